This design comes from an exercise in tuning for small area on the open sky130 flow, not from production work. RTL that was checked went through simulation tests only; none was proved equivalent to the original. The runs stand in the order in which they began. Some may have run side by side, so a run need not build on the results above it, and the first need not be the original design. Some runs may be left out. An edit can pass the tests and still lose a function that they never use. The RTL of run 1 was laid out without a check of its function. No activity file was given, so power comes from the tool's default toggle rates.

<file path="design.v">
`timescale 1ns / 1ps
module qadd #(
	parameter FP_WORD_LENGTH = 32,
    parameter FP_FRAC_LENGTH = 15
)
(
    input [FP_WORD_LENGTH-1:0] a,
    input [FP_WORD_LENGTH-1:0] b,
    output [FP_WORD_LENGTH-1:0] c
);
reg [FP_WORD_LENGTH-1:0] res;
assign c = res;
always @(a,b) begin
    if(a[FP_WORD_LENGTH-1] == b[FP_WORD_LENGTH-1]) begin						 
        res[FP_WORD_LENGTH-2:0] = a[FP_WORD_LENGTH-2:0] + b[FP_WORD_LENGTH-2:0];		 
        res[FP_WORD_LENGTH-1] = a[FP_WORD_LENGTH-1];							 
        end												 
    else if(a[FP_WORD_LENGTH-1] == 0 && b[FP_WORD_LENGTH-1] == 1) begin		 
        if( a[FP_WORD_LENGTH-2:0] > b[FP_WORD_LENGTH-2:0] ) begin					 
            res[FP_WORD_LENGTH-2:0] = a[FP_WORD_LENGTH-2:0] - b[FP_WORD_LENGTH-2:0];			 
            res[FP_WORD_LENGTH-1] = 0;										 
            end
        else begin												 
            res[FP_WORD_LENGTH-2:0] = b[FP_WORD_LENGTH-2:0] - a[FP_WORD_LENGTH-2:0];			 
            if (res[FP_WORD_LENGTH-2:0] == 0)
                res[FP_WORD_LENGTH-1] = 0;										 
            else
                res[FP_WORD_LENGTH-1] = 1;										 
            end
        end
    else begin												 
        if( a[FP_WORD_LENGTH-2:0] > b[FP_WORD_LENGTH-2:0] ) begin					 
            res[FP_WORD_LENGTH-2:0] = a[FP_WORD_LENGTH-2:0] - b[FP_WORD_LENGTH-2:0];			 
            if (res[FP_WORD_LENGTH-2:0] == 0)
                res[FP_WORD_LENGTH-1] = 0;										 
            else
                res[FP_WORD_LENGTH-1] = 1;										 
            end
        else begin												 
            res[FP_WORD_LENGTH-2:0] = b[FP_WORD_LENGTH-2:0] - a[FP_WORD_LENGTH-2:0];			 
            res[FP_WORD_LENGTH-1] = 0;										 
            end
    end
end
endmodule
`timescale 1ns / 1ps
module qmults 
    #(
	parameter FP_WORD_LENGTH = 32,
	parameter FP_FRAC_LENGTH = 15
	)
	(
	input wire clk,
	input wire valid,
	input wire [7:0] a,
	input wire [FP_WORD_LENGTH-1:0] b,
	output wire [FP_WORD_LENGTH-1:0] y
	);
    reg [7:0] a_pipeline [0:6];
    reg [2*FP_WORD_LENGTH-2:0] b_pipeline [0:6];
    reg [2*FP_WORD_LENGTH-2:0] partials [0:7];
    reg [0:7] signs;
    integer i;
	always @( posedge clk )
	begin
        if( valid ) begin
            a_pipeline[0] <= a;
            b_pipeline[0] <= b;
            signs[0] <= b[FP_WORD_LENGTH-1];
            for (i = 1; i < 7; i = i+1) begin
                a_pipeline[i] <= a_pipeline[i-1];
                b_pipeline[i] <= b_pipeline[i-1];
            end
            partials[0] <= a[0] ? b : 0;
            for (i = 1; i < 8; i = i+1) begin
                partials[i] <= (a_pipeline[i-1][i] ? b_pipeline[i-1] << i : 0) +
                        partials[i-1];
                signs[i] <= signs[i-1];
            end
        end
	end
	assign y[FP_WORD_LENGTH-1] = signs[7];
	assign y[FP_WORD_LENGTH-2:0] = partials[7][FP_WORD_LENGTH-2:0];
endmodule
`timescale 1ns / 1ps
module mac
#(
    parameter integer FP_WORD_LENGTH = 32,
    parameter integer FP_FRAC_LENGTH = 15
)
(
    input clk,
    input valid,
    input [7:0] in,
    input [FP_WORD_LENGTH-1:0] w,
    input [FP_WORD_LENGTH-1:0] b,
    output [FP_WORD_LENGTH-1:0] out
    );
	wire [FP_WORD_LENGTH-1:0] d;
    qmults 
    #(
        .FP_WORD_LENGTH(FP_WORD_LENGTH),
        .FP_FRAC_LENGTH(FP_FRAC_LENGTH)
    )qmults_unit(
        .clk(clk),
        .valid(valid),
        .a(in),
        .b(w),
        .y(d)
    );
    qadd #(
        .FP_WORD_LENGTH(FP_WORD_LENGTH),
        .FP_FRAC_LENGTH(FP_FRAC_LENGTH)
    )qadd_unit(
        .a(d),
        .b(b),
        .c(out)
    );
endmodule
`timescale 1 ns / 1 ps
module register
#(
    parameter FP_WORD_LENGTH = 32
) 
(
	input clk,
	input reset, 
	input valid,
	input [FP_WORD_LENGTH-1:0] w, 
	output reg [FP_WORD_LENGTH-1:0] r
);
always @(posedge clk)
begin
	if( reset ) 
		r <= 0;
	else if( valid )
		r <= w;
end	 
endmodule 
module shift
#(
    parameter FP_WORD_LENGTH = 32,
    parameter IMAGE_WIDTH = 640,
    parameter KERNEL_SIZE = 3
)
(
	input clk,
	input valid,
	input [FP_WORD_LENGTH-1:0] data_in,
	output [FP_WORD_LENGTH-1:0] data_out
);
	localparam D = IMAGE_WIDTH-KERNEL_SIZE;
	reg [FP_WORD_LENGTH-1:0] hr[D-1:0];
	integer i;
	always @(posedge clk) 
	begin
	   if( valid ) begin
            hr[0] <= data_in;
            for(i=1; i<D; i=i+1)
                hr[i] <= hr[i-1];
       end
	end
	assign data_out = hr[D-1];
endmodule
`timescale 1ns / 1ps
module conv
#(
    parameter integer IMAGE_HEIGHT = 480,
    parameter integer IMAGE_WIDTH  = 640,
    parameter integer KERNEL_SIZE  = 3,
    parameter integer FP_WORD_LENGTH = 32,
    parameter integer FP_FRAC_LENGTH = 15
)
(	
    input wire clk,
    input wire reset,
	input wire [6:0] display_mode,
    input wire [7:0] pxl_in,
    output reg [23:0] pxl_out,
    output wire ready_in,
	input wire valid_in,
	output wire valid_out,
	output wire sop_out,
	output wire eop_out
);
    reg [FP_WORD_LENGTH-1 : 0] kernel_00;
    reg [FP_WORD_LENGTH-1 : 0] kernel_01;
    reg [FP_WORD_LENGTH-1 : 0] kernel_02;
    reg [FP_WORD_LENGTH-1 : 0] kernel_10;
    reg [FP_WORD_LENGTH-1 : 0] kernel_11;
    reg [FP_WORD_LENGTH-1 : 0] kernel_12;
    reg [FP_WORD_LENGTH-1 : 0] kernel_20;
    reg [FP_WORD_LENGTH-1 : 0] kernel_21;
    reg [FP_WORD_LENGTH-1 : 0] kernel_22;
	always @*
	begin 
		case(display_mode)
			7'b0000000:			 
				begin
					kernel_00 = 32'b00000000000000000000000000000000;
					kernel_01 = 32'b00000000000000000000000000000000;
					kernel_02 = 32'b00000000000000000000000000000000;
					kernel_10 = 32'b00000000000000000000000000000000;
					kernel_11 = 32'b00000000000000001000000000000000;
					kernel_12 = 32'b00000000000000000000000000000000;
					kernel_20 = 32'b00000000000000000000000000000000;
					kernel_21 = 32'b00000000000000000000000000000000;
					kernel_22 = 32'b00000000000000000000000000000000;
				end
			7'b0000001:			 
				begin
					kernel_00 = 32'b00000000000000000000100110011101;
					kernel_01 = 32'b00000000000000000000111111011010;
					kernel_02 = 32'b00000000000000000000100110011101;
					kernel_10 = 32'b00000000000000000000111111011010;
					kernel_11 = 32'b00000000000000000001101000100011;
					kernel_12 = 32'b00000000000000000000111111011010;
					kernel_20 = 32'b00000000000000000000100110011101;
					kernel_21 = 32'b00000000000000000000111111011010;
					kernel_22 = 32'b00000000000000000000100110011101;
				end
			7'b0000010:			 
				begin
					kernel_00 = 32'b00000000000000000000110100001010;
					kernel_01 = 32'b00000000000000000000111011000110;
					kernel_02 = 32'b00000000000000000000110100001010;
					kernel_10 = 32'b00000000000000000000111011000110;
					kernel_11 = 32'b00000000000000000001000010111110;
					kernel_12 = 32'b00000000000000000000111011000110;
					kernel_20 = 32'b00000000000000000000110100001010;
					kernel_21 = 32'b00000000000000000000111011000110;
					kernel_22 = 32'b00000000000000000000110100001010;
				end
			7'b0000100:			 
				begin
					kernel_00 = 32'b00000000000000001000000000000000;
					kernel_01 = 32'b00000000000000000000000000000000;
					kernel_02 = 32'b10000000000000001000000000000000;
					kernel_10 = 32'b00000000000000010000000000000000;
					kernel_11 = 32'b00000000000000000000000000000000;
					kernel_12 = 32'b10000000000000010000000000000000;
					kernel_20 = 32'b00000000000000001000000000000000;
					kernel_21 = 32'b00000000000000000000000000000000;
					kernel_22 = 32'b10000000000000001000000000000000;
				end
			7'b0001000:			 
				begin
					kernel_00 = 32'b10000000000000001000000000000000;
					kernel_01 = 32'b10000000000000010000000000000000;
					kernel_02 = 32'b10000000000000001000000000000000;
					kernel_10 = 32'b00000000000000000000000000000000;
					kernel_11 = 32'b00000000000000000000000000000000;
					kernel_12 = 32'b00000000000000000000000000000000;
					kernel_20 = 32'b00000000000000001000000000000000;
					kernel_21 = 32'b00000000000000010000000000000000;
					kernel_22 = 32'b00000000000000001000000000000000;
				end
			7'b00010000:			 
				begin
					kernel_00 = 32'b00000000000000001000000000000000;
					kernel_01 = 32'b00000000000000000000000000000000;
					kernel_02 = 32'b10000000000000001000000000000000;
					kernel_10 = 32'b00000000000000001000000000000000;
					kernel_11 = 32'b00000000000000000000000000000000;
					kernel_12 = 32'b10000000000000001000000000000000;
					kernel_20 = 32'b00000000000000001000000000000000;
					kernel_21 = 32'b00000000000000000000000000000000;
					kernel_22 = 32'b10000000000000001000000000000000;
				end
			7'b0100000:			 
				begin
					kernel_00 = 32'b00000000000000001000000000000000;
					kernel_01 = 32'b00000000000000001000000000000000;
					kernel_02 = 32'b00000000000000001000000000000000;
					kernel_10 = 32'b00000000000000000000000000000000;
					kernel_11 = 32'b00000000000000000000000000000000;
					kernel_12 = 32'b00000000000000000000000000000000;
					kernel_20 = 32'b10000000000000001000000000000000;
					kernel_21 = 32'b10000000000000001000000000000000;
					kernel_22 = 32'b10000000000000001000000000000000;
				end
			default:		 
				begin
					kernel_00 = 32'b00000000000000000000111000111001;
					kernel_01 = 32'b00000000000000000000111000111001;
					kernel_02 = 32'b00000000000000000000111000111001;
					kernel_10 = 32'b00000000000000000000111000111001;
					kernel_11 = 32'b00000000000000000000111000111001;
					kernel_12 = 32'b00000000000000000000111000111001;
					kernel_20 = 32'b00000000000000000000111000111001;
					kernel_21 = 32'b00000000000000000000111000111001;
					kernel_22 = 32'b00000000000000000000111000111001;
				end
		endcase
	end 
	wire [FP_WORD_LENGTH-1:0] wire_00; wire [FP_WORD_LENGTH-1:0] wire_01; wire [FP_WORD_LENGTH-1:0] wire_02;
    wire [FP_WORD_LENGTH-1:0] wire_10; wire [FP_WORD_LENGTH-1:0] wire_11; wire [FP_WORD_LENGTH-1:0] wire_12;
    wire [FP_WORD_LENGTH-1:0] wire_20; wire [FP_WORD_LENGTH-1:0] wire_21; wire [FP_WORD_LENGTH-1:0] wire_22;
    wire [FP_WORD_LENGTH-1:0] reg_00; wire [FP_WORD_LENGTH-1:0] reg_01; wire [FP_WORD_LENGTH-1:0] reg_02; wire[FP_WORD_LENGTH-1:0] sr_0; 	
    wire [FP_WORD_LENGTH-1:0] reg_10; wire [FP_WORD_LENGTH-1:0] reg_11; wire [FP_WORD_LENGTH-1:0] reg_12; wire[FP_WORD_LENGTH-1:0] sr_1; 
    wire [FP_WORD_LENGTH-1:0] reg_20; wire [FP_WORD_LENGTH-1:0] reg_21; wire [FP_WORD_LENGTH-1:0] reg_22; 
	mac mac_00(clk, valid_in, pxl_in, kernel_00, 0, wire_00);
	register r_00(clk, reset, valid_in, wire_00, reg_00); 
	mac mac_01(clk, valid_in, pxl_in, kernel_01, reg_00, wire_01);
	register r_01(clk, reset, valid_in, wire_01, reg_01); 
	mac mac_02r(clk, valid_in, pxl_in, kernel_02, reg_01, wire_02);
	register r_02r(clk, reset, valid_in, wire_02, reg_02); 
    shift #(.FP_WORD_LENGTH(FP_WORD_LENGTH), .IMAGE_WIDTH(IMAGE_WIDTH), .KERNEL_SIZE(KERNEL_SIZE)) row_1r(clk, valid_in, reg_02, sr_0);
	mac mac_10(clk, valid_in, pxl_in, kernel_10, sr_0, wire_10); 
	register r_10(clk, reset, valid_in, wire_10, reg_10); 
	mac mac_11(clk, valid_in, pxl_in, kernel_11, reg_10, wire_11);
	register r_11(clk, reset, valid_in, wire_11, reg_11);
    mac mac_12r(clk, valid_in, pxl_in, kernel_12, reg_11, wire_12); 
	register r_12(clk, reset, valid_in, wire_12, reg_12); 
	shift #(.FP_WORD_LENGTH(FP_WORD_LENGTH), .IMAGE_WIDTH(IMAGE_WIDTH), .KERNEL_SIZE(KERNEL_SIZE)) row_2(clk, valid_in, reg_12, sr_1);
	mac mac_20(clk, valid_in, pxl_in, kernel_20, sr_1, wire_20);
	register r_20r(clk, reset, valid_in, wire_20, reg_20); 
	mac mac_21(clk, valid_in, pxl_in, kernel_21, reg_20, wire_21); 
	register r_21r(clk, reset, valid_in, wire_21, reg_21); 
	mac mac_22(clk, valid_in, pxl_in, kernel_22, reg_21, wire_22); 
	register r_22r(clk, reset, valid_in, wire_22, reg_22); 
    wire [7:0] temp;
	assign temp = reg_22[FP_WORD_LENGTH-1] ? 8'd0 : (reg_22[FP_WORD_LENGTH-2:FP_FRAC_LENGTH+8] ? 8'd255 : reg_22[FP_FRAC_LENGTH+7:FP_FRAC_LENGTH]);        
	wire zeros_padding;
	assign zeros_padding = (irow < KERNEL_SIZE-1) | (irow > IMAGE_HEIGHT) | 
						   (irow == KERNEL_SIZE-1 && icol0 < 8+1+1) | (irow == IMAGE_HEIGHT && icol0 > 8+1) |
						   (icol0 == 8+1) | (icol0 == KERNEL_SIZE-1+8);
	always @( posedge clk ) 
	begin
		if( zeros_padding ) 
			pxl_out <= 24'd0; 
		else 
			pxl_out <= {3{temp}};
	end 
	reg [9:0] irow;
    reg [9:0] icol0;
    reg [9:0] icol1;
    always @( posedge clk )
    begin
        if( reset ) begin 
			irow <= 10'd0;
			icol0 <= 10'd0;
		end
		else if( irow==IMAGE_HEIGHT+1 && icol0==8+1 ) begin 
			irow <= 10'd1;
			if ( valid_in ) 
				icol0 <= 10'd10;
			else 
				icol0 <= 10'd9;
		end
		else if( valid_in ) begin 
            icol0 <= icol0 + 1;
			if( icol0==IMAGE_WIDTH-1 ) begin
                irow <= irow + 1;
				icol0 <= 10'd0;
			end
		end 
    end
	always @( posedge clk )
	begin 
		if( reset ) 
			icol1 <= 10'd0;
		else 
			icol1 <= icol0;
	end 
	assign ready_in = 1'b1;
	reg valid_out_reg;
	always @( posedge clk )
	begin 
		if( reset )
			valid_out_reg <= 1'b0;
		else if( icol0 != icol1 ) begin 
			if( irow>KERNEL_SIZE/2-1 && irow<IMAGE_HEIGHT+1 ) begin
				if ( icol0>KERNEL_SIZE-1+8-1 )
					valid_out_reg <= 1'b1;
				else if ( irow>KERNEL_SIZE/2 && icol0<8+1+1 )
					valid_out_reg <= 1'b1;
				else
					valid_out_reg <= 1'b0;
			end 
			else if( irow==IMAGE_HEIGHT+1 ) begin 
			    if ( icol0<8+1+1 )
					valid_out_reg <= 1'b1;
				else
					valid_out_reg <= 1'b0; 
			end
			else 
				valid_out_reg <= 1'b0;
		end
		else 
			valid_out_reg <= 1'b0;
	end
    assign valid_out = valid_out_reg;
    reg eop_out_reg;
    always @( posedge clk )
    begin
		if( reset )
			eop_out_reg <= 1'b0;
		else if( icol0 != icol1 ) begin 
			if( irow==IMAGE_HEIGHT+1 && icol0==8+1 ) 
				eop_out_reg <= 1'b1;
			else 
				eop_out_reg <= 1'b0; 
		end
		else
		  eop_out_reg <= 1'b0;
    end
    assign eop_out = eop_out_reg;
	reg sop_out_reg;
    always @( posedge clk )
    begin
		if( reset )
			sop_out_reg <= 1'b0;
		else if( icol0 != icol1 ) begin 
			if( irow==KERNEL_SIZE/2 && icol0==KERNEL_SIZE-1+8 )
				sop_out_reg <= 1'b1;
			else 
				sop_out_reg <= 1'b0;
		end
		else
		  sop_out_reg <= 1'b0;
    end
    assign sop_out = sop_out_reg;
endmodule
`timescale 1 ns / 1 ps
	module avalon_filter_3x3 #
	(
        parameter integer IMAGE_HEIGHT = 48,
        parameter integer IMAGE_WIDTH  = 64,
        parameter integer KERNEL_SIZE  = 3,
        parameter integer FP_WORD_LENGTH = 32,
        parameter integer FP_FRAC_LENGTH = 15,
		parameter integer SINK_DATA_WIDTH	= 24,
		parameter integer SOURCE_DATA_WIDTH	= 24
	)
	(
		input wire Clk,
		input wire Reset,
		input wire [6:0] Display_mode,
		output wire Sink_ready,
		input wire Sink_valid,
		input wire Sink_sop,
		input wire Sink_eop,
		input wire [SINK_DATA_WIDTH-1 : 0] Sink_data,
		input wire Source_ready,
		output wire Source_valid,
		output wire Source_sop,
		output wire Source_eop,
		output wire [SOURCE_DATA_WIDTH-1 : 0] Source_data
	);
    conv #(
        .IMAGE_HEIGHT(IMAGE_HEIGHT),
        .IMAGE_WIDTH(IMAGE_WIDTH),
        .KERNEL_SIZE(KERNEL_SIZE),
        .FP_WORD_LENGTH(FP_WORD_LENGTH),
        .FP_FRAC_LENGTH(FP_FRAC_LENGTH)
    )conv_unit(
        .clk(Clk),
        .reset(Reset),
		.display_mode(Display_mode),
        .pxl_in(Sink_data[7:0]),
        .pxl_out(Source_data),
        .ready_in(Sink_ready),
		.valid_in(Sink_valid),
        .valid_out(Source_valid),
		.sop_out(Source_sop),
        .eop_out(Source_eop)
    );    
	endmodule
</file>
<file path="run.sh">
#!/bin/bash
# synth_recipe.tcl (not shown) runs the flow's synth.tcl, then flattens the netlist and writes it again
# the make line also repeats each setting of config.mk as NAME=value (left out here)
make -C /OpenROAD-flow-scripts/flow DESIGN_CONFIG=/design/flow/config.mk WORK_HOME=/design/flow/orfs CLKGATE_MAP_FILE= SYNTH_SCRIPT=/design/flow/synth_recipe.tcl finish
</file>
<file path="config.mk">
export PLATFORM = sky130hd
export DESIGN_NAME = avalon_filter_3x3
export DESIGN_NICKNAME = avalon_filter_3x3
export VERILOG_FILES = /design/flow/design.v
export SDC_FILE = /design/flow/constraint.sdc
export NUM_CORES = 8
export LEC_CHECK = 0
export CAP_MARGIN = 20
export CORE_MARGIN = 2
export CORE_UTILIZATION = 40
export SLEW_MARGIN = 20
</file>
<file path="constraint.sdc">
create_clock -name core_clock -period 6.0 [get_ports {Clk}]
set_input_delay 1.2000 -clock core_clock [delete_from_list [all_inputs] [get_ports {Clk}]]
set_output_delay 1.2000 -clock core_clock [all_outputs]
set_load 0.01 [all_outputs]
</file>
==> results of run 1 <==
## per-layer routing
layer,global-route usage (%),vias up,share of wire (%)
li1,-,55100,-
met1,25.2,56100,49
met2,25.0,2495,44
met3,2.60,670,5.1
met4,4.38,2,2.5
met5,0,-,0.0032
## worst max-delay path, delay by kind of cell (launching register included)
kind	cells	cell delay, ns
adder cells (fa/ha/maj)	1	0.31
AO/OA/AOI/OAI	10	3.18
buffers and inverters	1	0.49
flip-flops	1	0.62
AND/OR/NAND/NOR	2	0.22
XOR/XNOR	1	0.13
## cells by family after synthesis
family / share of synthesized area, %
other: 0.00172
AOI/OAI and AO/OA: 8.54
muxes: 0.778
adders and majority gates: 6.45
and+or+nand+nor: 6.49
xor gates and xnor gates: 3.57
buffers and inverters: 2.37
DFF: 71.8
## cell type report
cell class	instances	area, um^2
Fill cell	47800	299000
Sequential cell	5332	157000
Clock inverter	304	3130
Clock buffer	709	14900
Multi-Input combinational cell	7989	56500
Inverter	856	3210
Antenna cell	4	10.0
Timing Repair Buffer	238	2250
Tap cell	7234	9050
## path summary, 6_finish.rpt
kind,slack [ns],start,to,cells past startpoint
max,0.93,conv_unit.mac_20.qmults_unit.partials[7][1],conv_unit.r_20r.r[28],15
min,0.35,conv_unit.row_2.hr[9][5],conv_unit.row_2.hr[10][5],0
max reg2reg,0.93,conv_unit.mac_20.qmults_unit.partials[7][1],conv_unit.r_20r.r[28],15
min reg2reg,0.35,conv_unit.row_2.hr[9][5],conv_unit.row_2.hr[10][5],0
## power by group through the flow
stage	registers, mW	clock network [mW]	logic [mW]
after floorplan	46.0	0	12.8
after global placement	47.0	0	19.0
after detailed placement	47.0	0	18.9
after CTS	46.3	34.5	19.0
after global routing	46.5	36.0	21.0
final	46.2	33.4	19.1
## synthesized netlist by cell type (all sizes together), types with 113 or more instances
master | count | area, um^2
nand3 | 146 | 736
nor2 | 886 | 3330
edfxtp | 5018 | 151000
ha | 1032 | 12900
a211oi | 137 | 1050
nor3 | 231 | 1160
a31oi | 113 | 719
nand2 | 644 | 2420
nand4 | 116 | 732
nand2b | 145 | 907
o21bai | 188 | 1420
o21ai | 663 | 3350
clkbuf | 315 | 1180
xor2 | 259 | 2270
mux2i | 143 | 1430
nor2b | 131 | 820
buf | 151 | 781
xnor2 | 631 | 5530
a21oi | 905 | 4580
and2 | 285 | 1780
a21o | 268 | 2010
dfxtp | 314 | 6290
inv | 845 | 3170
## stage by stage
stage	setup WS (ns)	utilization [%]	cell area (um^2)	std cells
after detailed placement	1.06	41.9	228000	21600
after global routing	0.659	45.2	246000	22700
after floorplan	2.28	-	219000	14600
after global placement	1.02	41.9	228000	21600
after CTS	1.00	45.2	246000	22700
final	0.926	45.2	246000	22700
==> run_results.csv, run 1 <==
group,metric,value,unit
worst_setup_path,slowest_delay,0.78,ns
worst_setup_path,endpoint_kind,"register",
floorplanning,ioPinCount,65,
floorplanning,die_h,743,um
layout,final_common_cell,"edfxtp_1",
place,hpwl,330000,um
floorplanning,floorplan.initialDensity,40.1,%
logic_synthesis,avgSynthCellArea,14.9,um^2
floorplanning,fp.dieW,743,um
place,gp_congestion,0.920,
worst_setup_path,cp_slowest_cell,"a2111oi_0",
power,internal_power,70.2,mW
clocking,post_cts_buffers,0,
layout,reg.largest.list,"conv_unit.row_1r.hr: 1952 flops, conv_unit.row_2.hr: 1952 flops, conv_unit.mac_21.qmults_unit.partials: 161 flops",
layout,area_growth,12.5,%
clocking,cts_root_buf,"clkbuf_16",
logic_synthesis,synth_edf_count,5018,
timing,fmax,0.197,GHz
clocking,htree_levels,6,
global_route,grt_remaining_overflow,0,
power,p_switching,28.6,mW
clocking,cts_buffers,558,
drt,drc,0,
clocking,ctsHoldBuffers,0,
power,power_density,401,mW/mm^2
drt,viasPerCell,5.05,
global_route,antenna_found_initial,37,
clocking,clock_latency,1.11,ns
layout,layout_common_cells,"5,018 x edfxtp_1, 1,030 x ha_1, 896 x a21oi_1",
place,port-buffer-count,44,
floorplanning,die_area,0.552,mm^2
timing,worstMarginPinSlew,1.18,ns
drt,drt-total-wl,473000,um
worst_setup_path,path_class,"register to register",
timing,hold_slack,0.347,ns
power,seqPwrFrac,46.8,%
worst_setup_path,worstPathCellList,"inv_1, fa_1, o21bai_1, a21oi_1, o221ai_1, a21oi_1, o21bai_1, a2111oi_0, o41a_1, o22ai_1, o41a_1, nand3_1, xnor2_1, nand2_1, a221oi_1",
power,vdd_drop_max,0.277,mV
worst_setup_path,required,6.91,ns
timing,skew,0.131,ns
min_path,hp-class,"register to register",
timing,setup_violations,0,
worst_setup_path,worstPathMaxFanout,7,
logic_synthesis,syn_inst,14600,
timing,tns,0,ns
logic_synthesis,ys.warnings.count,9,
timing,period_needed,5.07,ns
global_route,grt_max_degree,206,
drt,ant_nets,0,
logic_synthesis,synth_ff_type,"edfxtp_1",
run_status,status,"timing/DRC/antenna clean",
drt,via_count,114000,
power,swShare,28.9,%
layout,nNetsFinal,16100,
worst_setup_path,critPathLaunchType,"register",
floorplanning,rows,271,
timing,max_slew_margin,21.2,%
power,leakage,90.2,nW
global_route,grt_usage,16.7,%
power,clkPwrFrac,33.8,%
clocking,ctsResizeCount,0,
timing,hold_violations,0,
global_route,grt_pass1_wl,703000,um
logic_synthesis,syn_nets,15800,
timing,slew_violations,0,
logic_synthesis,syn_area,0.219,mm^2
logic_synthesis,synth_cell_types,115,
drt,first_iter_violations,10100,
drt,firstDrtPassIters,6,
clocking,clk_pin_slew_worst_paths,0.06,ns
power,p_total,98.8,mW
clocking,cts_buffer_depth,4,
logic_synthesis,ys_ff_latch,5332,
run,drv_cap,0,
drt,wire_per_inst,20.9,um
timing,rsz0062_at_grt,"false",
power,power_frac_comb,19.4,%
clocking,cts_tree,"built",
global_route,grt_pass1_vias,111000,
logic_synthesis,yosysSeqAreaShare,71.8,%
worst_setup_path,crit_arrival,5.98,ns
floorplanning,core,0.545,mm^2
layout,drive_above_1_share,7.54,%
logic_synthesis,async_reset_ff_share,0,%
timing,timing.final.crit_share,84.6,%
clocking,clkSinkCount,5332,
==> run 2: changes to the inputs <==
==> design.v (replaced) <==
module wtree(input [9:0] Co, input [7:0] Ce, input [11:0] U, input g1, input g2, input mn, output [7:0] y);
    wire w0 = ((g1) & ~Co[0]);
    wire w1 = ((g1) & ~Co[1]);
    wire w2 = ((g1) & ~Co[2]);
    wire w3 = ((g1) & ~Co[3]);
    wire w4 = ((g1) & ~Co[4]);
    wire w5 = ((g1) & ~Co[5]);
    wire w6 = ((g1) & ~Co[6]);
    wire w7 = ((g1) & ~Co[7]);
    wire w8 = ((g1) & ~Co[8]);
    wire w9 = ((g1) & ~Co[9]);
    wire w10 = ((g1) & Ce[0]);
    wire w11 = ((g1) & Ce[1]);
    wire w12 = ((g1) & Ce[2]);
    wire w13 = ((g1) & Ce[3]);
    wire w14 = ((g1) & Ce[4]);
    wire w15 = ((g1) & Ce[5]);
    wire w16 = ((g1) & Ce[6]);
    wire w17 = ((g1) & Ce[7]);
    wire w18 = ~U[0];
    wire w19 = ~U[1];
    wire w20 = ~U[2];
    wire w21 = ~U[3];
    wire w22 = ~U[4];
    wire w23 = ~U[5];
    wire w24 = ~U[6];
    wire w25 = ~U[7];
    wire w26 = ~U[8];
    wire w27 = ~U[9];
    wire w28 = ~U[10];
    wire w29 = ~U[11];
    wire w30 = ((g1|mn) & ~U[0]);
    wire w31 = ((g1|mn) & ~U[1]);
    wire w32 = ((g1|mn) & ~U[2]);
    wire w33 = ((g1|mn) & ~U[3]);
    wire w34 = ((g1|mn) & ~U[4]);
    wire w35 = ((g1|mn) & ~U[5]);
    wire w36 = ((g1|mn) & ~U[6]);
    wire w37 = ((g1|mn) & ~U[7]);
    wire w38 = ((g1|mn) & ~U[8]);
    wire w39 = ((g1|mn) & ~U[9]);
    wire w40 = ((g1|mn) & ~U[10]);
    wire w41 = ((g1|mn) & ~U[11]);
    wire w42 = ((g1|g2) & Co[0]);
    wire w43 = ((g1|g2) & Co[1]);
    wire w44 = ((g1|g2) & Co[2]);
    wire w45 = ((g1|g2) & Co[3]);
    wire w46 = ((g1|g2) & Co[4]);
    wire w47 = ((g1|g2) & Co[5]);
    wire w48 = ((g1|g2) & Co[6]);
    wire w49 = ((g1|g2) & Co[7]);
    wire w50 = ((g1|g2) & Co[8]);
    wire w51 = ((g1|g2) & Co[9]);
    wire w52 = ((g2) & ~Ce[0]);
    wire w53 = ((g2) & ~Ce[1]);
    wire w54 = ((g2) & ~Ce[2]);
    wire w55 = ((g2) & ~Ce[3]);
    wire w56 = ((g2) & ~Ce[4]);
    wire w57 = ((g2) & ~Ce[5]);
    wire w58 = ((g2) & ~Ce[6]);
    wire w59 = ((g2) & ~Ce[7]);
    wire w60 = ((g1) & Ce[0]) | ((g2) & U[0]);
    wire w61 = ((g1) & Ce[1]) | ((g2) & U[1]);
    wire w62 = ((g1) & Ce[2]) | ((g2) & U[2]);
    wire w63 = ((g1) & Ce[3]) | ((g2) & U[3]);
    wire w64 = ((g1) & Ce[4]) | ((g2) & U[4]);
    wire w65 = ((g1) & Ce[5]) | ((g2) & U[5]);
    wire w66 = ((g1) & Ce[6]) | ((g2) & U[6]);
    wire w67 = ((g1) & Ce[7]) | ((g2) & U[7]);
    wire w68 = ((g2) & U[8]);
    wire w69 = ((g2) & U[9]);
    wire w70 = ((g2) & U[10]);
    wire w71 = ((g2) & U[11]);
    wire w72 = ((g1) & ~U[0]);
    wire w73 = ((g1) & ~U[1]);
    wire w74 = ((g1) & ~U[2]);
    wire w75 = ((g1) & ~U[3]);
    wire w76 = ((g1) & ~U[4]);
    wire w77 = ((g1) & ~U[5]);
    wire w78 = ((g1) & ~U[6]);
    wire w79 = ((g1) & ~U[7]);
    wire w80 = ((g1) & ~U[8]);
    wire w81 = ((g1) & ~U[9]);
    wire w82 = ((g1) & ~U[10]);
    wire w83 = ((g1) & ~U[11]);
    wire w84 = ((g1) & ~Co[0]) | ((g2) & ~U[0]);
    wire w85 = ((g1) & ~Co[1]) | ((g2) & ~U[1]);
    wire w86 = ((g1) & ~Co[2]) | ((g2) & ~U[2]);
    wire w87 = ((g1) & ~Co[3]) | ((g2) & ~U[3]);
    wire w88 = ((g1) & ~Co[4]) | ((g2) & ~U[4]);
    wire w89 = ((g1) & ~Co[5]) | ((g2) & ~U[5]);
    wire w90 = ((g1) & ~Co[6]) | ((g2) & ~U[6]);
    wire w91 = ((g1) & ~Co[7]) | ((g2) & ~U[7]);
    wire w92 = ((g1) & ~Co[8]) | ((g2) & ~U[8]);
    wire w93 = ((g1) & ~Co[9]) | ((g2) & ~U[9]);
    wire w94 = ((g2) & ~U[10]);
    wire w95 = ((g2) & ~U[11]);
    wire w96 = ((g1) & Ce[0]) | ((g2) & Co[0]) | ((mn) & U[0]);
    wire w97 = ((g1) & Ce[1]) | ((g2) & Co[1]) | ((mn) & U[1]);
    wire w98 = ((g1) & Ce[2]) | ((g2) & Co[2]) | ((mn) & U[2]);
    wire w99 = ((g1) & Ce[3]) | ((g2) & Co[3]) | ((mn) & U[3]);
    wire w100 = ((g1) & Ce[4]) | ((g2) & Co[4]) | ((mn) & U[4]);
    wire w101 = ((g1) & Ce[5]) | ((g2) & Co[5]) | ((mn) & U[5]);
    wire w102 = ((g1) & Ce[6]) | ((g2) & Co[6]) | ((mn) & U[6]);
    wire w103 = ((g1) & Ce[7]) | ((g2) & Co[7]) | ((mn) & U[7]);
    wire w104 = ((g2) & Co[8]) | ((mn) & U[8]);
    wire w105 = ((g2) & Co[9]) | ((mn) & U[9]);
    wire w106 = ((mn) & U[10]);
    wire w107 = ((mn) & U[11]);
    wire w108 = ((g2) & ~U[0]);
    wire w109 = ((g2) & ~U[1]);
    wire w110 = ((g2) & ~U[2]);
    wire w111 = ((g2) & ~U[3]);
    wire w112 = ((g2) & ~U[4]);
    wire w113 = ((g2) & ~U[5]);
    wire w114 = ((g2) & ~U[6]);
    wire w115 = ((g2) & ~U[7]);
    wire w116 = ((g2) & ~U[8]);
    wire w117 = ((g2) & ~U[9]);
    wire w118 = ((g2) & ~U[10]);
    wire w119 = ((g2) & ~U[11]);
    wire w120 = ((g1|g2) & ~Co[0]) | ((mn) & ~U[0]);
    wire w121 = ((g1|g2) & ~Co[1]) | ((mn) & ~U[1]);
    wire w122 = ((g1|g2) & ~Co[2]) | ((mn) & ~U[2]);
    wire w123 = ((g1|g2) & ~Co[3]) | ((mn) & ~U[3]);
    wire w124 = ((g1|g2) & ~Co[4]) | ((mn) & ~U[4]);
    wire w125 = ((g1|g2) & ~Co[5]) | ((mn) & ~U[5]);
    wire w126 = ((g1|g2) & ~Co[6]) | ((mn) & ~U[6]);
    wire w127 = ((g1|g2) & ~Co[7]) | ((mn) & ~U[7]);
    wire w128 = ((g1|g2) & ~Co[8]) | ((mn) & ~U[8]);
    wire w129 = ((g1|g2) & ~Co[9]) | ((mn) & ~U[9]);
    wire w130 = ((mn) & ~U[10]);
    wire w131 = ((mn) & ~U[11]);
    wire w132 = ((g1|g2) & Ce[0]);
    wire w133 = ((g1|g2) & Ce[1]);
    wire w134 = ((g1|g2) & Ce[2]);
    wire w135 = ((g1|g2) & Ce[3]);
    wire w136 = ((g1|g2) & Ce[4]);
    wire w137 = ((g1|g2) & Ce[5]);
    wire w138 = ((g1|g2) & Ce[6]);
    wire w139 = ((g1|g2) & Ce[7]);
    wire w140 = ((g1) & ~Co[0]);
    wire w141 = ((g1) & ~Co[1]);
    wire w142 = ((g1) & ~Co[2]);
    wire w143 = ((g1) & ~Co[3]);
    wire w144 = ((g1) & ~Co[4]);
    wire w145 = ((g1) & ~Co[5]);
    wire w146 = ((g1) & ~Co[6]);
    wire w147 = ((g1) & ~Co[7]);
    wire w148 = ((g1) & ~Co[8]);
    wire w149 = ((g1) & ~Co[9]);
    wire w150 = ((g1) & Ce[0]);
    wire w151 = ((g1) & Ce[1]);
    wire w152 = ((g1) & Ce[2]);
    wire w153 = ((g1) & Ce[3]);
    wire w154 = ((g1) & Ce[4]);
    wire w155 = ((g1) & Ce[5]);
    wire w156 = ((g1) & Ce[6]);
    wire w157 = ((g1) & Ce[7]);
    wire w158 = U[0];
    wire w159 = U[1];
    wire w160 = U[2];
    wire w161 = U[3];
    wire w162 = U[4];
    wire w163 = U[5];
    wire w164 = U[6];
    wire w165 = U[7];
    wire w166 = U[8];
    wire w167 = U[9];
    wire w168 = U[10];
    wire w169 = (g1);
    wire w170 = (g1 | mn);
    wire w171 = (g2);
    wire w172 = (g1);
    wire w173 = (g1 | g2);
    wire w174 = (g2);
    wire w175 = (g2);
    wire w176 = (g2);
    wire w177 = (g1 | mn);
    wire w178 = (g2);
    wire w179 = (g2 | mn);
    wire w180 = (g2 | mn);
    wire w181 = (g1 | mn);
    wire w182 = (mn);
    wire w183 = (mn);
    wire w184 = (g1 | g2);
    wire w185 = w6 ^ w16 ^ w23;
    wire w186 = (w6 & w16) | (w23 & (w6 ^ w16));
    wire w187 = w7 ^ w17 ^ w24;
    wire w188 = (w7 & w17) | (w24 & (w7 ^ w17));
    wire w189 = w8 ^ w25 ^ w36;
    wire w190 = (w8 & w25) | (w36 & (w8 ^ w25));
    wire w191 = w48 ^ w57;
    wire w192 = w48 & w57;
    wire w193 = w9 ^ w26 ^ w37;
    wire w194 = (w9 & w26) | (w37 & (w9 ^ w26));
    wire w195 = w49 ^ w58 ^ w66;
    wire w196 = (w49 & w58) | (w66 & (w49 ^ w58));
    wire w197 = w76 ^ w87 ^ w99;
    wire w198 = (w76 & w87) | (w99 & (w76 ^ w87));
    wire w199 = w27 ^ w38 ^ w50;
    wire w200 = (w27 & w38) | (w50 & (w27 ^ w38));
    wire w201 = w59 ^ w67 ^ w77;
    wire w202 = (w59 & w67) | (w77 & (w59 ^ w67));
    wire w203 = w88 ^ w100 ^ w110;
    wire w204 = (w88 & w100) | (w110 & (w88 ^ w100));
    wire w205 = w28 ^ w39 ^ w51;
    wire w206 = (w28 & w39) | (w51 & (w28 ^ w39));
    wire w207 = w68 ^ w78 ^ w89;
    wire w208 = (w68 & w78) | (w89 & (w68 ^ w78));
    wire w209 = w101 ^ w111 ^ w122;
    wire w210 = (w101 & w111) | (w122 & (w101 ^ w111));
    wire w211 = w134 ^ w141;
    wire w212 = w134 & w141;
    wire w213 = w29 ^ w40 ^ w69;
    wire w214 = (w29 & w40) | (w69 & (w29 ^ w40));
    wire w215 = w79 ^ w90 ^ w102;
    wire w216 = (w79 & w90) | (w102 & (w79 ^ w90));
    wire w217 = w112 ^ w123 ^ w135;
    wire w218 = (w112 & w123) | (w135 & (w112 ^ w123));
    wire w219 = w142 ^ w151 ^ w158;
    wire w220 = (w142 & w151) | (w158 & (w142 ^ w151));
    wire w221 = w41 ^ w70 ^ w80;
    wire w222 = (w41 & w70) | (w80 & (w41 ^ w70));
    wire w223 = w91 ^ w103 ^ w113;
    wire w224 = (w91 & w103) | (w113 & (w91 ^ w103));
    wire w225 = w124 ^ w136 ^ w143;
    wire w226 = (w124 & w136) | (w143 & (w124 ^ w136));
    wire w227 = w152 ^ w159;
    wire w228 = w152 & w159;
    wire w229 = w71 ^ w81 ^ w92;
    wire w230 = (w71 & w81) | (w92 & (w71 ^ w81));
    wire w231 = w104 ^ w114 ^ w125;
    wire w232 = (w104 & w114) | (w125 & (w104 ^ w114));
    wire w233 = w137 ^ w144 ^ w153;
    wire w234 = (w137 & w144) | (w153 & (w137 ^ w144));
    wire w235 = w82 ^ w93 ^ w105;
    wire w236 = (w82 & w93) | (w105 & (w82 ^ w93));
    wire w237 = w115 ^ w126 ^ w138;
    wire w238 = (w115 & w126) | (w138 & (w115 ^ w126));
    wire w239 = w83 ^ w94 ^ w106;
    wire w240 = (w83 & w94) | (w106 & (w83 ^ w94));
    wire w241 = w116 ^ w127;
    wire w242 = w116 & w127;
    wire w243 = w95 ^ w107;
    wire w244 = w95 & w107;
    wire w245 = w3 ^ w13 ^ w20;
    wire w246 = (w3 & w13) | (w20 & (w3 ^ w13));
    wire w247 = w4 ^ w14 ^ w21;
    wire w248 = (w4 & w14) | (w21 & (w4 ^ w14));
    wire w249 = w5 ^ w15 ^ w22;
    wire w250 = (w5 & w15) | (w22 & (w5 ^ w15));
    wire w251 = w33 ^ w45 ^ w54;
    wire w252 = (w33 & w45) | (w54 & (w33 ^ w45));
    wire w253 = w185 ^ w34 ^ w46;
    wire w254 = (w185 & w34) | (w46 & (w185 ^ w34));
    wire w255 = w55 ^ w63 ^ w73;
    wire w256 = (w55 & w63) | (w73 & (w55 ^ w63));
    wire w257 = w84 ^ w96;
    wire w258 = w84 & w96;
    wire w259 = w186 ^ w187 ^ w35;
    wire w260 = (w186 & w187) | (w35 & (w186 ^ w187));
    wire w261 = w47 ^ w56 ^ w64;
    wire w262 = (w47 & w56) | (w64 & (w47 ^ w56));
    wire w263 = w74 ^ w85 ^ w97;
    wire w264 = (w74 & w85) | (w97 & (w74 ^ w85));
    wire w265 = w188 ^ w189 ^ w191;
    wire w266 = (w188 & w189) | (w191 & (w188 ^ w189));
    wire w267 = w65 ^ w75 ^ w86;
    wire w268 = (w65 & w75) | (w86 & (w65 ^ w75));
    wire w269 = w98 ^ w108 ^ w174;
    wire w270 = (w98 & w108) | (w174 & (w98 ^ w108));
    wire w271 = w190 ^ w192 ^ w193;
    wire w272 = (w190 & w192) | (w193 & (w190 ^ w192));
    wire w273 = w195 ^ w197 ^ w109;
    wire w274 = (w195 & w197) | (w109 & (w195 ^ w197));
    wire w275 = w120 ^ w132 ^ 1'b1;
    wire w276 = (w120 & w132) | (1'b1 & (w120 ^ w132));
    wire w277 = w194 ^ w196 ^ w198;
    wire w278 = (w194 & w196) | (w198 & (w194 ^ w196));
    wire w279 = w199 ^ w201 ^ w203;
    wire w280 = (w199 & w201) | (w203 & (w199 ^ w201));
    wire w281 = w121 ^ w133 ^ w140;
    wire w282 = (w121 & w133) | (w140 & (w121 ^ w133));
    wire w283 = w200 ^ w202 ^ w204;
    wire w284 = (w200 & w202) | (w204 & (w200 ^ w202));
    wire w285 = w205 ^ w207 ^ w209;
    wire w286 = (w205 & w207) | (w209 & (w205 ^ w207));
    wire w287 = w211 ^ w150 ^ w175;
    wire w288 = (w211 & w150) | (w175 & (w211 ^ w150));
    wire w289 = w206 ^ w208 ^ w210;
    wire w290 = (w206 & w208) | (w210 & (w206 ^ w208));
    wire w291 = w212 ^ w213 ^ w215;
    wire w292 = (w212 & w213) | (w215 & (w212 ^ w213));
    wire w293 = w217 ^ w219 ^ w176;
    wire w294 = (w217 & w219) | (w176 & (w217 ^ w219));
    wire w295 = w214 ^ w216 ^ w218;
    wire w296 = (w214 & w216) | (w218 & (w214 ^ w216));
    wire w297 = w220 ^ w221 ^ w223;
    wire w298 = (w220 & w221) | (w223 & (w220 ^ w221));
    wire w299 = w225 ^ w227 ^ w177;
    wire w300 = (w225 & w227) | (w177 & (w225 ^ w227));
    wire w301 = w222 ^ w224 ^ w226;
    wire w302 = (w222 & w224) | (w226 & (w222 ^ w224));
    wire w303 = w228 ^ w229 ^ w231;
    wire w304 = (w228 & w229) | (w231 & (w228 ^ w229));
    wire w305 = w233 ^ w160 ^ w178;
    wire w306 = (w233 & w160) | (w178 & (w233 ^ w160));
    wire w307 = w230 ^ w232 ^ w234;
    wire w308 = (w230 & w232) | (w234 & (w230 ^ w232));
    wire w309 = w235 ^ w237 ^ w145;
    wire w310 = (w235 & w237) | (w145 & (w235 ^ w237));
    wire w311 = w154 ^ w161 ^ 1'b1;
    wire w312 = (w154 & w161) | (1'b1 & (w154 ^ w161));
    wire w313 = w236 ^ w238 ^ w239;
    wire w314 = (w236 & w238) | (w239 & (w236 ^ w238));
    wire w315 = w241 ^ w139 ^ w146;
    wire w316 = (w241 & w139) | (w146 & (w241 ^ w139));
    wire w317 = w155 ^ w162 ^ w179;
    wire w318 = (w155 & w162) | (w179 & (w155 ^ w162));
    wire w319 = w240 ^ w242 ^ w243;
    wire w320 = (w240 & w242) | (w243 & (w240 ^ w242));
    wire w321 = w117 ^ w128 ^ w147;
    wire w322 = (w117 & w128) | (w147 & (w117 ^ w128));
    wire w323 = w156 ^ w163 ^ w180;
    wire w324 = (w156 & w163) | (w180 & (w156 ^ w163));
    wire w325 = w244 ^ w118 ^ w129;
    wire w326 = (w244 & w118) | (w129 & (w244 ^ w118));
    wire w327 = w148 ^ w157 ^ w164;
    wire w328 = (w148 & w157) | (w164 & (w148 ^ w157));
    wire w329 = w119 ^ w130;
    wire w330 = w119 & w130;
    wire w331 = w2 ^ w12 ^ w19;
    wire w332 = (w2 & w12) | (w19 & (w2 ^ w12));
    wire w333 = w245 ^ w31 ^ w43;
    wire w334 = (w245 & w31) | (w43 & (w245 ^ w31));
    wire w335 = w52 ^ w60;
    wire w336 = w52 & w60;
    wire w337 = w246 ^ w247 ^ w32;
    wire w338 = (w246 & w247) | (w32 & (w246 ^ w247));
    wire w339 = w44 ^ w53 ^ w61;
    wire w340 = (w44 & w53) | (w61 & (w44 ^ w53));
    wire w341 = w248 ^ w249 ^ w251;
    wire w342 = (w248 & w249) | (w251 & (w248 ^ w249));
    wire w343 = w62 ^ w72 ^ w172;
    wire w344 = (w62 & w72) | (w172 & (w62 ^ w72));
    wire w345 = w250 ^ w252 ^ w253;
    wire w346 = (w250 & w252) | (w253 & (w250 ^ w252));
    wire w347 = w255 ^ w257 ^ w173;
    wire w348 = (w255 & w257) | (w173 & (w255 ^ w257));
    wire w349 = w254 ^ w256 ^ w258;
    wire w350 = (w254 & w256) | (w258 & (w254 ^ w256));
    wire w351 = w259 ^ w261 ^ w263;
    wire w352 = (w259 & w261) | (w263 & (w259 ^ w261));
    wire w353 = w260 ^ w262 ^ w264;
    wire w354 = (w260 & w262) | (w264 & (w260 ^ w262));
    wire w355 = w265 ^ w267 ^ w269;
    wire w356 = (w265 & w267) | (w269 & (w265 ^ w267));
    wire w357 = w266 ^ w268 ^ w270;
    wire w358 = (w266 & w268) | (w270 & (w266 ^ w268));
    wire w359 = w271 ^ w273 ^ w275;
    wire w360 = (w271 & w273) | (w275 & (w271 ^ w273));
    wire w361 = w272 ^ w274 ^ w276;
    wire w362 = (w272 & w274) | (w276 & (w272 ^ w274));
    wire w363 = w277 ^ w279 ^ w281;
    wire w364 = (w277 & w279) | (w281 & (w277 ^ w279));
    wire w365 = w278 ^ w280 ^ w282;
    wire w366 = (w278 & w280) | (w282 & (w278 ^ w280));
    wire w367 = w283 ^ w285 ^ w287;
    wire w368 = (w283 & w285) | (w287 & (w283 ^ w285));
    wire w369 = w284 ^ w286 ^ w288;
    wire w370 = (w284 & w286) | (w288 & (w284 ^ w286));
    wire w371 = w289 ^ w291 ^ w293;
    wire w372 = (w289 & w291) | (w293 & (w289 ^ w291));
    wire w373 = w290 ^ w292 ^ w294;
    wire w374 = (w290 & w292) | (w294 & (w290 ^ w292));
    wire w375 = w295 ^ w297 ^ w299;
    wire w376 = (w295 & w297) | (w299 & (w295 ^ w297));
    wire w377 = w296 ^ w298 ^ w300;
    wire w378 = (w296 & w298) | (w300 & (w296 ^ w298));
    wire w379 = w301 ^ w303 ^ w305;
    wire w380 = (w301 & w303) | (w305 & (w301 ^ w303));
    wire w381 = w302 ^ w304 ^ w306;
    wire w382 = (w302 & w304) | (w306 & (w302 ^ w304));
    wire w383 = w307 ^ w309 ^ w311;
    wire w384 = (w307 & w309) | (w311 & (w307 ^ w309));
    wire w385 = w308 ^ w310 ^ w312;
    wire w386 = (w308 & w310) | (w312 & (w308 ^ w310));
    wire w387 = w313 ^ w315 ^ w317;
    wire w388 = (w313 & w315) | (w317 & (w313 ^ w315));
    wire w389 = w314 ^ w316 ^ w318;
    wire w390 = (w314 & w316) | (w318 & (w314 ^ w316));
    wire w391 = w319 ^ w321 ^ w323;
    wire w392 = (w319 & w321) | (w323 & (w319 ^ w321));
    wire w393 = w320 ^ w322 ^ w324;
    wire w394 = (w320 & w322) | (w324 & (w320 ^ w322));
    wire w395 = w325 ^ w327 ^ w181;
    wire w396 = (w325 & w327) | (w181 & (w325 ^ w327));
    wire w397 = w326 ^ w328 ^ w329;
    wire w398 = (w326 & w328) | (w329 & (w326 ^ w328));
    wire w399 = w149 ^ w165 ^ w182;
    wire w400 = (w149 & w165) | (w182 & (w149 ^ w165));
    wire w401 = w330 ^ w131 ^ w166;
    wire w402 = (w330 & w131) | (w166 & (w330 ^ w131));
    wire w403 = w1 ^ w11;
    wire w404 = w1 & w11;
    wire w405 = w331 ^ w30 ^ w42;
    wire w406 = (w331 & w30) | (w42 & (w331 ^ w30));
    wire w407 = w332 ^ w333 ^ w335;
    wire w408 = (w332 & w333) | (w335 & (w332 ^ w333));
    wire w409 = w334 ^ w336 ^ w337;
    wire w410 = (w334 & w336) | (w337 & (w334 ^ w336));
    wire w411 = w338 ^ w340 ^ w341;
    wire w412 = (w338 & w340) | (w341 & (w338 ^ w340));
    wire w413 = w342 ^ w344 ^ w345;
    wire w414 = (w342 & w344) | (w345 & (w342 ^ w344));
    wire w415 = w346 ^ w348 ^ w349;
    wire w416 = (w346 & w348) | (w349 & (w346 ^ w348));
    wire w417 = w350 ^ w352 ^ w353;
    wire w418 = (w350 & w352) | (w353 & (w350 ^ w352));
    wire w419 = w354 ^ w356 ^ w357;
    wire w420 = (w354 & w356) | (w357 & (w354 ^ w356));
    wire w421 = w358 ^ w360 ^ w361;
    wire w422 = (w358 & w360) | (w361 & (w358 ^ w360));
    wire w423 = w362 ^ w364 ^ w365;
    wire w424 = (w362 & w364) | (w365 & (w362 ^ w364));
    wire w425 = w366 ^ w368 ^ w369;
    wire w426 = (w366 & w368) | (w369 & (w366 ^ w368));
    wire w427 = w370 ^ w372 ^ w373;
    wire w428 = (w370 & w372) | (w373 & (w370 ^ w372));
    wire w429 = w374 ^ w376 ^ w377;
    wire w430 = (w374 & w376) | (w377 & (w374 ^ w376));
    wire w431 = w378 ^ w380 ^ w381;
    wire w432 = (w378 & w380) | (w381 & (w378 ^ w380));
    wire w433 = w382 ^ w384 ^ w385;
    wire w434 = (w382 & w384) | (w385 & (w382 ^ w384));
    wire w435 = w386 ^ w388 ^ w389;
    wire w436 = (w386 & w388) | (w389 & (w386 ^ w388));
    wire w437 = w390 ^ w392 ^ w393;
    wire w438 = (w390 & w392) | (w393 & (w390 ^ w392));
    wire w439 = w394 ^ w396 ^ w397;
    wire w440 = (w394 & w396) | (w397 & (w394 ^ w396));
    wire w441 = w398 ^ w400 ^ w401;
    wire w442 = (w398 & w400) | (w401 & (w398 ^ w400));
    wire w443 = w402 ^ w167;
    wire w444 = w402 & w167;
    wire w445 = w0 ^ w10;
    wire w446 = w0 & w10;
    wire w447 = w403 ^ w18 ^ 1'b1;
    wire w448 = (w403 & w18) | (1'b1 & (w403 ^ w18));
    wire w449 = w404 ^ w405 ^ w170;
    wire w450 = (w404 & w405) | (w170 & (w404 ^ w405));
    wire w451 = w406 ^ w407 ^ w171;
    wire w452 = (w406 & w407) | (w171 & (w406 ^ w407));
    wire w453 = w408 ^ w409 ^ w339;
    wire w454 = (w408 & w409) | (w339 & (w408 ^ w409));
    wire w455 = w410 ^ w411 ^ w343;
    wire w456 = (w410 & w411) | (w343 & (w410 ^ w411));
    wire w457 = w412 ^ w413 ^ w347;
    wire w458 = (w412 & w413) | (w347 & (w412 ^ w413));
    wire w459 = w414 ^ w415 ^ w351;
    wire w460 = (w414 & w415) | (w351 & (w414 ^ w415));
    wire w461 = w416 ^ w417 ^ w355;
    wire w462 = (w416 & w417) | (w355 & (w416 ^ w417));
    wire w463 = w418 ^ w419 ^ w359;
    wire w464 = (w418 & w419) | (w359 & (w418 ^ w419));
    wire w465 = w420 ^ w421 ^ w363;
    wire w466 = (w420 & w421) | (w363 & (w420 ^ w421));
    wire w467 = w422 ^ w423 ^ w367;
    wire w468 = (w422 & w423) | (w367 & (w422 ^ w423));
    wire w469 = w424 ^ w425 ^ w371;
    wire w470 = (w424 & w425) | (w371 & (w424 ^ w425));
    wire w471 = w426 ^ w427 ^ w375;
    wire w472 = (w426 & w427) | (w375 & (w426 ^ w427));
    wire w473 = w428 ^ w429 ^ w379;
    wire w474 = (w428 & w429) | (w379 & (w428 ^ w429));
    wire w475 = w430 ^ w431 ^ w383;
    wire w476 = (w430 & w431) | (w383 & (w430 ^ w431));
    wire w477 = w432 ^ w433 ^ w387;
    wire w478 = (w432 & w433) | (w387 & (w432 ^ w433));
    wire w479 = w434 ^ w435 ^ w391;
    wire w480 = (w434 & w435) | (w391 & (w434 ^ w435));
    wire w481 = w436 ^ w437 ^ w395;
    wire w482 = (w436 & w437) | (w395 & (w436 ^ w437));
    wire w483 = w438 ^ w439 ^ w399;
    wire w484 = (w438 & w439) | (w399 & (w438 ^ w439));
    wire w485 = w440 ^ w441 ^ w183;
    wire w486 = (w440 & w441) | (w183 & (w440 ^ w441));
    wire w487 = w442 ^ w443 ^ w184;
    wire w488 = (w442 & w443) | (w184 & (w442 ^ w443));
    wire w489 = w444 ^ w168 ^ 1'b1;
    wire w490 = (w444 & w168) | (1'b1 & (w444 ^ w168));
    wire [22:0] wa = {w488, w486, w484, w482, w480, w478, w476, w474, w472, w470, w468, w466, w464, w462, w460, w458, w456, w454, w452, w450, w448, w446, w445};
    wire [22:0] wb = {w489, w487, w485, w483, w481, w479, w477, w475, w473, w471, w469, w467, w465, w463, w461, w459, w457, w455, w453, w451, w449, w447, w169};
    wire [22:0] ws = wa + wb;
    assign y = ws[22:15];
endmodule
`timescale 1 ns / 1 ps
module avalon_filter_3x3 #(
    parameter integer IMAGE_HEIGHT = 48,
    parameter integer IMAGE_WIDTH  = 64,
    parameter integer KERNEL_SIZE  = 3,
    parameter integer FP_WORD_LENGTH = 32,
    parameter integer FP_FRAC_LENGTH = 15,
    parameter integer SINK_DATA_WIDTH   = 24,
    parameter integer SOURCE_DATA_WIDTH = 24
) (
    input  wire Clk,
    input  wire Reset,
    input  wire [6:0] Display_mode,
    output wire Sink_ready,
    input  wire Sink_valid,
    input  wire Sink_sop,
    input  wire Sink_eop,
    input  wire [SINK_DATA_WIDTH-1:0] Sink_data,
    input  wire Source_ready,
    output wire Source_valid,
    output wire Source_sop,
    output wire Source_eop,
    output wire [SOURCE_DATA_WIDTH-1:0] Source_data
);
    localparam integer W = IMAGE_WIDTH;
    assign Sink_ready = 1'b1;
    wire acc = Sink_valid & ~Reset;
    reg m_id, g1, g2, sx, sy, px, py, mn;
    always @(posedge Clk) begin
        if (Reset) begin
            m_id <= Display_mode == 7'd0;
            g1   <= Display_mode == 7'd1;
            g2   <= Display_mode == 7'd2;
            sx   <= Display_mode == 7'd4;
            sy   <= Display_mode == 7'd8;
            px   <= Display_mode == 7'd16;
            py   <= Display_mode == 7'd32;
            mn   <= Display_mode != 7'd0 && Display_mode != 7'd1 && Display_mode != 7'd2 &&
                    Display_mode != 7'd4 && Display_mode != 7'd8 && Display_mode != 7'd16 &&
                    Display_mode != 7'd32;
        end
    end
    wire xm = sx | px;
    wire ym = sy | py;
    wire wm = g1 | g2 | mn;
    reg [7:0] lb [0:2*W-1];
    integer i;
    always @(posedge Clk) begin
        if (acc) begin
            lb[0] <= Sink_data[7:0];
            for (i = 1; i < 2*W; i = i + 1) lb[i] <= lb[i-1];
        end
    end
    wire [7:0] cb = Sink_data[7:0] ^ {8{py}};
    wire [7:0] ct = lb[2*W-1] ^ {8{sy}};
    reg [8:0] x0, x1, x2;
    always @(posedge Clk) begin
        if (acc) begin
            x2 <= cb + ct;
            x1 <= x2;
            x0 <= x1;
        end
    end
    reg [5:0] col, row;
    reg primed;
    always @(posedge Clk) begin
        if (Reset) begin
            col <= 6'd0; row <= 6'd0; primed <= 1'b0;
        end else if (Sink_valid) begin
            col <= col + 6'd1;
            if (col == W - 1) row <= (row == IMAGE_HEIGHT - 1) ? 6'd0 : row + 6'd1;
            if (row == 6'd1 && col == 6'd0) primed <= 1'b1;
        end
    end
    reg v1, v2, v3, s1, s2, s3, e1, e2, e3, b1, b2;
    always @(posedge Clk) begin
        v1 <= acc & primed;
        v2 <= v1 & ~Reset;
        v3 <= v2 & ~Reset;
        s1 <= (row == 6'd1) & (col == 6'd1);
        e1 <= (row == 6'd1) & (col == 6'd0);
        b1 <= (row[5:1] == 5'd0) | (col[5:1] == 5'd0);
        s2 <= s1; s3 <= s2;
        e2 <= e1; e3 <= e2;
        b2 <= b1;
    end
    assign Source_valid = v3;
    assign Source_sop = s3;
    assign Source_eop = e3;
    wire [7:0] m0 = lb[W+2], m1 = lb[W+1], m2 = lb[W];
    wire [10:0] f1n = {2'b00, x0} + (xm ? {2'b11, ~x2} : {2'b00, x2}) + {10'd0, xm};
    wire [11:0] f2n = (wm ? {3'd0, x0} + {3'd0, x2} + {4'd0, m1} : 12'd0)
                    + (xm ? 12'd0 : {3'd0, x1})
                    + (ym ? 12'd0 : {4'd0, m0})
                    + (ym ? 12'd0 : (xm ? {4'hf, ~m2} + 12'd1 : {4'd0, m2}));
    reg [10:0] f1;
    reg [11:0] f2;
    reg [7:0] f3;
    always @(posedge Clk) begin
        f1 <= f1n;
        f2 <= f2n;
        f3 <= m1;
    end
    wire [7:0] yw;
    wtree wt (.Co(f1[9:0]), .Ce(f3), .U(f2), .g1(g1), .g2(g2), .mn(mn), .y(yw));
    wire [11:0] t = {f1[10], f1} + ((sx | sy) ? {f2[10:0], 1'b0} : f2)
                  + (sy ? 12'hc04 : py ? 12'hd03 : 12'h000);
    wire [7:0] yi = t[11] ? 8'd0 : (t[10:8] != 3'd0 ? 8'd255 : t[7:0]);
    wire [7:0] y = wm ? yw : (m_id ? f3 : yi);
    reg [7:0] yo;
    always @(posedge Clk) yo <= b2 ? 8'd0 : y;
    assign Source_data = {yo, yo, yo};
endmodule
--- a/config.mk
+++ b/config.mk
@@ -8,4 +8,6 @@
 export CAP_MARGIN = 20
 export CORE_MARGIN = 2
-export CORE_UTILIZATION = 40
+export CORE_UTILIZATION = 60
+export CTS_BUF_LIST = sky130_fd_sc_hd__clkbuf_8
+export PLACE_DENSITY = 0.75
 export SLEW_MARGIN = 20
==> run 2 against run 1 <==
Effect of this change: still clean on timing, DRC and antenna; wire length shrank 85%; cell count fell by 84%; clock-buffer cell count shrank 540; non-clock buffer count shrank 104; clock skew is 0.094 ns lower; maximum frequency is 13% lower; via count shrank 84%; final area fell by 81%; die area decreased by 87%; largest cell class unchanged; highest routed layer is now met4.
==> run_results.csv, run 2 <==
group,metric,value,unit
clocking,cts_root_buf,"clkbuf_8",
floorplanning,core,0.0699,mm^2
timing,setup_violations,0,
logic_synthesis,syn_inst,2261,
run_status,status,"timing/DRC/antenna clean",
logic_synthesis,synth.area.top_cells,"edfxtp_1 75%, fa_1 8.1%, dfxtp_1 3.0%, ha_1 2.9%, inv_1 2.3%",
worst_setup_path,worstPathMaxFanout,7,
logic_synthesis,synth_cell_types,61,
clocking,clk_pin_slew_worst_paths,0.06,ns
run,drv_cap,0,
drt,drt-total-wl,71300,um
clocking,clock_latency,0.79,ns
logic_synthesis,avgSynthCellArea,18.7,um^2
clocking,htree_levels,4,
drt,viasPerCell,5.23,
logic_synthesis,yosysSeqAreaShare,78.2,%
logic_synthesis,synth_edf_count,1059,
layout,area_growth,13.0,%
floorplanning,die_area,0.0726,mm^2
timing,skew,0.0366,ns
worst_setup_path,slowest_delay,0.54,ns
global_route,grt_usage,20.1,%
worst_setup_path,crit_arrival,6.45,ns
place,place_area,0.0444,mm^2
logic_synthesis,synth_top_cells_by_count,"1,059 x edfxtp_1, 263 x inv_1, 171 x fa_1",
logic_synthesis,yosysMostFrequentCell,"edfxtp_1",
clocking,cts_buffer_depth,3,
worst_setup_path,cp_slowest_cell,"fa_1",
logic_synthesis,ys_ff_latch,1122,
worst_setup_path,endpoint_kind,"register",
timing,max_slew_margin,35.3,%
logic_synthesis,syn_nets,2568,
global_route,grt_max_degree,170,
floorplanning,die_h,269,um
clocking,clkSinkCount,1122,
layout,layout_common_cells,"1,059 x edfxtp_1, 312 x inv_1, 169 x clkbuf_8",
logic_synthesis,ys.warnings.count,2,
timing,hold_violations,0,
timing,worstMarginPinSlew,0.967,ns
timing,fin_ws,0.176,ns
global_route,grt_pass1_wl,110000,um
timing,slew_violations,0,
worst_setup_path,path_class,"register to register",
layout,reg.largest.list,"lb: 1024 flops, f2: 12 flops, f1: 11 flops",
layout,fin_util,68.4,%
worst_setup_path,critPathLaunchType,"register",
logic_synthesis,synth_top_area_cell,"edfxtp_1",
worst_setup_path,required,6.63,ns
layout,final_common_cell,"edfxtp_1",
layout,largest_reg_flops,1024,
floorplanning,rows,97,
timing,fmax,0.172,GHz
floorplanning,fp.dieW,269,um
worst_setup_path,worstPathCellList,"buf_6, and2_2, fa_1, inv_1, fa_1, fa_1, inv_1, fa_1, inv_1, fa_1, inv_1, ha_1, a21o_1, nand3_1, a31oi_2, o311a_4, a31o_1, or4_1, a31oi_1, a211oi_1",
logic_synthesis,synth_ff_type,"edfxtp_1",
floorplanning,ioPinCount,65,
timing,period_needed,5.82,ns
global_route,grt_pass1_vias,19600,
place,pre_cts_slack,-0.243,ns
place,gp_congestion,0.882,
drt,wire_per_inst,19.9,um
drt,drc,0,
layout,top_register,"lb",
timing,timing.final.crit_share,97.1,%
logic_synthesis,async_reset_ff_share,0,%
drt,via_count,18800,
drt,ant_nets,0,
layout,drive_above_1_share,13.1,%
floorplanning,floorplan.initialDensity,60.5,%
clocking,cts_tree,"built",
drt,first_iter_violations,1573,
layout,final_area,0.0478,mm^2
worst_setup_path,crit_path_frequent_cell,"fa_1",
global_route,grt_remaining_overflow,0,
clocking,cts_buffers,164,
place,hpwl,45200,um
layout,nNetsFinal,2823,
logic_synthesis,syn_area,0.0423,mm^2
min_path,hp-class,"register to register",
global_route,antenna_found_initial,1,
place,port-buffer-count,44,
drt,firstDrtPassIters,5,
logic_synthesis,yosysTopAreaCellShare,75.2,%
## run 2: logic make-up after synthesis
family | synth area share (%)
compound gates | 2.95
mux | 0.189
flops | 78.2
other cells | 0.00887
xor+xnor | 1.64
fa+ha+maj | 11.0
simple gates | 3.09
buf+inv | 2.92
## run 2: metrics by stage
stage                     TNS, ns  hold WS (ns)  cells
after floorplan                 -         0.310   2261
after global placement    -0.0711         0.311   3274
after detailed placement   -0.700         0.312   3274
after CTS                       0         0.325   3575
after global routing      -0.0409         0.331   3589
final                           0         0.324   3589
## run 2: routing by layer
layer	track usage (%)	wire length, um	vias up
li1	-	-	8693
met1	28.4	32600	9515
met2	30.8	33500	434
met3	4.79	3190	119
met4	7.73	1990	0
met5	0	0	-
## run 2: repair_timing
action,4_1_cts,5_1_grt
setup buffers,4,12
pin swaps,1,19
gates resized for setup,3,40
setup endpoints to repair,6,8
hold buffers,0,0
## run 2: path summary, 6_finish.rpt
check,start,endpoint,slack (ns),depth (start not counted)
max reg2reg,g1,yo[7],0.18,20
min reg2reg,s2,s3,0.32,0
min,s2,s3,0.32,0
max,g1,yo[7],0.18,20
## run 2: cell type report
class	instances	area, um^2
Antenna cell	2	5.00
Clock buffer	169	2330
Clock inverter	128	777
Fill cell	4337	22100
Inverter	267	1010
Multi-Input combinational cell	827	8150
Sequential cell	1122	33100
Tap cell	940	1180
Timing Repair Buffer	134	1280
## run 2: critical path: cells and delay by family, from the launching register on
family	cells	cell delay, ns
buffers and inverters	5	0.43
DFF	1	0.45
adders and majority gates	6	2.84
AOI/OAI and AO/OA	6	1.17
and+or+nand+nor	3	0.79
Power of run 2 is left out: the tool's default activity adds up to more than one toggle a clock period on the data nets, which glitch-free logic cannot reach.
==> run 3: changes to the inputs <==
--- a/config.mk
+++ b/config.mk
@@ -10,4 +10,6 @@
 export CORE_UTILIZATION = 60
 export CTS_BUF_LIST = sky130_fd_sc_hd__clkbuf_8
+export CTS_CLUSTER_DIAMETER = 60
+export CTS_CLUSTER_SIZE = 20
 export PLACE_DENSITY = 0.75
 export SLEW_MARGIN = 20
==> run 3 against run 2 <==
Effect of this change: global-route usage is 0.90 points lower; die area stayed put; cell count is 5.5% lower; sequential cell count unchanged; clock-buffer cell count fell by 96; sequential share of layout area grew 2.7 points; final area fell by 3.7%; via count shrank 3.8%; synthesized cell count is the same; clock skew shrank 0.0072 ns; area after synthesis unchanged; still clean; wire length down 4.0%.
==> run_results.csv, run 3 <==
group,metric,value,unit
global_route,grt_max_degree,170,
clocking,cts_buffer_depth,3,
place,gp_congestion,0.882,
layout,reg.largest.list,"lb: 1024 flops, f2: 12 flops, f1: 11 flops",
logic_synthesis,synth.area.top_cells,"edfxtp_1 75%, fa_1 8.1%, dfxtp_1 3.0%, ha_1 2.9%, inv_1 2.3%",
worst_setup_path,worstPathMaxFanout,3,
layout,n_fill_cell,4577,
logic_synthesis,syn_area,0.0423,mm^2
drt,via_count,18000,
clocking,cts_tree,"built",
clocking,clk_pin_slew_worst_paths,0.11,ns
place,pre_cts_slack,-0.243,ns
floorplanning,die_h,269,um
global_route,busiest_layer,"met2",
logic_synthesis,syn_inst,2261,
logic_synthesis,yosysTopAreaCellShare,75.2,%
logic_synthesis,ys_ff_latch,1122,
timing,hold_violations,0,
global_route,met2_usage,30.7,%
place,port-buffer-count,44,
worst_setup_path,crit_arrival,6.44,ns
place,place_area,0.0444,mm^2
logic_synthesis,yosysMostFrequentCell,"edfxtp_1",
floorplanning,floorplan.initialDensity,60.5,%
logic_synthesis,synth_cell_types,61,
logic_synthesis,avgSynthCellArea,18.7,um^2
logic_synthesis,yosysSeqAreaShare,78.2,%
timing,setup_violations,0,
run_status,status,"timing/DRC/antenna clean",
timing,rsz0062_at_grt,"true",
global_route,grt_remaining_overflow,0,
global_route,antenna_found_initial,1,
timing,worstMarginPinSlew,0.940,ns
floorplanning,die_area,0.0726,mm^2
min_path,hp-class,"register to register",
worst_setup_path,endpoint_kind,"register",
layout,top_register,"lb",
worst_setup_path,critPathLaunchType,"register",
run,drv_cap,0,
timing,slew_violations,0,
clocking,cts_buffers,71,
global_route,gr-usage-met3,2.71,%
clocking,htree_levels,3,
timing,fin_ws,0.0963,ns
global_route,use_met1,28.0,%
logic_synthesis,syn_nets,2568,
global_route,grt_usage,19.2,%
logic_synthesis,synth_edf_count,1059,
drt,drt-total-wl,68500,um
drt,ant_nets,0,
worst_setup_path,path_class,"register to register",
drt,viasPerCell,5.32,
global_route,grt_pass1_vias,18500,
logic_synthesis,synth_ff_type,"edfxtp_1",
timing,skew,0.0294,ns
drt,wire_per_inst,20.2,um
floorplanning,core,0.0699,mm^2
timing,max_slew_margin,37.1,%
global_route,grt_pass1_wl,106000,um
layout,area_growth,8.83,%
drt,firstDrtPassIters,5,
clocking,cts_root_buf,"clkbuf_8",
layout,layout_common_cells,"1,059 x edfxtp_1, 263 x inv_1, 159 x fa_1",
place,hpwl,45200,um
floorplanning,ioPinCount,65,
worst_setup_path,required,6.54,ns
layout,nNetsFinal,2730,
timing,fmax,0.169,GHz
layout,drive_above_1_share,9.87,%
floorplanning,fp.dieW,269,um
layout,final_area,0.0460,mm^2
layout,largest_reg_flops,1024,
drt,first_iter_violations,1481,
logic_synthesis,synth_top_area_cell,"edfxtp_1",
logic_synthesis,synth_top_cells_by_count,"1,059 x edfxtp_1, 263 x inv_1, 171 x fa_1",
clocking,clkSinkCount,1122,
timing,period_needed,5.90,ns
timing,timing.final.crit_share,98.4,%
logic_synthesis,ys.warnings.count,2,
drt,drc,0,
clocking,clock_latency,0.69,ns
timing,hold_slack,0.339,ns
logic_synthesis,async_reset_ff_share,0,%
layout,final_common_cell,"edfxtp_1",
floorplanning,rows,97,
[run 3: timing repair]
item,4_1_cts,5_1_grt
endpoints found under the hold margin,0,0
gates cloned,0,0
hold buffers,0,0
resized for setup,3,63
pin swaps,1,31
buffers inserted,4,12
setup endpoints to repair,6,8
[run 3: path summary, 6_finish.rpt]
kind / to / cells past startpoint / slack, ns / startpoint
setup reg to reg: yo[7] / 21 / 0.1 / g2
setup / recovery: yo[7] / 21 / 0.1 / g2
hold reg to reg: e3 / 0 / 0.34 / e2
hold / removal: e3 / 0 / 0.34 / e2
[run 3: final cells by class]
class / instances / area (um^2) / share of cell area, %
Multi-Input combinational cell: 827 / 8190 / 17.8
Sequential cell: 1122 / 33100 / 71.8
Timing Repair Buffer: 134 / 1310 / 2.84
Clock buffer: 73 / 1000 / 2.18
Clock inverter: 28 / 260 / 0.566
Antenna cell: 2 / 5.00 / 0.0109
Inverter: 267 / 1010 / 2.19
Tap cell: 940 / 1180 / 2.56
[run 3: routing by layer]
| layer | routed length [um] | share of wire (%) |
|---|---|---|
| met2 | 32900 | 48 |
| met4 | 1510 | 2.2 |
| met5 | 0 | 0 |
| met1 | 31500 | 46 |
| met3 | 2640 | 3.9 |
[run 3: logic make-up (layout without fill, tap and decap cells)]
family | count (synthesis) | count (layout) | synth area share (%)
xor gates and xnor gates | 79 | 79 | 1.64
buffers and inverters | 312 | 502 | 2.92
DFF | 1122 | 1122 | 78.2
other | 1 | 3 | 0.00887
muxes | 8 | 8 | 0.189
and+or+nand+nor | 274 | 274 | 3.09
adders and majority gates | 270 | 270 | 11.0
AOI/OAI and AO/OA | 195 | 195 | 2.95
[run 3: critical path, cell delays in order (launching register included)]
cell      delay (ns)
edfxtp_1        0.46
buf_12          0.16
a221o_1         0.38
fa_2            0.63
inv_2           0.05
fa_2            0.35
inv_2           0.06
fa_1            0.43
fa_1            0.54
inv_2           0.04
fa_1            0.55
inv_2           0.05
ha_4            0.23
buf_4           0.14
and3_2          0.22
nor3_2          0.22
a21oi_2         0.12
o311a_4         0.16
a31o_1          0.20
or4_1           0.52
a31oi_1         0.18
a211oi_1        0.07
[run 3: metrics by stage]
step	TNS, ns	util [%]	instances
final	0	65.8	3393
after global routing	-0.0968	65.8	3392
after CTS	0	65.4	3379
after detailed placement	-0.700	63.5	3274
after global placement	-0.0711	63.5	3274
after floorplan	-	-	2261
Power of run 3 is left out for the same reason.
==> run 4: changes to the inputs <==
--- a/config.mk
+++ b/config.mk
@@ -9,7 +9,7 @@
 export CORE_MARGIN = 2
 export CORE_UTILIZATION = 60
-export CTS_BUF_LIST = sky130_fd_sc_hd__clkbuf_8
+export CTS_BUF_LIST = sky130_fd_sc_hd__clkbuf_16
 export CTS_CLUSTER_DIAMETER = 60
-export CTS_CLUSTER_SIZE = 20
+export CTS_CLUSTER_SIZE = 36
 export PLACE_DENSITY = 0.75
 export SLEW_MARGIN = 20
==> run 4 against run 3 <==
Effect of this change: via count up 0.47%; synthesized cell count unchanged; cell count down 0.24%; worst hold slack worse by 0.00057 ns; non-clock buffer count down 1; register-to-register slack about the same; worst setup slack better by 0.0085 ns; still clean; sequential cell count unchanged; largest cell class unchanged.
==> run_results.csv, run 4 <==
group,metric,value,unit
run_status,status,"timing/DRC/antenna clean",
layout,drive_above_1_share,9.98,%
clocking,clkSinkCount,1122,
floorplanning,die_h,269,um
drt,drt-total-wl,71500,um
logic_synthesis,syn_area,0.0423,mm^2
global_route,grt_pass1_vias,18700,
timing,skew,0.0391,ns
floorplanning,fp.dieW,269,um
logic_synthesis,syn_nets,2568,
layout,n_fill_cell,4536,
logic_synthesis,synth.area.top_cells,"edfxtp_1 75%, fa_1 8.1%, dfxtp_1 3.0%, ha_1 2.9%, inv_1 2.3%",
logic_synthesis,yosysMostFrequentCell,"edfxtp_1",
clocking,htree_levels,2,
clocking,ctsHoldBuffers,0,
timing,fmax,0.170,GHz
global_route,grt_max_degree,170,
place,hpwl,45200,um
timing,timing.final.crit_share,98.3,%
drt,drc,0,
global_route,grt_usage,19.9,%
place,port-buffer-count,44,
timing,setup_violations,0,
worst_setup_path,path_class,"register to register",
clocking,cts_tree,"built",
worst_setup_path,crit_arrival,6.37,ns
floorplanning,rows,97,
timing,fin_ws,0.105,ns
logic_synthesis,yosysSeqAreaShare,78.2,%
drt,ant_nets,0,
timing,rsz0062_at_grt,"true",
min_path,hp-class,"register to register",
run,drv_cap,0,
logic_synthesis,avgSynthCellArea,18.7,um^2
layout,n_antenna_cell,0,
logic_synthesis,async_reset_ff_share,0,%
drt,wl_met2,35200,um
drt,wl_met1,32100,um
timing,worstMarginPinSlew,0.940,ns
layout,layout_common_cells,"1,059 x edfxtp_1, 249 x inv_1, 161 x fa_1",
drt,wl_met3,2670,um
timing,max_slew_margin,37.2,%
layout,fin_util,67.0,%
layout,nNetsFinal,2711,
logic_synthesis,synth_edf_count,1059,
logic_synthesis,ys_ff_latch,1122,
worst_setup_path,endpoint_kind,"register",
logic_synthesis,synth_cell_types,61,
clocking,cts_buffers,53,
clocking,clk_pin_slew_worst_paths,0.11,ns
floorplanning,die_area,0.0726,mm^2
worst_setup_path,critPathLaunchType,"register",
place,pre_cts_slack,-0.243,ns
global_route,grt_remaining_overflow,0,
logic_synthesis,ys.warnings.count,2,
logic_synthesis,synth_top_area_cell,"edfxtp_1",
drt,first_iter_violations,1538,
global_route,grt_pass1_wl,109000,um
timing,hold_violations,0,
layout,final_common_cell,"edfxtp_1",
drt,via_count,18100,
logic_synthesis,synth_top_cells_by_count,"1,059 x edfxtp_1, 263 x inv_1, 171 x fa_1",
layout,largest_reg_flops,1024,
logic_synthesis,syn_inst,2261,
timing,period_needed,5.90,ns
layout,top_register,"lb",
layout,reg.largest.list,"lb: 1024 flops, f2: 12 flops, f1: 11 flops",
clocking,cts_root_buf,"clkbuf_16",
drt,firstDrtPassIters,5,
drt,wire_per_inst,21.1,um
clocking,cts_buffer_depth,3,
floorplanning,core,0.0699,mm^2
timing,slew_violations,0,
global_route,antenna_found_initial,1,
logic_synthesis,synth_ff_type,"edfxtp_1",
drt,viasPerCell,5.35,
layout,area_growth,10.7,%
place,gp_congestion,0.882,
clocking,clock_latency,0.65,ns
worst_setup_path,worstPathMaxFanout,7,
floorplanning,floorplan.initialDensity,60.5,%
logic_synthesis,yosysTopAreaCellShare,75.2,%
worst_setup_path,required,6.47,ns
drt,top_layer,"met4",
floorplanning,ioPinCount,65,
==> run 4: cell types whose count changed in the layout (fill, tap and decap cells not counted), sizes merged <==
cell / previous run / this run
clkbuf: 73 / 54
buf: 90 / 89
clkinv: 7 / 26
inv: 284 / 277
clkinvlp: 3 / 5
diode: 2 / 0
==> run 4: kinds of logic (layout without fill, tap and decap cells) <==
logic type,Yosys count,after routing,share of synthesized area [%]
AOI/OAI and AO/OA,195,195,2.95
adders and majority gates,270,270,11.0
buffers and inverters,312,496,2.92
and+or+nand+nor,274,274,3.09
DFF,1122,1122,78.2
xor gates and xnor gates,79,79,1.64
other,1,1,0.00887
muxes,8,8,0.189
==> run 4: final cells by class <==
cell class                      count  area [um^2]  area share (%)
Timing Repair Buffer              133         1290            2.75
Sequential cell                  1122        33100            70.6
Multi-Input combinational cell    827         8180            17.5
Clock inverter                     42          743            1.59
Inverter                          267         1010            2.16
Tap cell                          940         1180            2.51
Clock buffer                       54         1350            2.89
==> run 4: path summary, 6_finish.rpt <==
path	startpoint	endpoint	slack (ns)	cells after the start
worst max-delay path	g1	yo[7]	0.10	20
worst min-delay path	e1	e2	0.34	0
worst max register to register	g1	yo[7]	0.10	20
worst min register to register	e1	e2	0.34	0
==> run 4: routing by layer <==
metal / vias to the layer above / GRT usage, %
li1: 8370 / -
met4: 0 / 4.94
met2: 339 / 33.1
met5: - / 0
met1: 9332 / 28.5
met3: 85 / 2.63
==> run 4: timing repair <==
action                                  in CTS  in global routing
endpoints found under the setup margin       6                  8
resized for setup                            3                 60
pin swaps                                    3                 28
buffers inserted                             5                 10
==> run 4: stage by stage <==
stage	cell area [um^2]	setup TNS [ns]	hold WS, ns	std cells
floorplan	42300	-	0.310	2261
global placement	44400	-0.0711	0.311	3274
detailed placement	44400	-0.700	0.312	3274
CTS	46500	0	0.338	3375
global route	46800	-0.0551	0.345	3385
finish	46800	0	0.338	3385
==> run 4: critical path, cell delays in order (launching register included) <==
cell and delay [ns]:
edfxtp_1 0.46, buf_6 0.18, and2_2 0.22, fa_1 0.52
inv_1 0.10, fa_1 0.49, fa_1 0.49, inv_1 0.05
fa_1 0.48, inv_1 0.05, fa_1 0.53, inv_1 0.05
ha_1 0.31, a21o_1 0.19, nand3_1 0.09, a31oi_2 0.13
o311a_4 0.41, a31o_1 0.20, or4_1 0.52, a31oi_1 0.18
a211oi_1 0.07
Power of run 4 is left out for the same reason.
==> run 5: changes to the inputs <==
--- a/config.mk
+++ b/config.mk
@@ -9,7 +9,7 @@
 export CORE_MARGIN = 2
 export CORE_UTILIZATION = 60
-export CTS_BUF_LIST = sky130_fd_sc_hd__clkbuf_16
+export CTS_BUF_LIST = sky130_fd_sc_hd__clkbuf_8
 export CTS_CLUSTER_DIAMETER = 60
-export CTS_CLUSTER_SIZE = 36
+export CTS_CLUSTER_SIZE = 18
 export PLACE_DENSITY = 0.75
 export SLEW_MARGIN = 20
==> run 5 against run 4 <==
Effect of this change: area after synthesis stayed put; worst hold slack lost 0.0018 ns; maximum frequency is 0.17% lower; global-route usage is 0.65 points lower; largest cell class unchanged; first-iteration DRC count grew 2.5%.
==> run_results.csv, run 5 <==
group,metric,value,unit
clocking,ctsHoldBuffers,0,
timing,timing.final.crit_share,98.4,%
timing,max_slew_margin,36.0,%
min_path,hp-class,"register to register",
timing,skew,0.0508,ns
drt,via_count,18100,
logic_synthesis,async_reset_ff_share,0,%
floorplanning,die_h,269,um
logic_synthesis,synth.area.top_cells,"edfxtp_1 75%, fa_1 8.1%, dfxtp_1 3.0%, ha_1 2.9%, inv_1 2.3%",
floorplanning,die_area,0.0726,mm^2
floorplanning,ioPinCount,65,
layout,drive_above_1_share,9.66,%
floorplanning,core,0.0699,mm^2
logic_synthesis,synth_top_cells_by_count,"1,059 x edfxtp_1, 263 x inv_1, 171 x fa_1",
layout,nNetsFinal,2739,
place,pre_cts_slack,-0.243,ns
clocking,htree_levels,3,
drt,wire_per_inst,20.2,um
logic_synthesis,synth_ff_type,"edfxtp_1",
logic_synthesis,synth_edf_count,1059,
worst_setup_path,worst_r2r_startpoint,"mn",
layout,area_growth,8.98,%
global_route,antenna_found_initial,1,
logic_synthesis,ys_ff_latch,1122,
timing,hold_slack,0.336,ns
clocking,cts_root_buf,"clkbuf_8",
layout,reg.largest.list,"lb: 1024 flops, f2: 12 flops, f1: 11 flops",
place,gp_congestion,0.882,
global_route,grt_remaining_overflow,0,
run,drv_cap,0,
timing,hold_violations,0,
logic_synthesis,yosysTopAreaCellShare,75.2,%
drt,first_iter_violations,1576,
layout,regArea,0.0331,mm^2
floorplanning,rows,97,
timing,fin_ws,0.0950,ns
logic_synthesis,syn_area,0.0423,mm^2
timing,worstMarginPinSlew,0.957,ns
layout,top_register,"lb",
timing,rsz0062_at_grt,"true",
layout,fin_util,65.9,%
logic_synthesis,syn_inst,2261,
place,dp.cells,3274,
timing,fmax,0.169,GHz
worst_setup_path,endpoint_kind,"register",
global_route,grt_max_degree,170,
drt,drt-total-wl,68900,um
layout,n_fill_cell,4557,
worst_setup_path,crit_arrival,6.56,ns
logic_synthesis,avgSynthCellArea,18.7,um^2
global_route,grt_pass1_vias,18600,
floorplanning,floorplan.initialDensity,60.5,%
logic_synthesis,ys.warnings.count,2,
worst_setup_path,worstPathMaxFanout,5,
clocking,clkSinkCount,1122,
logic_synthesis,yosysMostFrequentCell,"edfxtp_1",
clocking,cts_buffers,77,
clocking,clock_latency,0.70,ns
floorplanning,fp.dieW,269,um
clocking,clk_pin_slew_worst_paths,0.11,ns
worst_setup_path,crit_path_start,"mn",
run_status,status,"timing/DRC/antenna clean",
layout,final_common_cell,"edfxtp_1",
place,hpwl,45200,um
clocking,cts_buffer_depth,3,
logic_synthesis,yosysSeqAreaShare,78.2,%
drt,firstDrtPassIters,7,
drt,drc,0,
global_route,grt_usage,19.3,%
clocking,cts_tree,"built",
drt,ant_nets,0,
layout,layout_common_cells,"1,059 x edfxtp_1, 275 x inv_1, 164 x fa_1",
timing,slew_violations,0,
layout,finalNonFillerCells,3406,
worst_setup_path,required,6.66,ns
layout,largest_reg_flops,1024,
drt,viasPerCell,5.33,
min_path,hp-start,"e2",
worst_setup_path,path_class,"register to register",
logic_synthesis,syn_nets,2568,
layout,multi_input_area,0.00817,mm^2
logic_synthesis,synth_cell_types,61,
worst_setup_path,critPathLaunchType,"register",
timing,period_needed,5.90,ns
logic_synthesis,synth_top_area_cell,"edfxtp_1",
global_route,grt_pass1_wl,106000,um
timing,setup_violations,0,
place,port-buffer-count,44,
## run 5: cell count changes in the layout (fill, tap and decap cells not counted), moves of 2 or more
cell	previous run	this run
clkbuf_8	0	78
clkbuf_16	54	0
inv_1	249	275
clkinv_16	13	0
inv_2	15	4
buf_4	69	74
clkinv_8	6	2
inv_16	4	0
clkinvlp_4	5	2
fa_1	161	164
fa_2	10	7
buf_6	8	6
inv_12	0	2
## run 5: final cells by class
type	count	share of cell area [%]
antenna	1	0.00543
clock buffer	78	2.33
clock inverter	34	0.578
inverter	267	2.19
multi-input combinational	827	17.7
sequential	1122	71.7
tap	940	2.55
timing repair buffer	137	2.87
## run 5: metal layers
layer | routed length [um] | track usage (%)
met3 | 2430 | 2.86
met5 | 0 | 0
met1 | 31700 | 28.3
met4 | 1810 | 5.64
met2 | 32900 | 30.6
## run 5: logic make-up (layout without fill, tap and decap cells)
family	count (synthesis)	after routing	share of synthesized area, %
other cells	1	2	0.00887
flops	1122	1122	78.2
buf+inv	312	516	2.92
xor+xnor	79	79	1.64
compound gates	195	195	2.95
mux	8	8	0.189
simple gates	274	274	3.09
fa+ha+maj	270	270	11.0
## run 5: worst max-delay path: stages (launching register included)
cell and delay [ns]:
edfxtp_1 0.47, buf_4 0.19, buf_4 0.14, clkinvlp_4 0.12, buf_6 0.13, a21oi_1 0.08
fa_1 0.52, inv_1 0.07, fa_1 0.39, inv_1 0.09, fa_2 0.44, fa_1 0.51
inv_1 0.07, fa_1 0.51, inv_1 0.04, ha_1 0.21, a21o_1 0.21, a21oi_2 0.17
nand3_2 0.10, buf_4 0.14, buf_4 0.12, o31ai_1 0.23, xor2_1 0.21, a221oi_1 0.54
buf_4 0.20
## run 5: path summary, 6_finish.rpt
kind                            cells past startpoint     to  slack (ns)
worst min-delay path                                0     e3        0.34
worst max register to register                     24  yo[3]         0.1
worst max-delay path                               24  yo[3]         0.1
worst min register to register                      0     e3        0.34
## run 5: repair_timing
action	CTS	global route
resized for setup	4	43
endpoints found under the hold margin	0	0
cloned	0	0
endpoints found under the setup margin	6	8
pin swaps	1	21
setup buffers	2	17
## run 5: per-stage QoR
step | setup TNS (ns) | area (um^2)
finish | 0 | 46100
global placement | -0.0711 | 44400
CTS | 0 | 45800
global route | -0.106 | 46100
floorplan | - | 42300
detailed placement | -0.700 | 44400
Power of run 5 is left out for the same reason.

==> what the ideal ports hide <==
In the flow no input, the clock included, has a driving cell. The finished layouts below were timed again as built, in two steps.
Step 1 sets driving cells, clkbuf_16 on the clock port and buf_2 on the other inputs (assumed; they add their load-dependent delay and slew).
Step 2 adds t to the input delays and takes it off the output delays; t is the mean of the earliest and latest rising clock arrival at the registers after step 1. Input paths then give back, and output paths get back, about the clock's delay inside the block.
Slacks: no drivers / after step 1 / after step 2; pairs: no drivers / after step 1.
run | t (ns) | setup WS [ns] | hold slack, ns | clock arrival spread, ns | slew at the worst register clock pin (ns)
run 1 | 1.153 | 0.926 / 0.926 / 0.926 | 0.347 / 0.347 / 0.347 | 0.143 / 0.144 | 0.07 / 0.07
run 2 | 0.831 | 0.176 / 0.176 / 0.176 | 0.324 / 0.324 / 0.324 | 0.040 / 0.040 | 0.07 / 0.07
run 3 | 0.738 | 0.096 / 0.096 / 0.096 | 0.339 / 0.339 / 0.339 | 0.034 / 0.034 | 0.12 / 0.12
run 4 | 0.699 | 0.105 / 0.105 / 0.105 | 0.338 / 0.338 / 0.338 | 0.055 / 0.055 | 0.12 / 0.12
run 5 | 0.732 | 0.095 / 0.095 / 0.095 | 0.336 / 0.336 / 0.336 | 0.052 / 0.052 | 0.11 / 0.11
After both steps every run listed still meets setup and hold.
